From an optimization exercise on the open Yosys and OpenROAD flow, aimed at small area; shortcuts taken in it are not production practice.
At most, simulation tests tie the RTL to the original design; equivalence was not proved.
Order is by start time. A run may have started before the one above it ended, and the first run may already hold edits.
Not every run is shown, and edits may drop behaviour that the tests do not exercise.
Function not checked in run 1: the RTL went through the layout flow alone.

===== design.v =====
module Direct (
    input wire clk,
    input wire reset,
    input wire[7:0] ascii,
    input wire press,
    output reg[2:0] direct,
    output reg moving,
    output reg shoot
    );
parameter LEFT = 3'b000;
parameter RIGHT = 3'b001;
parameter UP = 3'b010;
parameter DOWN = 3'b011;
always @(posedge clk) begin
    if (reset) begin
        direct <= LEFT;
        moving <= 1'b0;
        shoot <= 1'b0;
    end
    else if (press) begin
        case (ascii)
            8'h61: begin
                direct <= LEFT;
                moving <= 1'b1;
                shoot <= 1'b0;
            end 
            8'h64: begin
                direct <= RIGHT;
                moving <= 1'b1;
                shoot <= 1'b0;
            end 
            8'h77: begin
                direct <= UP;
                moving <= 1'b1;
                shoot <= 1'b0;
            end 
            8'h73: begin
                direct <= DOWN;
                moving <= 1'b1;
                shoot <= 1'b0;
            end
            8'h6A: begin
                shoot <= 1'b1;
                moving <= 1'b0;
                direct <= direct;
            end
            default: begin
                direct <= direct;
                moving <= 1'b0;
                shoot <= 1'b0;
            end
        endcase
    end
    else begin
        moving <= 1'b0;
        shoot <= 1'b0;
        direct <= direct;
    end
end
endmodule
module GameLoop (
    input wire clk_100mhz,
    input wire reset,
    input wire clk_500ms,
    input wire clk_250ms,
    input wire clk_5s,
    input wire clk_bullet,
    input wire[2:0] direct,
    input wire moving,
    input wire shoot,
    input wire[9:0] pixel_x,
    input wire[9:0] pixel_y,
    input wire rst,
	 input wire press,
    output reg[3:0] category,
    output reg[9:0] addr,
    output reg[2:0] tank_direct,
    output reg alive,
    output reg start,
    output reg[15:0] score,
    output reg player_tank
    ); 
parameter MAX_TANKS = 6'd10;            
parameter MAX_BULLETS = 7'd10;          
parameter WIDTH = 10'd60;
parameter HEIGHT = 10'd45;
parameter BLOCK_SIZE = 10'd10;
parameter BOUNDARY_WIDTH = 10'd10;
parameter LEFT = 3'b000;
parameter RIGHT = 3'b001;
parameter UP = 3'b010;
parameter DOWN = 3'b011;
parameter NONE = 4'd0;
parameter WALL = 4'd1;
parameter TANK = 4'd2;
parameter BULLET = 4'd3;
reg[9:0] tanks_x[MAX_TANKS : 0];
reg[9:0] tanks_y[MAX_TANKS : 0];
reg[2:0] tanks_direct[MAX_TANKS : 0];
reg[5:0] n_tanks;
reg[9:0] bullets_x[MAX_BULLETS : 0];
reg[9:0] bullets_y[MAX_BULLETS : 0];
reg[2:0] bullets_direct[MAX_BULLETS : 0];
reg[6:0] n_bullets;
reg is_player[MAX_BULLETS : 0];
integer i, j, k, m, n;
reg[6:0] bullets_ptr;
reg[5:0] tanks_ptr;
reg[5:0] tanks_cnt;
reg[5:0] tanks_p;
reg bullets_go;
reg tanks_go;
reg tank_turn;
reg[4:0] random_pos;
reg[1:0] random_direct;
always @(posedge clk_100mhz) begin
    if (reset)
        random_pos <= 5'd0;
    else
        random_pos <= random_pos + 1'd1;
end
reg[2:0] moving_sync;
reg[2:0] clk500_sync;
reg[2:0] shoot_sync;
reg[2:0] clk250_sync;
reg[2:0] clk5s_sync;
reg[2:0] clkbullet_sync;
always @(posedge clk_100mhz) begin
  if (reset) begin
    moving_sync <= 3'b0;
    clk500_sync <= 3'b0;
    shoot_sync <= 3'b0;
    clk250_sync <= 3'b0;
    clk5s_sync <= 3'b0;
    clkbullet_sync <= 3'b0;
  end
  else begin
    moving_sync <= {moving, moving_sync[2:1]};
    clk500_sync <= {clk_500ms, clk500_sync[2:1]};
    shoot_sync <= {shoot, shoot_sync[2:1]};
    clk250_sync <= {clk_250ms, clk250_sync[2:1]};
    clk5s_sync <= {clk_5s, clk5s_sync[2:1]};
    clkbullet_sync <= {clk_bullet, clkbullet_sync[2:1]};
  end
end
assign moving_edge = ~moving_sync[0] & moving_sync[1];
assign clk500_edge = ~clk500_sync[0] & clk500_sync[1];
assign shoot_edge = ~shoot_sync[0] & shoot_sync[1];
assign clk250_edge = ~clk250_sync[0] & clk250_sync[1];
assign clk5s_edge = ~clk5s_sync[0] & clk5s_sync[1];
assign clkbullet_edge = ~clkbullet_sync[0] & clkbullet_sync[1];
always @(posedge clk_100mhz) begin
if (reset) begin
    n_bullets <= 7'd0;
    bullets_ptr <= 7'd0;
    bullets_go <= 1'b0;
    tanks_cnt <= 6'd1;
end
else if (start) begin  
if (rst) begin
    n_bullets <= 7'd0;
    bullets_ptr <= 7'd0;
    bullets_go <= 1'b0;
    tanks_cnt <= 6'd1;  
end
else begin
    if (shoot_edge && n_bullets < MAX_BULLETS) begin
        case (tanks_direct[0])
        LEFT: begin
            if (tanks_x[0] > 10'd0) begin
                n_bullets <= n_bullets + 7'd1;
                bullets_x[n_bullets] <= tanks_x[0] - 10'd1;
                bullets_y[n_bullets] <= tanks_y[0] + 10'd1;
                bullets_direct[n_bullets] <= tanks_direct[0];
                is_player[n_bullets] <= 1'b1;
            end
        end
        RIGHT: begin
            if (tanks_x[0] < WIDTH - 1) begin
                n_bullets <= n_bullets + 7'd1;
                bullets_x[n_bullets] <= tanks_x[0] + 10'd3;
                bullets_y[n_bullets] <= tanks_y[0] + 10'd1;
                bullets_direct[n_bullets] <= tanks_direct[0];
                is_player[n_bullets] <= 1'b1;
            end
        end
        UP: begin
            if (tanks_y[0] > 10'd0) begin
                n_bullets <= n_bullets + 7'd1;
                bullets_x[n_bullets] <= tanks_x[0] + 10'd1;
                bullets_y[n_bullets] <= tanks_y[0] - 10'd1;
                bullets_direct[n_bullets] <= tanks_direct[0];
                is_player[n_bullets] <= 1'b1;
            end
        end
        DOWN: begin
            if (tanks_y[0] < HEIGHT - 1) begin
                n_bullets <= n_bullets + 7'd1;
                bullets_x[n_bullets] <= tanks_x[0] + 10'd1;
                bullets_y[n_bullets] <= tanks_y[0] + 10'd3;
                bullets_direct[n_bullets] <= tanks_direct[0];
                is_player[n_bullets] <= 1'b1;
            end
        end
        endcase
    end
    else if (clkbullet_edge | bullets_go) begin
        if (clkbullet_edge & ~bullets_go) begin
            bullets_go <= 1'b1;
        end
        if (bullets_ptr < n_bullets) begin
            if (bullets_x[bullets_ptr] < 0 | bullets_x[bullets_ptr] > WIDTH | bullets_y[bullets_ptr] < 0 | bullets_y[bullets_ptr] > HEIGHT) begin
                n_bullets <= n_bullets - 7'd1;
                if (n_bullets != 7'd0) begin
                    bullets_x[bullets_ptr] <= bullets_x[n_bullets - 7'd1];
                    bullets_y[bullets_ptr] <= bullets_y[n_bullets - 7'd1];
                    bullets_direct[bullets_ptr] <= bullets_direct[n_bullets - 7'd1];
                    is_player[bullets_ptr] <= is_player[n_bullets - 7'd1];
                end
            end
            else begin
                case (bullets_direct[bullets_ptr])
                    LEFT: begin
                        bullets_x[bullets_ptr] <= bullets_x[bullets_ptr] - 10'd1;
                    end
                    RIGHT: begin
                        bullets_x[bullets_ptr] <= bullets_x[bullets_ptr] + 10'd1;
                    end
                    UP: begin
                        bullets_y[bullets_ptr] <= bullets_y[bullets_ptr] - 10'd1;
                    end
                    DOWN: begin
                        bullets_y[bullets_ptr] <= bullets_y[bullets_ptr] + 10'd1;
                    end
                endcase
                bullets_ptr <= bullets_ptr + 7'd1;
            end
        end
        else begin
            bullets_ptr <= 7'd0;
            bullets_go <= 1'b0;
        end
    end
    else if (clk250_edge && n_bullets < MAX_BULLETS) begin
        if (tanks_cnt < n_tanks && tanks_cnt != 6'd0) begin
            case (tanks_direct[tanks_cnt])
            LEFT: begin
                if (tanks_x[tanks_cnt] > 10'd0) begin
                    n_bullets <= n_bullets + 7'd1;
                    bullets_x[n_bullets] <= tanks_x[tanks_cnt] - 10'd1;
                    bullets_y[n_bullets] <= tanks_y[tanks_cnt] + 10'd1;
                    bullets_direct[n_bullets] <= LEFT;
                    is_player[n_bullets] <= 1'b0;
                end
            end
            RIGHT: begin
                if (tanks_x[tanks_cnt] < WIDTH - 1) begin
                    n_bullets <= n_bullets + 7'd1;
                    bullets_x[n_bullets] <= tanks_x[tanks_cnt] + 10'd3;
                    bullets_y[n_bullets] <= tanks_y[tanks_cnt] + 10'd1;
                    bullets_direct[n_bullets] <= RIGHT;
                    is_player[n_bullets] <= 1'b0;
                end
            end
            UP: begin
                if (tanks_y[tanks_cnt] > 10'd0) begin
                    n_bullets <= n_bullets + 7'd1;
                    bullets_x[n_bullets] <= tanks_x[tanks_cnt] + 10'd1;
                    bullets_y[n_bullets] <= tanks_y[tanks_cnt] - 10'd1;
                    bullets_direct[n_bullets] <= UP;
                    is_player[n_bullets] <= 1'b0;
                end
            end
            DOWN: begin
                if (tanks_y[tanks_cnt] < HEIGHT - 1) begin
                    n_bullets <= n_bullets + 7'd1;
                    bullets_x[n_bullets] <= tanks_x[tanks_cnt] + 10'd1;
                    bullets_y[n_bullets] <= tanks_y[tanks_cnt] + 10'd3;
                    bullets_direct[n_bullets] <= DOWN;
                    is_player[n_bullets] <= 1'b0;
                end
            end
            endcase 
            tanks_cnt <= tanks_cnt + 6'd1;       
        end
        else begin
            tanks_cnt <= 6'd1;
        end
    end
end
end  
end
always @(posedge clk_100mhz) begin
if (reset) begin
    tanks_x[0] <= 10'd0;
    tanks_y[0] <= 10'd0;
    tanks_direct[0] <= RIGHT;
    n_tanks <= 6'd1;
    tanks_ptr <= 6'd1;
    tanks_go <= 1'b0;
    tanks_p <= 6'd1;
    tank_turn <= 1'b0;
    random_direct <= 2'b00;
    score <= 16'b0;
end
else if (start) begin  
if (rst) begin
    tanks_x[0] <= 10'd0;
    tanks_y[0] <= 10'd0;
    tanks_direct[0] <= RIGHT;
    n_tanks <= 6'd1;
    tanks_ptr <= 6'd1;
    tanks_go <= 1'b0;
    score <= 16'b0;
end
else begin
    if (clk5s_edge && (n_tanks < MAX_TANKS)) begin
        n_tanks <= n_tanks + 6'd1;
        tanks_x[n_tanks] <= {5'b00, random_pos};
        tanks_y[n_tanks] <= {5'b00, random_pos};
        tanks_direct[n_tanks] <= {1'b0, random_direct};
        random_direct <= random_direct + 2'b01;
    end
    if (moving_edge | clk500_edge) begin  
        if (moving) begin
            if (tanks_x[0] >= 10'd0 && tanks_x[0] < WIDTH - 10'd2 && tanks_y[0] >= 0 && tanks_y[0] < HEIGHT - 10'd2) begin
                case (direct)
                LEFT:
                    if (tanks_x[0] > 10'd0) begin
                        tanks_x[0] <= tanks_x[0] - 10'd1;
                    end
                RIGHT:
                    if (tanks_x[0] < WIDTH - 10'd3) begin
                        tanks_x[0] <= tanks_x[0] + 10'd1;
                    end
                UP:
                    if (tanks_y[0] > 10'd0) begin
                        tanks_y[0] <= tanks_y[0] - 10'd1;
                    end
                DOWN:
                    if (tanks_y[0] < HEIGHT - 10'd3) begin
                        tanks_y[0] <= tanks_y[0] + 10'd1;
                    end
                endcase 
                tanks_direct[0] <= direct;
            end
        end
    end
    n = 0;
    if (clk250_edge | tanks_go) begin    
        if (clk250_edge & ~tanks_go) begin
            tanks_go <= 1'b1;
        end
        if (tanks_ptr != n_tanks) begin
            for (m = 0; m < MAX_BULLETS; m = m + 1) begin
                if (m < n_bullets && is_player[m] == 1'b1) begin
                    if (bullets_x[m] >= tanks_x[tanks_ptr] && bullets_x[m] < tanks_x[tanks_ptr] + 10'd3 && 
                        bullets_y[m] >= tanks_y[tanks_ptr] && bullets_y[m] < tanks_y[tanks_ptr] + 10'd3) begin
                        n = 1;    
                    end
                end
            end
            if (n == 1) begin
                n_tanks <= n_tanks - 6'b1;
                tanks_x[tanks_ptr] <= tanks_x[n_tanks - 6'd1];
                tanks_y[tanks_ptr] <= tanks_y[n_tanks - 6'd1];
                tanks_direct[tanks_ptr] <= tanks_direct[n_tanks - 6'd1];
                if (score[3:0] < 4'b1001)
                    score[3:0] <= score[3:0] + 4'b0001;   
                else if (score[7:4] < 4'b1001) begin
                    score[7:4] <= score[7:4] + 4'b0001;
                    score[3:0] <= 4'b0000;
                end
                else if (score[11:8] < 4'b1001) begin
                    score[11:8] <= score[11:8] + 4'b0001;
                    score[7:4] <= 4'b0000;
                    score[3:0] <= 4'b0000;
                end
                else if (score[15:12] < 4'b1001) begin
                    score[15:12] <= score[15:12] + 4'b0001;
                    score[11:8] <= 4'b0000;
                    score[7:4] <= 4'b0000;
                    score[3:0] <= 4'b0000;                    
                end
            end
            else begin
                case (tanks_direct[tanks_ptr])
                LEFT:
                    if (tanks_x[tanks_ptr] > 10'd0) begin
                        tanks_x[tanks_ptr] <= tanks_x[tanks_ptr] - 10'd1;
                    end
                    else begin
                        tanks_direct[tanks_ptr] <= {1'b0, random_direct};
                        random_direct <= random_direct + 2'b01;
                    end
                RIGHT: begin
                    if (tanks_x[tanks_ptr] < WIDTH - 10'd3) begin
                        tanks_x[tanks_ptr] <= tanks_x[tanks_ptr] + 10'd1;
                    end
                    else begin
                        tanks_direct[tanks_ptr] <= {1'b0, random_direct};
                        random_direct <= random_direct + 2'b01;
                    end                    
                end
                UP:
                    if (tanks_y[tanks_ptr] > 10'd0) begin
                        tanks_y[tanks_ptr] <= tanks_y[tanks_ptr] - 10'd1;
                    end
                    else begin
                        tanks_direct[tanks_ptr] <= {1'b0, random_direct};
                        random_direct <= random_direct + 2'b01;
                    end                    
                DOWN:
                    if (tanks_y[tanks_ptr] < HEIGHT - 10'd3) begin
                        tanks_y[tanks_ptr] <= tanks_y[tanks_ptr] + 10'd1;
                    end
                    else begin
                        tanks_direct[tanks_ptr] <= {1'b0, random_direct};
                        random_direct <= random_direct + 2'b01;
                    end                    
                endcase
                tanks_ptr <= tanks_ptr + 6'd1;
            end
        end
        else begin
            tanks_ptr <= 6'd1;
            tanks_go <= 1'b0;
        end
    end
    if (clk5s_edge | tank_turn) begin
        if (clk5s_edge & ~tank_turn) begin
            tank_turn <= 1'b1;
        end
        if (tanks_p < n_tanks && tanks_p != 6'd0) begin
            tanks_direct[tanks_p] <= random_direct;
            random_direct <= random_direct + 2'b01;
            tanks_p <= tanks_p + 6'd1;
        end
        else begin
            tanks_p <= 6'd1;
            tank_turn <= 1'b0;
        end
    end
end
end  
end
always @(posedge clk_100mhz) begin
if (reset) begin
    category <= NONE;
    tank_direct <= RIGHT;
    addr <= 10'b0;
    player_tank <= 1'b0;
end
else if (start) begin  
    j = 0;
    if (pixel_x >= 0 && pixel_x < (WIDTH) * BLOCK_SIZE + 2 * BOUNDARY_WIDTH && pixel_y >= 0 && pixel_y < (HEIGHT) * BLOCK_SIZE + 2 * BOUNDARY_WIDTH &&
        (pixel_x < BOUNDARY_WIDTH || pixel_x >= (WIDTH) * BLOCK_SIZE + BOUNDARY_WIDTH || pixel_y < BOUNDARY_WIDTH || pixel_y >= (HEIGHT) * BLOCK_SIZE + BOUNDARY_WIDTH)) begin
        j = 1;   
    end
    for (i = 0; i < MAX_TANKS; i = i + 1) begin
        if (i < n_tanks) begin
            if (pixel_x >= tanks_x[i] * BLOCK_SIZE + BOUNDARY_WIDTH && pixel_x < (tanks_x[i] + 10'd3) * BLOCK_SIZE + BOUNDARY_WIDTH &&
                pixel_y >= tanks_y[i] * BLOCK_SIZE + BOUNDARY_WIDTH && pixel_y < (tanks_y[i] + 10'd3) * BLOCK_SIZE + BOUNDARY_WIDTH) begin
                j = 2;
                addr <= (pixel_y - tanks_y[i] * BLOCK_SIZE - BOUNDARY_WIDTH) * 10'd30 + (pixel_x - tanks_x[i] * BLOCK_SIZE - BOUNDARY_WIDTH) + 10'b1;
                tank_direct <= tanks_direct[i];
                player_tank <= (i == 0) ? 1'b1 : 1'b0;
            end
        end
	end
    for (k = 0; k < MAX_BULLETS; k = k + 1) begin
        if (k < n_bullets) begin
            if (pixel_x >= bullets_x[k] * BLOCK_SIZE + BOUNDARY_WIDTH && pixel_x < (bullets_x[k] + 10'd1) * BLOCK_SIZE + BOUNDARY_WIDTH &&
                pixel_y >= bullets_y[k] * BLOCK_SIZE + BOUNDARY_WIDTH && pixel_y < (bullets_y[k] + 10'd1) * BLOCK_SIZE + BOUNDARY_WIDTH) begin
                j = 3;
            end            
        end
    end
    if (j == 0) begin
        category <= NONE;
    end 
    else if (j == 1) begin
        category <= WALL;
    end
    else if (j == 2) begin
        category <= TANK;
    end
    else if (j == 3) begin
        category <= BULLET;
    end
    else begin
        category <= NONE;
    end
end  
end
integer a, b, c;
always @(posedge clk_100mhz) begin
if (reset) begin
    alive <= 1'b1;
    start <= 1'b0;
end
else if (start) begin  
if (rst) begin
    alive <= 1'b1;
    start <= 1'b0;
end
else begin
    b = 0;
    for (a = 0; a < MAX_BULLETS; a = a + 1) begin
        if (a < n_bullets && is_player[a] == 1'b0) begin
            if (bullets_x[a] >= tanks_x[0] && bullets_x[a] < tanks_x[0] + 10'd3 && 
                bullets_y[a] >= tanks_y[0] && bullets_y[a] < tanks_y[0] + 10'd3) begin
                b = 1;    
            end            
        end
    end
    if (b == 1) begin
        alive <= 1'b0;    
    end
end
end  
else begin 
    if (alive && press) begin
        start <= 1'b1;
    end
end
end
endmodule
module TankGame (
    input wire clk,
    input wire reset,
    input wire[7:0] ascii,
    input wire press,
    input wire tick_bullet,
    input wire tick_250ms,
    input wire tick_500ms,
    input wire tick_5s,
    input wire[9:0] pixel_x,
    input wire[9:0] pixel_y,
    output wire[3:0] category,
    output wire[9:0] addr,
    output wire[2:0] tank_direct,
    output wire alive,
    output wire start,
    output wire[15:0] score,
    output wire player_tank
    );
wire[2:0] moving_direct;
wire moving;
wire shoot;
Direct M2 (
    .clk(clk),
    .reset(reset),
    .ascii(ascii),
    .press(press),
    .direct(moving_direct),
    .moving(moving),
    .shoot(shoot)
    );
GameLoop M3 (
    .clk_100mhz(clk),
    .reset(reset),
    .clk_500ms(tick_500ms),
    .clk_250ms(tick_250ms),
    .clk_5s(tick_5s),
    .clk_bullet(tick_bullet),
    .direct(moving_direct),
    .moving(moving),
    .pixel_x(pixel_x),
    .pixel_y(pixel_y),
    .shoot(shoot),
    .rst(1'b0),
    .press(press),
    .category(category),
    .addr(addr),
    .tank_direct(tank_direct),
    .alive(alive),
    .start(start),
    .score(score),
    .player_tank(player_tank)
    );
endmodule

===== run.sh =====
#!/bin/bash
# synth_recipe.tcl (not shown) runs the flow's synth.tcl, then flattens the netlist and writes it again
# the make line also repeats each setting of config.mk as NAME=value (left out here)
make -C /OpenROAD-flow-scripts/flow DESIGN_CONFIG=/design/flow/config.mk WORK_HOME=/design/flow/orfs CLKGATE_MAP_FILE= SYNTH_SCRIPT=/design/flow/synth_recipe.tcl finish

===== config.mk =====
export PLATFORM = sky130hd
export DESIGN_NAME = TankGame
export DESIGN_NICKNAME = TankGame
export VERILOG_FILES = /design/flow/design.v
export SDC_FILE = /design/flow/constraint.sdc
export NUM_CORES = 4
export LEC_CHECK = 0
export CAP_MARGIN = 40
export CORE_MARGIN = 2
export CORE_UTILIZATION = 35
export SLEW_MARGIN = 20

===== constraint.sdc =====
create_clock -name core_clock -period 12.0 [get_ports {clk}]
set_input_delay 2.4000 -clock core_clock [delete_from_list [all_inputs] [get_ports {clk}]]
set_output_delay 2.4000 -clock core_clock [all_outputs]
set_load 0.01 [all_outputs]

==> reports/metrics.cfg, run 1 <==
[place]
place.gp.congestion=1.01
io_buffers=68
hpwl_um=427000
pre_cts_ws_ns=2.22

[clock_tree]
postCtsResizedCells=0
cts_sinks=853
cts_root_buf=clkbuf_16
clockBufferDepth=3
tritoncts=yes
clk_latency_ns=0.83
post_cts_buffers=0
ctsHoldBuffers=0
clkSlewWorstSetupHoldPaths_ns=0.07
h-tree-depth=3
cts_buffers=101

[floorplan]
die_height_um=623
coreArea_um2=382000
die_x_um=623
num_rows=227
start_util=0.351
ioPinCount=71
dieArea_um2=388000

[layout]
drive_gt1_frac=0.108
utilization=0.384
seq_area_um2=24300
multiInputGateArea_um2=104000
area_delta_synth_final_pct=9.47
final_common_cell=ha_1
nets=17100
n_fill_cell=38200
final_cell_mix=2882 x ha_1, 1179 x xnor2_1, 1113 x inv_1, 838 x a21oi_1, 721 x edfxtp_1

[synthesis]
yosys-top-cells-area=ha_1 27%, edfxtp_1 16%, mux4_2 8.6%, xnor2_1 7.7%, fa_1 4.0%
yosys.area.top_type=ha_1
synth_cells=13700
yosys.area_share.simple=0.101
syn_area_um2=134000
synth_fa_ha_area_frac=0.310
synth_cell_types=106
synth_top_family_by_area=adder cells
synth-seq-cells=853
ys_async_sr_fraction=0
synth-compound-area-share=0.137
synthFlopType=edfxtp_1
synth_edf_count=721
synth_top_area_share=0.269
synth.mux.area_fraction=0.113
synth_seq_area_share=0.181
yosys_warnings=8
synth_xor_area_frac=0.113
synth.avg_cell_area_um2=9.78

[timing]
finalHoldViolCount=0
maxSlewViolCount=0
relSlewSlack=0.280
period_minus_slack_ns=9.04
finalClockSkew_ns=0.0699
setup_violations=0
fin_tns_setup_ns=0
fmax_mhz=111
fin_crit_sh=0.753
setup_ws_ns=2.96
max_slew.worst_pin.slew_ns=1.08
rsz0062_at_grt=no

[worst_setup_path]
arrival_ns=9.78
cp_max_fo=13
crit_type=input pin to register
worstSetupEndpointType=register
crit_slowest_cell=clkdlybuf4s50_1
crit_family=adder cells
critPathBufInv=7
critPathLaunchType=input pin
critPathMaxStageDelay_ns=0.53
cp.required_ns=12.74

[drt]
dr.pass1.iters=6
drt-total-wl_um=537000
ant_nets=0
drt_drc_violations_left=0
vias=113000
drt-initial-drc-count=12000
wl_per_cell_um=28.2
viasPerCell=5.95

[grt]
grtUsageTotal=0.270
grt_pass1_wl_um=766000
grt_pass1_vias=109000
grt_max_degree=55
grt-ovfl-total=0
antenna_found_initial=44

[worst_hold_path]
min_path_type=register to register

[outcome]
status=no timing/DRC/antenna violations

[flow_run]
max-cap-violations=0

final cells by class:
| type | count | area share |
|---|---|---|
| Clock inverter | 79 | 0.00646 |
| Inverter | 1123 | 0.0287 |
| Sequential cell | 853 | 0.166 |
| Timing Repair Buffer | 525 | 0.0293 |
| Tap cell | 5038 | 0.0430 |
| Clock buffer | 111 | 0.0178 |
| Multi-Input combinational cell | 11300 | 0.709 |
| Antenna cell | 10 | 0.000171 |
metrics by stage:
stage / area, µm² / cells / hold slack (ns)
2_1_floorplan: 134000 / 13700 / 0.414
3_3_place_gp: 142000 / 18800 / 0.421
3_5_place_dp: 143000 / 18800 / 0.429
4_1_cts: 146000 / 19000 / 0.444
5_1_grt: 147000 / 19100 / 0.458
6_report: 147000 / 19100 / 0.439
logic make-up after synthesis:
kind of cell	after synthesis
adder cells (fa/ha/maj)	3160
AO/OA/AOI/OAI	2870
AND/OR/NAND/NOR	2735
XOR/XNOR	1705
buffers and inverters	1532
flip-flops	853
multiplexers	850
other	1
state kept, by name (all words and copies together) (netlist names), 10 cells and up, named ones only:
name	cells
M3.bullets_x	160
M3.bullets_y	160
M3.tanks_x	160
M3.is_player	16
M3.tanks_y	160
M3.addr	10
M3.tanks_direct	48
M3.bullets_direct	33
M3.score	16
path summary, 6_finish.rpt:
| check | startpoint | end | slack (ns) | cells after the start |
|---|---|---|---|---|
| setup / recovery | pixel_y[1] | M3.addr[9] | 2.96 | 27 |
| hold / removal | M3.clk5s_sync[2] | M3.clk5s_sync[1] | 0.44 | 1 |
| setup reg to reg | register | M3.tanks_y[14][8] | 3.14 | 20 |
| hold reg to reg | M3.clk5s_sync[2] | M3.clk5s_sync[1] | 0.44 | 1 |
synth_stat cells, drive strengths merged (98+ instances only):
library cell	count
mux4	512
o21bai	179
mux2i	114
fa	270
xor2	512
dfxtp	132
nand2	610
edfxtp	721
nor2	692
nor2b	172
nand2b	126
o21ai	594
ha	2884
nand3	394
nor3	175
inv	1116
mux2	224
a21oi	843
a21o	355
buf	159
o21a	234
o211ai	98
a211oi	114
clkbuf	250
xnor2	1183
per-layer routing:
metal,vias to the layer above,track usage,wire [µm],share of wire
met4,18,0.179,44500,0.083
met3,1493,0.0569,51100,0.095
met1,55300,0.331,205000,0.38
li1,50800,-,-,-
met2,5842,0.426,236000,0.44
met5,-,0,118,0.00022
Power of run 1 is not shown: the default activity estimate is doubtful for this run.
==> run 2, diff against run 1 <==
==> design.v (replaced) <==
module Direct (
    input wire clk,
    input wire reset,
    input wire[7:0] ascii,
    input wire press,
    output reg[1:0] direct,
    output reg moving,
    output reg shoot
    );
wire k_a = (ascii == 8'h61);
wire k_d = (ascii == 8'h64);
wire k_w = (ascii == 8'h77);
wire k_s = (ascii == 8'h73);
wire k_j = (ascii == 8'h6A);
always @(posedge clk) begin
    if (reset) begin
        direct <= 2'd0;
        moving <= 1'b0;
        shoot <= 1'b0;
    end
    else begin
        moving <= press & (k_a | k_d | k_w | k_s);
        shoot <= press & k_j;
        if (press & (k_a | k_d | k_w | k_s))
            direct <= {k_w | k_s, k_d | k_s};
    end
end
endmodule
module GameLoop (
    input wire clk,
    input wire reset,
    input wire clk_500ms,
    input wire clk_250ms,
    input wire clk_5s,
    input wire clk_bullet,
    input wire[1:0] direct,
    input wire moving,
    input wire shoot,
    input wire[9:0] pixel_x,
    input wire[9:0] pixel_y,
    input wire press,
    output reg[1:0] category,
    output reg[9:0] addr,
    output reg[1:0] tank_direct,
    output reg alive,
    output reg start,
    output reg[15:0] score,
    output reg player_tank
    );
localparam LEFT = 2'd0;
localparam RIGHT = 2'd1;
localparam UP = 2'd2;
localparam DOWN = 2'd3;
function [5:0] sel6(input [59:0] v, input [3:0] i);
    case (i[3] ? {3'b100, i[0]} : {1'b0, i[2:0]})
        4'd0: sel6 = v[5:0];
        4'd1: sel6 = v[11:6];
        4'd2: sel6 = v[17:12];
        4'd3: sel6 = v[23:18];
        4'd4: sel6 = v[29:24];
        4'd5: sel6 = v[35:30];
        4'd6: sel6 = v[41:36];
        4'd7: sel6 = v[47:42];
        4'd8: sel6 = v[53:48];
        default: sel6 = v[59:54];
    endcase
endfunction
function [1:0] sel2(input [19:0] v, input [3:0] i);
    case (i[3] ? {3'b100, i[0]} : {1'b0, i[2:0]})
        4'd0: sel2 = v[1:0];
        4'd1: sel2 = v[3:2];
        4'd2: sel2 = v[5:4];
        4'd3: sel2 = v[7:6];
        4'd4: sel2 = v[9:8];
        4'd5: sel2 = v[11:10];
        4'd6: sel2 = v[13:12];
        4'd7: sel2 = v[15:14];
        4'd8: sel2 = v[17:16];
        default: sel2 = v[19:18];
    endcase
endfunction
function sel1(input [9:0] v, input [3:0] i);
    case (i[3] ? {3'b100, i[0]} : {1'b0, i[2:0]})
        4'd0: sel1 = v[0];
        4'd1: sel1 = v[1];
        4'd2: sel1 = v[2];
        4'd3: sel1 = v[3];
        4'd4: sel1 = v[4];
        4'd5: sel1 = v[5];
        4'd6: sel1 = v[6];
        4'd7: sel1 = v[7];
        4'd8: sel1 = v[8];
        default: sel1 = v[9];
    endcase
endfunction
function in3(input [5:0] a, input [5:0] b);
    reg [5:0] d;
    begin
        d = a - b;
        in3 = (d[5:2] == 4'd0) & ~(d[1] & d[0]);
    end
endfunction
reg[4:0] random_pos;
always @(posedge clk) begin
    if (reset)
        random_pos <= 5'd0;
    else
        random_pos <= random_pos + 5'd1;
end
reg[2:0] moving_sync;
reg[2:0] clk500_sync;
reg[2:0] shoot_sync;
reg[2:0] clk250_sync;
reg[2:0] clk5s_sync;
reg[2:0] clkbullet_sync;
always @(posedge clk) begin
    if (reset) begin
        moving_sync <= 3'b0;
        clk500_sync <= 3'b0;
        shoot_sync <= 3'b0;
        clk250_sync <= 3'b0;
        clk5s_sync <= 3'b0;
        clkbullet_sync <= 3'b0;
    end
    else begin
        moving_sync <= {moving, moving_sync[2:1]};
        clk500_sync <= {clk_500ms, clk500_sync[2:1]};
        shoot_sync <= {shoot, shoot_sync[2:1]};
        clk250_sync <= {clk_250ms, clk250_sync[2:1]};
        clk5s_sync <= {clk_5s, clk5s_sync[2:1]};
        clkbullet_sync <= {clk_bullet, clkbullet_sync[2:1]};
    end
end
wire moving_edge = ~moving_sync[0] & moving_sync[1];
wire clk500_edge = ~clk500_sync[0] & clk500_sync[1];
wire shoot_edge = ~shoot_sync[0] & shoot_sync[1];
wire clk250_edge = ~clk250_sync[0] & clk250_sync[1];
wire clk5s_edge = ~clk5s_sync[0] & clk5s_sync[1];
wire clkbullet_edge = ~clkbullet_sync[0] & clkbullet_sync[1];
reg[59:0] tx, ty;
reg[19:0] td;
reg[3:0] n_tanks;
reg[3:0] tanks_ptr;
reg[3:0] tanks_p;
reg[3:0] tanks_cnt;
reg tanks_go;
reg tank_turn;
reg[1:0] random_direct;
reg[59:0] bx, by;
reg[19:0] bd;
reg[9:0] bp;
reg[3:0] n_bullets;
reg[3:0] bullets_ptr;
reg bullets_go;
wire[5:0] t0x = tx[5:0];
wire[5:0] t0y = ty[5:0];
wire[1:0] t0d = td[1:0];
wire b_room = (n_bullets < 4'd10);
wire pl_shoot = shoot_edge & b_room;
wire b_pass = ~pl_shoot & (clkbullet_edge | bullets_go);
wire en_shoot = ~pl_shoot & ~b_pass & clk250_edge & b_room;
wire en_fire = en_shoot & (tanks_cnt < n_tanks);
wire[3:0] s_idx = pl_shoot ? 4'd0 : tanks_cnt;
wire[5:0] s_x = sel6(tx, s_idx);
wire[5:0] s_y = sel6(ty, s_idx);
wire[1:0] s_d = sel2(td, s_idx);
reg[5:0] nb_x, nb_y;
reg nb_ok;
always @(*) begin
    case (s_d)
        LEFT:  begin nb_x = s_x - 6'd1; nb_y = s_y + 6'd1; nb_ok = (s_x != 6'd1); end
        RIGHT: begin nb_x = s_x + 6'd3; nb_y = s_y + 6'd1; nb_ok = 1'b1; end
        UP:    begin nb_x = s_x + 6'd1; nb_y = s_y - 6'd1; nb_ok = (s_y != 6'd1); end
        default: begin nb_x = s_x + 6'd1; nb_y = s_y + 6'd3; nb_ok = 1'b1; end
    endcase
end
wire create = (pl_shoot | en_fire) & nb_ok;
wire[9:0] b_out;
genvar g;
generate
    for (g = 0; g < 10; g = g + 1) begin : bo
        wire[5:0] sx = bx[6*g +: 6];
        wire[5:0] sy = by[6*g +: 6];
        assign b_out[g] = (sx == 6'd0) | (sx >= 6'd62) | (sy == 6'd0) | (sy >= 6'd47);
    end
endgenerate
wire p_act = b_pass & (bullets_ptr < n_bullets);
wire p_del = sel1(b_out, bullets_ptr);
wire[3:0] b_last = n_bullets - 4'd1;
wire[3:0] r_idx = p_del ? b_last : bullets_ptr;
wire[5:0] r_x = sel6(bx, r_idx);
wire[5:0] r_y = sel6(by, r_idx);
wire[1:0] r_d = sel2(bd, r_idx);
wire r_p = sel1(bp, r_idx);
reg[5:0] m_x, m_y;
always @(*) begin
    m_x = r_x;
    m_y = r_y;
    if (!p_del) begin
        case (r_d)
            LEFT:  m_x = r_x - 6'd1;
            RIGHT: m_x = r_x + 6'd1;
            UP:    m_y = r_y - 6'd1;
            default: m_y = r_y + 6'd1;
        endcase
    end
end
wire b_we = create | p_act;
wire[3:0] w_idx = create ? n_bullets : bullets_ptr;
wire[5:0] w_x = create ? nb_x : m_x;
wire[5:0] w_y = create ? nb_y : m_y;
wire[1:0] w_d = create ? s_d : r_d;
wire w_p = create ? pl_shoot : r_p;
integer k;
always @(posedge clk) begin
    if (start) begin
        for (k = 0; k < 10; k = k + 1) begin
            if (b_we && w_idx == k) begin
                bx[6*k +: 6] <= w_x;
                by[6*k +: 6] <= w_y;
                bd[2*k +: 2] <= w_d;
                bp[k] <= w_p;
            end
        end
    end
end
always @(posedge clk) begin
    if (reset) begin
        n_bullets <= 4'd0;
        bullets_ptr <= 4'd0;
        bullets_go <= 1'b0;
        tanks_cnt <= 4'd1;
    end
    else if (start) begin
        if (create)
            n_bullets <= n_bullets + 4'd1;
        else if (p_act & p_del)
            n_bullets <= b_last;
        if (b_pass) begin
            if (clkbullet_edge & ~bullets_go)
                bullets_go <= 1'b1;
            if (p_act) begin
                if (!p_del)
                    bullets_ptr <= bullets_ptr + 4'd1;
            end
            else begin
                bullets_ptr <= 4'd0;
                bullets_go <= 1'b0;
            end
        end
        if (en_shoot)
            tanks_cnt <= (tanks_cnt < n_tanks) ? tanks_cnt + 4'd1 : 4'd1;
    end
end
wire[5:0] c_x = sel6(tx, tanks_ptr);
wire[5:0] c_y = sel6(ty, tanks_ptr);
wire[1:0] c_d = sel2(td, tanks_ptr);
wire[3:0] t_last = n_tanks - 4'd1;
wire[5:0] l_x = sel6(tx, t_last);
wire[5:0] l_y = sel6(ty, t_last);
wire[1:0] l_d = sel2(td, t_last);
wire[9:0] hit_e, hit_p;
generate
    for (g = 0; g < 10; g = g + 1) begin : hc
        wire[5:0] sx = bx[6*g +: 6];
        wire[5:0] sy = by[6*g +: 6];
        wire v = (g < n_bullets);
        assign hit_e[g] = v & bp[g] & in3(sx, c_x) & in3(sy, c_y);
        assign hit_p[g] = v & ~bp[g] & in3(sx, t0x) & in3(sy, t0y);
    end
endgenerate
wire spawn = clk5s_edge & (n_tanks < 4'd10);
wire t_pass = clk250_edge | tanks_go;
wire t_act = t_pass & (tanks_ptr != n_tanks);
wire kill = t_act & (|hit_e);
wire turn_on = clk5s_edge | tank_turn;
wire turn_act = turn_on & (tanks_p < n_tanks);
reg[5:0] e_x, e_y;
reg e_bounce;
always @(*) begin
    e_x = c_x;
    e_y = c_y;
    e_bounce = 1'b0;
    case (c_d)
        LEFT:  if (c_x > 6'd1) e_x = c_x - 6'd1; else e_bounce = 1'b1;
        RIGHT: if (c_x < 6'd58) e_x = c_x + 6'd1; else e_bounce = 1'b1;
        UP:    if (c_y > 6'd1) e_y = c_y - 6'd1; else e_bounce = 1'b1;
        default: if (c_y < 6'd43) e_y = c_y + 6'd1; else e_bounce = 1'b1;
    endcase
end
wire[5:0] pw_x = kill ? l_x : e_x;
wire[5:0] pw_y = kill ? l_y : e_y;
wire[1:0] pw_d = kill ? l_d : (e_bounce ? random_direct : c_d);
wire[5:0] sp = {1'b0, random_pos} + 6'd1;
wire pl_move = (moving_edge | clk500_edge) & moving;
reg[5:0] p_x, p_y;
always @(*) begin
    p_x = t0x;
    p_y = t0y;
    case (direct)
        LEFT:  if (t0x > 6'd1) p_x = t0x - 6'd1;
        RIGHT: if (t0x < 6'd58) p_x = t0x + 6'd1;
        UP:    if (t0y > 6'd1) p_y = t0y - 6'd1;
        default: if (t0y < 6'd43) p_y = t0y + 6'd1;
    endcase
end
integer i;
always @(posedge clk) begin
    if (reset) begin
        tx[5:0] <= 6'd1;
        ty[5:0] <= 6'd1;
        td[1:0] <= RIGHT;
    end
    else if (start) begin
        if (pl_move) begin
            tx[5:0] <= p_x;
            ty[5:0] <= p_y;
            td[1:0] <= direct;
        end
    end
end
always @(posedge clk) begin
    if (start) begin
        for (i = 1; i < 10; i = i + 1) begin
            if (t_act && tanks_ptr == i) begin
                tx[6*i +: 6] <= pw_x;
                ty[6*i +: 6] <= pw_y;
            end
            else if (spawn && n_tanks == i) begin
                tx[6*i +: 6] <= sp;
                ty[6*i +: 6] <= sp;
            end
            if ((turn_act && tanks_p == i) || (spawn && n_tanks == i))
                td[2*i +: 2] <= random_direct;
            else if (t_act && tanks_ptr == i)
                td[2*i +: 2] <= pw_d;
        end
    end
end
always @(posedge clk) begin
    if (reset) begin
        n_tanks <= 4'd1;
        tanks_ptr <= 4'd1;
        tanks_go <= 1'b0;
        tanks_p <= 4'd1;
        tank_turn <= 1'b0;
        random_direct <= 2'b00;
        score <= 16'b0;
    end
    else if (start) begin
        if (kill)
            n_tanks <= t_last;
        else if (spawn)
            n_tanks <= n_tanks + 4'd1;
        if (spawn | (t_act & ~kill & e_bounce) | turn_act)
            random_direct <= random_direct + 2'b01;
        if (t_pass) begin
            if (clk250_edge & ~tanks_go)
                tanks_go <= 1'b1;
            if (t_act) begin
                if (!kill)
                    tanks_ptr <= tanks_ptr + 4'd1;
            end
            else begin
                tanks_ptr <= 4'd1;
                tanks_go <= 1'b0;
            end
        end
        if (turn_on) begin
            if (clk5s_edge & ~tank_turn)
                tank_turn <= 1'b1;
            if (turn_act)
                tanks_p <= tanks_p + 4'd1;
            else begin
                tanks_p <= 4'd1;
                tank_turn <= 1'b0;
            end
        end
        if (kill) begin
            if (score[3:0] < 4'd9)
                score[3:0] <= score[3:0] + 4'd1;
            else if (score[7:4] < 4'd9) begin
                score[7:4] <= score[7:4] + 4'd1;
                score[3:0] <= 4'd0;
            end
            else if (score[11:8] < 4'd9) begin
                score[11:8] <= score[11:8] + 4'd1;
                score[7:4] <= 4'd0;
                score[3:0] <= 4'd0;
            end
            else if (score[15:12] < 4'd9) begin
                score[15:12] <= score[15:12] + 4'd1;
                score[11:8] <= 4'd0;
                score[7:4] <= 4'd0;
                score[3:0] <= 4'd0;
            end
        end
    end
end
wire[17:0] px_m = pixel_x * 8'd205;
wire[17:0] py_m = pixel_y * 8'd205;
wire[6:0] qx7 = px_m[17:11];
wire[6:0] qy7 = py_m[17:11];
wire[5:0] qx = (pixel_x >= 10'd630) ? 6'd63 : qx7[5:0];
wire[5:0] qy = (pixel_y >= 10'd630) ? 6'd63 : qy7[5:0];
wire[3:0] rx = pixel_x[3:0] - {qx7[2:0], 1'b0} - {qx7[0], 3'b000};
wire[3:0] ry = pixel_y[3:0] - {qy7[2:0], 1'b0} - {qy7[0], 3'b000};
wire wall = (qx <= 6'd61) & (qy <= 6'd46) &
            ((qx == 6'd0) | (qx >= 6'd61) | (qy == 6'd0) | (qy >= 6'd46));
wire[9:0] b_hit;
wire[9:0] t_hit;
wire[19:0] t_dx, t_dy;
generate
    for (g = 0; g < 10; g = g + 1) begin : pc
        wire[5:0] dx = qx - tx[6*g +: 6];
        wire[5:0] dy = qy - ty[6*g +: 6];
        assign t_dx[2*g +: 2] = dx[1:0];
        assign t_dy[2*g +: 2] = dy[1:0];
        assign t_hit[g] = (g < n_tanks) & (dx[5:2] == 4'd0) & ~(dx[1] & dx[0]) &
                          (dy[5:2] == 4'd0) & ~(dy[1] & dy[0]);
        assign b_hit[g] = (g < n_bullets) & (bx[6*g +: 6] == qx) & (by[6*g +: 6] == qy);
    end
endgenerate
reg[1:0] w_dx, w_dy, w_dir;
integer j;
always @(*) begin
    w_dx = t_dx[1:0];
    w_dy = t_dy[1:0];
    w_dir = td[1:0];
    for (j = 1; j < 10; j = j + 1) begin
        if (t_hit[j]) begin
            w_dx = t_dx[2*j +: 2];
            w_dy = t_dy[2*j +: 2];
            w_dir = td[2*j +: 2];
        end
    end
end
wire w_player = ~(|t_hit[9:1]);
wire[9:0] a_base = {1'b0, ry, 5'd0} - {5'd0, ry, 1'b0} + {6'd0, rx} + 10'd1;
reg[9:0] a_off;
always @(*) begin
    case ({w_dy, w_dx})
        4'b0000: a_off = 10'd0;
        4'b0001: a_off = 10'd10;
        4'b0010: a_off = 10'd20;
        4'b0100: a_off = 10'd300;
        4'b0101: a_off = 10'd310;
        4'b0110: a_off = 10'd320;
        4'b1000: a_off = 10'd600;
        4'b1001: a_off = 10'd610;
        default: a_off = 10'd620;
    endcase
end
always @(posedge clk) begin
    if (reset) begin
        category <= 2'd0;
        tank_direct <= RIGHT;
        addr <= 10'b0;
        player_tank <= 1'b0;
    end
    else if (start) begin
        if (|t_hit) begin
            addr <= a_base + a_off;
            tank_direct <= w_dir;
            player_tank <= w_player;
        end
        if (|b_hit)
            category <= 2'd3;
        else if (|t_hit)
            category <= 2'd2;
        else if (wall)
            category <= 2'd1;
        else
            category <= 2'd0;
    end
end
always @(posedge clk) begin
    if (reset) begin
        alive <= 1'b1;
        start <= 1'b0;
    end
    else if (start) begin
        if (|hit_p)
            alive <= 1'b0;
    end
    else if (alive && press) begin
        start <= 1'b1;
    end
end
endmodule
module TankGame (
    input wire clk,
    input wire reset,
    input wire[7:0] ascii,
    input wire press,
    input wire tick_bullet,
    input wire tick_250ms,
    input wire tick_500ms,
    input wire tick_5s,
    input wire[9:0] pixel_x,
    input wire[9:0] pixel_y,
    output wire[3:0] category,
    output wire[9:0] addr,
    output wire[2:0] tank_direct,
    output wire alive,
    output wire start,
    output wire[15:0] score,
    output wire player_tank
    );
wire[1:0] moving_direct;
wire moving;
wire shoot;
wire[1:0] cat2;
wire[1:0] tdir2;
assign category = {2'b00, cat2};
assign tank_direct = {1'b0, tdir2};
Direct M2 (
    .clk(clk),
    .reset(reset),
    .ascii(ascii),
    .press(press),
    .direct(moving_direct),
    .moving(moving),
    .shoot(shoot)
    );
GameLoop M3 (
    .clk(clk),
    .reset(reset),
    .clk_500ms(tick_500ms),
    .clk_250ms(tick_250ms),
    .clk_5s(tick_5s),
    .clk_bullet(tick_bullet),
    .direct(moving_direct),
    .moving(moving),
    .pixel_x(pixel_x),
    .pixel_y(pixel_y),
    .shoot(shoot),
    .press(press),
    .category(cat2),
    .addr(addr),
    .tank_direct(tdir2),
    .alive(alive),
    .start(start),
    .score(score),
    .player_tank(player_tank)
    );
endmodule
==> reports/metrics.cfg, run 2 <==
[synthesis]
yosys.area_share.simple=0.152
synth.mux.area_fraction=0.0624
synth_cell_types=114
synth_cells=4645
yosys.area.top_type=edfxtp_1
syn_area_um2=41500
synth_seq_area_share=0.249
yosys_warnings=2
synthFlopType=edfxtp_1
synth_top_area_share=0.200
synth_commonest_cells=484 x ha_1, 420 x inv_1, 310 x nand2_1
synth_fa_ha_area_frac=0.195
synth_most_common_cell=ha_1
synth_edf_count=276
synth.avg_cell_area_um2=8.94
synth_top_family_by_area=adder cells
synth-compound-area-share=0.194
synth_xor_area_frac=0.0890
synth-seq-cells=379
yosys-top-cells-area=edfxtp_1 20%, ha_1 15%, xnor2_1 5.7%, dfxtp_1 5.0%, fa_1 4.9%
ys_async_sr_fraction=0

[grt]
grt-ovfl-total=0
grt_pass1_vias=37300
antenna_found_initial=14
grt_max_degree=50
grtUsageTotal=0.300
grt_pass1_wl_um=265000

[layout]
utilization=0.408
final_common_cell=ha_1
n_fill_cell=11700
area_delta_synth_final_pct=15.8
final_cell_mix=484 x ha_1, 418 x inv_1, 310 x nand2_1, 307 x buf_4, 276 x edfxtp_1
nets=5546
drive_gt1_frac=0.125

[place]
hpwl_um=143000
io_buffers=67
place.gp.congestion=1.04

[floorplan]
dieArea_um2=121000
num_rows=126
ioPinCount=71
die_x_um=348
die_height_um=348
start_util=0.352
coreArea_um2=118000

[timing]
fin_crit_sh=0.951
period_minus_slack_ns=11.42
relSlewSlack=0.345
fmax_mhz=87.6
maxSlewViolCount=0
max_slew.worst_pin.slew_ns=0.983
finalClockSkew_ns=0.0359
fin_tns_setup_ns=0
setup_violations=0
rsz0062_at_grt=no
finalHoldViolCount=0

[worst_setup_path]
crit_type=input pin to register
ff2ff_setup_slack_ns=3.94
critPathLaunchType=input pin
cp_max_fo=5
critPathMaxStageDelay_ns=0.56
arrival_ns=11.91
r2r_end=M3.ty[15]
cp.required_ns=12.50
crit_slowest_cell=fa_1
ff2ff_path_depth=24
rr_startpoint=M3.tanks_ptr[0]
worstSetupEndpointType=register

[clock_tree]
clkSlewWorstSetupHoldPaths_ns=0.06
tritoncts=yes
ctsHoldBuffers=0
cts_buffers=48
h-tree-depth=2
cts_root_buf=clkbuf_16
clk_latency_ns=0.66
cts_sinks=379
clockBufferDepth=3

[drt]
drt_drc_violations_left=0
viasPerCell=6.11
dr.pass1.iters=8
wl_per_cell_um=28.8
drt-initial-drc-count=5143
ant_nets=0
vias=39700
drt-total-wl_um=187000

[worst_hold_path]
min_to=M3.shoot_sync[2]
min_path_type=register to register
worstHoldPathCells=1
hp-start=M2.shoot

[outcome]
status=no timing/DRC/antenna violations

[flow_run]
max-cap-violations=0

-- run 2: changes by cell type after synthesis, sizes merged, moves of 297 or more --
cell    change
inv       -693
edfxtp    -445
mux4      -480
nor2      -444
xnor2     -912
nand2     -297
a21oi     -569
ha       -2400
xor2      -361
o21ai     -315
-- run 2: timing repair --
action,4_1_cts,5_1_grt
buffers inserted,0,2
resized for setup,0,36
setup endpoints to repair,0,3
-- run 2: worst max-delay path, delay by kind of cell --
family / cells / cell delay (ns)
AO/OA/AOI/OAI: 14 / 1.90
multiplexers: 1 / 0.17
buffers and inverters: 7 / 0.91
adder cells (fa/ha/maj): 9 / 3.79
AND/OR/NAND/NOR: 10 / 2.38
XOR/XNOR: 2 / 0.39
-- run 2: cell type report --
class                   instances  area [µm²]  share of cell area
inverters                     425        1600              0.0332
clock buffers                  66        1290              0.0268
diodes                          3        7.51            0.000156
well taps                    1536        1920              0.0400
multi-input cells            3660       29100               0.605
flip-flops and latches        379       10400               0.215
repair buffers                412        3530              0.0733
clock inverters                24         289             0.00601
-- run 2: metrics by stage --
stage	instance area [µm²]	hold WS, ns	setup slack, ns	cells
CTS	47800	0.435	0.331	6493
finish	48100	0.436	0.585	6505
detailed placement	46200	0.420	-0.323	6403
floorplan	41500	0.410	0.130	4647
global route	48100	0.450	0.00921	6502
global placement	45800	0.418	-0.243	6366
-- run 2: layer usage --
layer | routed length [µm] | GRT usage | vias to the layer above
li1 | - | - | 17500
met1 | 78900 | 0.419 | 19400
met2 | 76800 | 0.439 | 2306
met3 | 22300 | 0.0752 | 438
met4 | 9080 | 0.124 | 14
met5 | 89 | 0 | -
-- run 2: worst max-delay path by stage --
stage | from | to | slack [ns]
after floorplan | pixel_y[3] | M3.addr[9] | 0.13
after global placement | pixel_x[3] | M3.addr[9] | -0.24
after detailed placement | pixel_x[3] | M3.addr[9] | -0.32
after CTS | pixel_x[3] | M3.addr[9] | 0.33
after global routing | pixel_y[3] | M3.addr[9] | 0.009
final | pixel_x[3] | M3.addr[9] | 0.58
-- run 2: cell families (layout without fill, tap and decap cells) --
| logic type | Yosys count | in the layout |
|---|---|---|
| other cells | 1 | 6 |
| simple gates | 1232 | 1232 |
| flops | 379 | 379 |
| buf+inv | 608 | 927 |
| mux | 210 | 210 |
| xor+xnor | 422 | 422 |
| fa+ha+maj | 585 | 585 |
| compound gates | 1208 | 1208 |
Power of run 2 is not shown: the default activity estimate is doubtful for this run.
==> run 3, diff against run 2 <==
--- a/design.v
+++ b/design.v
@@ -51,55 +51,45 @@
 localparam RIGHT = 2'd1;
 localparam UP = 2'd2;
 localparam DOWN = 2'd3;
-function [5:0] sel6(input [59:0] v, input [3:0] i);
-    case (i[3] ? {3'b100, i[0]} : {1'b0, i[2:0]})
-        4'd0: sel6 = v[5:0];
-        4'd1: sel6 = v[11:6];
-        4'd2: sel6 = v[17:12];
-        4'd3: sel6 = v[23:18];
-        4'd4: sel6 = v[29:24];
-        4'd5: sel6 = v[35:30];
-        4'd6: sel6 = v[41:36];
-        4'd7: sel6 = v[47:42];
-        4'd8: sel6 = v[53:48];
-        default: sel6 = v[59:54];
-    endcase
-endfunction
-function [1:0] sel2(input [19:0] v, input [3:0] i);
-    case (i[3] ? {3'b100, i[0]} : {1'b0, i[2:0]})
-        4'd0: sel2 = v[1:0];
-        4'd1: sel2 = v[3:2];
-        4'd2: sel2 = v[5:4];
-        4'd3: sel2 = v[7:6];
-        4'd4: sel2 = v[9:8];
-        4'd5: sel2 = v[11:10];
-        4'd6: sel2 = v[13:12];
-        4'd7: sel2 = v[15:14];
-        4'd8: sel2 = v[17:16];
-        default: sel2 = v[19:18];
-    endcase
+function [9:0] dec10(input [3:0] i);
+    integer n;
+    begin
+        for (n = 0; n < 8; n = n + 1)
+            dec10[n] = ~i[3] & (i[2:0] == n);
+        dec10[8] = i[3] & ~i[0];
+        dec10[9] = i[3] & i[0];
+    end
 endfunction
-function sel1(input [9:0] v, input [3:0] i);
-    case (i[3] ? {3'b100, i[0]} : {1'b0, i[2:0]})
-        4'd0: sel1 = v[0];
-        4'd1: sel1 = v[1];
-        4'd2: sel1 = v[2];
-        4'd3: sel1 = v[3];
-        4'd4: sel1 = v[4];
-        4'd5: sel1 = v[5];
-        4'd6: sel1 = v[6];
-        4'd7: sel1 = v[7];
-        4'd8: sel1 = v[8];
-        default: sel1 = v[9];
-    endcase
+function [5:0] sel6(input [59:0] v, input [9:0] oh);
+    integer n;
+    begin
+        sel6 = 6'd0;
+        for (n = 0; n < 10; n = n + 1)
+            sel6 = sel6 | (v[6*n +: 6] & {6{oh[n]}});
+    end
 endfunction
-function in3(input [5:0] a, input [5:0] b);
-    reg [5:0] d;
+function [1:0] sel2(input [19:0] v, input [9:0] oh);
+    integer n;
     begin
-        d = a - b;
-        in3 = (d[5:2] == 4'd0) & ~(d[1] & d[0]);
+        sel2 = 2'd0;
+        for (n = 0; n < 10; n = n + 1)
+            sel2 = sel2 | (v[2*n +: 2] & {2{oh[n]}});
     end
 endfunction
+function sel1(input [9:0] v, input [9:0] oh);
+    sel1 = |(v & oh);
+endfunction
+function [7:0] wmask(input [1:0] bl);
+    case (bl)
+        2'd0: wmask = {4'b0000, 4'b0111};
+        2'd1: wmask = {4'b0000, 4'b1110};
+        2'd2: wmask = {4'b0001, 4'b1100};
+        default: wmask = {4'b0011, 4'b1000};
+    endcase
+endfunction
+function in3(input [5:0] a, input [3:0] bh, input [3:0] bh1, input [7:0] m);
+    in3 = ((a[5:2] == bh) & m[a[1:0]]) | ((a[5:2] == bh1) & m[4 + a[1:0]]);
+endfunction
 reg[4:0] random_pos;
 always @(posedge clk) begin
     if (reset)
@@ -160,7 +150,7 @@
 wire b_pass = ~pl_shoot & (clkbullet_edge | bullets_go);
 wire en_shoot = ~pl_shoot & ~b_pass & clk250_edge & b_room;
 wire en_fire = en_shoot & (tanks_cnt < n_tanks);
-wire[3:0] s_idx = pl_shoot ? 4'd0 : tanks_cnt;
+wire[9:0] s_idx = pl_shoot ? 10'd1 : dec10(tanks_cnt);
 wire[5:0] s_x = sel6(tx, s_idx);
 wire[5:0] s_y = sel6(ty, s_idx);
 wire[1:0] s_d = sel2(td, s_idx);
@@ -185,9 +175,10 @@
     end
 endgenerate
 wire p_act = b_pass & (bullets_ptr < n_bullets);
-wire p_del = sel1(b_out, bullets_ptr);
+wire[9:0] bptr_oh = dec10(bullets_ptr);
+wire p_del = sel1(b_out, bptr_oh);
 wire[3:0] b_last = n_bullets - 4'd1;
-wire[3:0] r_idx = p_del ? b_last : bullets_ptr;
+wire[9:0] r_idx = p_del ? dec10(b_last) : bptr_oh;
 wire[5:0] r_x = sel6(bx, r_idx);
 wire[5:0] r_y = sel6(by, r_idx);
 wire[1:0] r_d = sel2(bd, r_idx);
@@ -252,21 +243,31 @@
             tanks_cnt <= (tanks_cnt < n_tanks) ? tanks_cnt + 4'd1 : 4'd1;
     end
 end
-wire[5:0] c_x = sel6(tx, tanks_ptr);
-wire[5:0] c_y = sel6(ty, tanks_ptr);
-wire[1:0] c_d = sel2(td, tanks_ptr);
+wire[9:0] tptr_oh = dec10(tanks_ptr);
+wire[5:0] c_x = sel6(tx, tptr_oh);
+wire[5:0] c_y = sel6(ty, tptr_oh);
+wire[1:0] c_d = sel2(td, tptr_oh);
+wire[3:0] c_xh1 = c_x[5:2] + 4'd1;
+wire[3:0] c_yh1 = c_y[5:2] + 4'd1;
+wire[3:0] t0_xh1 = t0x[5:2] + 4'd1;
+wire[3:0] t0_yh1 = t0y[5:2] + 4'd1;
+wire[7:0] c_xm = wmask(c_x[1:0]);
+wire[7:0] c_ym = wmask(c_y[1:0]);
+wire[7:0] t0_xm = wmask(t0x[1:0]);
+wire[7:0] t0_ym = wmask(t0y[1:0]);
 wire[3:0] t_last = n_tanks - 4'd1;
-wire[5:0] l_x = sel6(tx, t_last);
-wire[5:0] l_y = sel6(ty, t_last);
-wire[1:0] l_d = sel2(td, t_last);
+wire[9:0] tlast_oh = dec10(t_last);
+wire[5:0] l_x = sel6(tx, tlast_oh);
+wire[5:0] l_y = sel6(ty, tlast_oh);
+wire[1:0] l_d = sel2(td, tlast_oh);
 wire[9:0] hit_e, hit_p;
 generate
     for (g = 0; g < 10; g = g + 1) begin : hc
         wire[5:0] sx = bx[6*g +: 6];
         wire[5:0] sy = by[6*g +: 6];
         wire v = (g < n_bullets);
-        assign hit_e[g] = v & bp[g] & in3(sx, c_x) & in3(sy, c_y);
-        assign hit_p[g] = v & ~bp[g] & in3(sx, t0x) & in3(sy, t0y);
+        assign hit_e[g] = v & bp[g] & in3(sx, c_x[5:2], c_xh1, c_xm) & in3(sy, c_y[5:2], c_yh1, c_ym);
+        assign hit_p[g] = v & ~bp[g] & in3(sx, t0x[5:2], t0_xh1, t0_xm) & in3(sy, t0y[5:2], t0_yh1, t0_ym);
     end
 endgenerate
 wire spawn = clk5s_edge & (n_tanks < 4'd10);
@@ -397,44 +398,56 @@
         end
     end
 end
-wire[17:0] px_m = pixel_x * 8'd205;
-wire[17:0] py_m = pixel_y * 8'd205;
-wire[6:0] qx7 = px_m[17:11];
-wire[6:0] qy7 = py_m[17:11];
-wire[5:0] qx = (pixel_x >= 10'd630) ? 6'd63 : qx7[5:0];
-wire[5:0] qy = (pixel_y >= 10'd630) ? 6'd63 : qy7[5:0];
-wire[3:0] rx = pixel_x[3:0] - {qx7[2:0], 1'b0} - {qx7[0], 3'b000};
-wire[3:0] ry = pixel_y[3:0] - {qy7[2:0], 1'b0} - {qy7[0], 3'b000};
+wire[9:0] qx10 = pixel_x / 10'd10;
+wire[9:0] qy10 = pixel_y / 10'd10;
+wire[9:0] rx10 = pixel_x % 10'd10;
+wire[9:0] ry10 = pixel_y % 10'd10;
+wire[5:0] qx = (pixel_x >= 10'd630) ? 6'd63 : qx10[5:0];
+wire[5:0] qy = (pixel_y >= 10'd630) ? 6'd63 : qy10[5:0];
+wire[3:0] rx = rx10[3:0];
+wire[3:0] ry = ry10[3:0];
 wire wall = (qx <= 6'd61) & (qy <= 6'd46) &
             ((qx == 6'd0) | (qx >= 6'd61) | (qy == 6'd0) | (qy >= 6'd46));
+wire[3:0] qxh1 = qx[5:2] - 4'd1;
+wire[3:0] qyh1 = qy[5:2] - 4'd1;
+function [7:0] qmask(input [1:0] ql);
+    case (ql)
+        2'd0: qmask = {4'b1100, 4'b0001};
+        2'd1: qmask = {4'b1000, 4'b0011};
+        2'd2: qmask = {4'b0000, 4'b0111};
+        default: qmask = {4'b0000, 4'b1110};
+    endcase
+endfunction
+wire[7:0] qxm = qmask(qx[1:0]);
+wire[7:0] qym = qmask(qy[1:0]);
 wire[9:0] b_hit;
 wire[9:0] t_hit;
-wire[19:0] t_dx, t_dy;
 generate
     for (g = 0; g < 10; g = g + 1) begin : pc
-        wire[5:0] dx = qx - tx[6*g +: 6];
-        wire[5:0] dy = qy - ty[6*g +: 6];
-        assign t_dx[2*g +: 2] = dx[1:0];
-        assign t_dy[2*g +: 2] = dy[1:0];
-        assign t_hit[g] = (g < n_tanks) & (dx[5:2] == 4'd0) & ~(dx[1] & dx[0]) &
-                          (dy[5:2] == 4'd0) & ~(dy[1] & dy[0]);
+        wire[5:0] ex = tx[6*g +: 6];
+        wire[5:0] ey = ty[6*g +: 6];
+        wire mx = ((qx[5:2] == ex[5:2]) & qxm[ex[1:0]]) | ((qxh1 == ex[5:2]) & qxm[4 + ex[1:0]]);
+        wire my = ((qy[5:2] == ey[5:2]) & qym[ey[1:0]]) | ((qyh1 == ey[5:2]) & qym[4 + ey[1:0]]);
+        assign t_hit[g] = (g < n_tanks) & mx & my;
         assign b_hit[g] = (g < n_bullets) & (bx[6*g +: 6] == qx) & (by[6*g +: 6] == qy);
     end
 endgenerate
-reg[1:0] w_dx, w_dy, w_dir;
+reg[1:0] w_xl, w_yl, w_dir;
 integer j;
 always @(*) begin
-    w_dx = t_dx[1:0];
-    w_dy = t_dy[1:0];
+    w_xl = tx[1:0];
+    w_yl = ty[1:0];
     w_dir = td[1:0];
     for (j = 1; j < 10; j = j + 1) begin
         if (t_hit[j]) begin
-            w_dx = t_dx[2*j +: 2];
-            w_dy = t_dy[2*j +: 2];
+            w_xl = tx[6*j +: 2];
+            w_yl = ty[6*j +: 2];
             w_dir = td[2*j +: 2];
         end
     end
 end
+wire[1:0] w_dx = qx[1:0] - w_xl;
+wire[1:0] w_dy = qy[1:0] - w_yl;
 wire w_player = ~(|t_hit[9:1]);
 wire[9:0] a_base = {1'b0, ry, 5'd0} - {5'd0, ry, 1'b0} + {6'd0, rx} + 10'd1;
 reg[9:0] a_off;
==> reports/metrics.cfg, run 3 <==
[worst_setup_path]
cp_max_fo=12
arrival_ns=11.90
crit_type=input pin to register
worstSetupEndpointType=register
critPathLaunchType=input pin
cp.required_ns=12.54
ff2ff_path_depth=33
cp.depth=41
cp_common_cell=a21o_1
crit_slowest_cell=clkdlybuf4s50_1
crit_family=compound AO/OA/AOI/OAI gates
critPathMaxStageDelay_ns=0.68
critPathBufInv=6

[synthesis]
synth_xor_area_frac=0.152
synth_most_common_cell=xnor2_1
yosys-top-cells-area=edfxtp_1 23%, xnor2_1 7.8%, xor2_1 6.8%, dfxtp_1 5.7%, ha_1 4.4%
synth_seq_area_share=0.286
synth-seq-cells=379
synth_cells=4209
yosys.area.top_type=edfxtp_1
synth_cell_types=129
syn_area_um2=36200
yosys_warnings=2
yosys.area_share.simple=0.171
synth_top_area_share=0.229
ys_async_sr_fraction=0
synthFlopType=edfxtp_1
synth-compound-area-share=0.228
synth.mux.area_fraction=0.0527
synth.avg_cell_area_um2=8.61
synth_edf_count=276
synth_commonest_cells=324 x xnor2_1, 280 x xor2_1, 276 x clkbuf_1, 276 x edfxtp_1
synth_fa_ha_area_frac=0.0481
synth_top_family_by_area=compound AO/OA/AOI/OAI gates

[clock_tree]
postCtsResizedCells=0
clockBufferDepth=3
cts_sinks=379
cts_root_buf=clkbuf_16
post_cts_buffers=0
ctsHoldBuffers=0
clkSlewWorstSetupHoldPaths_ns=0.06
clk_latency_ns=0.66
h-tree-depth=2
tritoncts=yes
cts_buffers=45

[grt]
met1_usage=0.427
antenna_found_initial=5
grt_max_degree=47
grt_pass1_wl_um=242000
use_met3=0.0881
grt_pass1_vias=33000
grtUsageTotal=0.308
grt-ovfl-total=0
grt-busiest-layer=met2
use_met2=0.436

[timing]
period_minus_slack_ns=11.37
fin_tns_setup_ns=0
relSlewSlack=0.327
finalHoldViolCount=0
max_slew.worst_pin.slew_ns=1.01
finalClockSkew_ns=0.0493
fin_crit_sh=0.947
fmax_mhz=88.0
rsz0062_at_grt=no
maxSlewViolCount=0
setup_violations=0

[drt]
vias=36300
drt-initial-drc-count=5899
drt-total-wl_um=171000
drt_drc_violations_left=0
ant_nets=0
wl_per_cell_um=30.6
dr.pass1.iters=13
viasPerCell=6.50

[floorplan]
dieArea_um2=106000
ioPinCount=71
coreArea_um2=103000
start_util=0.351
die_x_um=326
die_height_um=326
num_rows=118

[place]
place.gp.congestion=1.06
hpwl_um=125000
io_buffers=67

[layout]
final_common_cell=xnor2_1
drive_gt1_frac=0.109
final_cell_mix=324 x xnor2_1, 279 x xor2_1, 276 x edfxtp_1, 258 x nand2_1, 254 x a21oi_1
nets=4329
area_delta_synth_final_pct=11.6

[worst_hold_path]
worstHoldPathCells=1
min_path_type=register to register

[flow_run]
max-cap-violations=0

[outcome]
status=no timing/DRC/antenna violations

## run 3: final cells by class
class	instances	area, µm²
Sequential cell	379	10300
Tap cell	1380	1730
Antenna cell	1	2.50
Multi-Input combinational cell	3285	23700
Inverter	151	567
Fill cell	10500	62600
Clock buffer	59	1270
Timing Repair Buffer	297	2530
Clock inverter	24	231
## run 3: cells by family (layout without fill, tap and decap cells)
family          count (synthesis)  count (layout)
buf+inv                       547             531
simple gates                 1187            1187
flops                         379             379
xor+xnor                      613             613
compound gates               1169            1169
other cells                     1               4
fa+ha+maj                     135             135
mux                           178             178
## run 3: stage by stage
step / instance area [µm²] / hold WS [ns] / utilization / setup WS [ns] / instances
after floorplan: 36200 / 0.414 / - / 0.824 / 4211
after global placement: 38400 / 0.419 / 0.373 / 0.172 / 5447
after detailed placement: 38800 / 0.426 / 0.377 / 0.192 / 5481
after CTS: 40300 / 0.443 / 0.391 / 0.755 / 5564
after global routing: 40400 / 0.454 / 0.392 / 0.0132 / 5575
final: 40400 / 0.436 / 0.392 / 0.633 / 5576
## run 3: path summary, 6_finish.rpt
| path | startpoint | to | slack (ns) |
|---|---|---|---|
| setup / recovery | pixel_x[7] | M3.addr[9] | 0.63 |
| hold / removal | M3.shoot_sync[2] | M3.shoot_sync[1] | 0.44 |
| hold reg to reg | M3.shoot_sync[2] | M3.shoot_sync[1] | 0.44 |
| setup reg to reg | M3.n_tanks[1] | M3.addr[9] | 3.82 |
## run 3: metal layers
metal	vias up	wire (µm)
li1	15600	-
met1	17600	70600
met2	2536	68700
met3	519	21700
met4	6	9750
met5	-	55
Power of run 3 is not shown: the default activity estimate is doubtful for this run.
==> run 4, diff against run 3 <==
--- a/config.mk
+++ b/config.mk
@@ -5,6 +5,7 @@
 export SDC_FILE = /design/flow/constraint.sdc
 export NUM_CORES = 4
 export LEC_CHECK = 0
+export ABC_AREA = 1
 export CAP_MARGIN = 40
 export CORE_MARGIN = 2
 export CORE_UTILIZATION = 35
==> reports/metrics.cfg, run 4 <==
[clock_tree]
ctsHoldBuffers=0
clockBufferDepth=3
tritoncts=yes
h-tree-depth=2
clkSlewWorstSetupHoldPaths_ns=0.06
cts_buffers=47
cts_sinks=379
cts_root_buf=clkbuf_16
clk_latency_ns=0.67
postCtsResizedCells=0
post_cts_buffers=0

[timing]
max_slew.worst_pin.slew_ns=1.02
finalHoldViolCount=0
fin_tns_setup_ns=0
fmax_mhz=89.3
period_minus_slack_ns=11.19
maxSlewViolCount=0
fin_crit_sh=0.933
relSlewSlack=0.305
finalClockSkew_ns=0.0281
setup_violations=0
setup_ws_ns=0.807
rsz0062_at_grt=no

[floorplan]
coreArea_um2=96600
dieArea_um2=99700
die_height_um=316
num_rows=114
ioPinCount=71
start_util=0.352
die_x_um=316

[place]
hpwl_um=146000
dp.cells=5963
pre_cts_ws_ns=0.398
place.gp.congestion=1.14
io_buffers=67

[layout]
drive_gt1_frac=0.0855
final_cell_count_no_fill=6061
area_delta_synth_final_pct=12.7
n_fill_cell=10200
final_common_cell=nand2_1
nets=4916
utilization=0.397
final_cell_mix=747 x nand2_1, 567 x inv_1, 449 x o21ai_0, 334 x nor2_1, 320 x a21oi_1

[synthesis]
synth_most_common_cell=nand2_1
yosys.area.top_type=edfxtp_1
synth_top_area_share=0.244
synth.avg_cell_area_um2=7.28
synth_commonest_cells=747 x nand2_1, 568 x inv_1, 457 x o21ai_0
ys_async_sr_fraction=0
synth_cells=4678
synthFlopType=edfxtp_1
synth_seq_area_share=0.304
yosys-top-cells-area=edfxtp_1 24%, nand2_1 8.2%, xor2_1 6.8%, o21ai_0 6.7%, inv_1 6.3%
synth_edf_count=276
yosys_warnings=2
synth-seq-cells=379
syn_area_um2=34000
synth_cell_types=82

[drt]
vias=38400
viasPerCell=6.33
wl_per_cell_um=31.1
dr.pass1.iters=9
drt-initial-drc-count=5938
ant_nets=0
drt_drc_violations_left=0
drt-total-wl_um=189000

[worst_setup_path]
arrival_ns=11.72
cp.required_ns=12.52
ff2ff_setup_slack_ns=3.67
worstSetupEndpointType=register
r2r_end=M3.tx[15]
startpoint=pixel_y[8]
crit_slowest_cell=ha_1
crit_type=input pin to register
critPathLaunchType=input pin
cp_max_fo=10
critPathMaxStageDelay_ns=0.56
ff2ff_path_depth=22
rr_startpoint=M3.tanks_ptr[0]

[worst_hold_path]
min_path_type=register to register
hp-start=M3.clk500_sync[2]
worstHoldPathCells=2
min_to=M3.clk500_sync[1]

[grt]
grt_max_degree=52
grtUsageTotal=0.367
grt_pass1_vias=35100
antenna_found_initial=9
grt_pass1_wl_um=263000
grt-ovfl-total=0

[flow_run]
max-cap-violations=0

[outcome]
status=no timing/DRC/antenna violations

==> run 4: cell count changes after synthesis, moves of 46 or more <==
cell	change
xnor2_1	-269
and3_1	-63
nor2_1	+86
a22oi_1	-102
o22ai_1	+118
mux2_2	-46
clkbuf_1	-109
o21ai_0	+239
a21oi_1	+67
nand3_1	+88
inv_1	+423
mux2i_1	-124
a222oi_1	-54
nand2_1	+489
==> run 4: per-layer routing <==
layer  track usage  wire (µm)
met5             0         56
met4         0.164      10200
met3         0.136      27200
met2         0.513      74400
met1         0.500      76700
==> run 4: worst max path at each step <==
stage | end | slack [ns] | cells after the start
2_1_floorplan | M3.addr[9] | 1.87 | 59
6_report | M3.addr[9] | 0.81 | 57
3_3_place_gp | M3.addr[9] | 0.63 | 56
4_1_cts | M3.addr[9] | 1.06 | 57
5_1_grt | M3.addr[9] | 0.03 | 58
3_5_place_dp | M3.addr[9] | 0.40 | 57
==> run 4: critical path, delay by kind of cell <==
family	cells	cell delay, ns
xor gates and xnor gates	2	0.29
adders and majority gates	5	1.80
and+or+nand+nor	27	3.45
buffers and inverters	8	1.35
AOI/OAI and AO/OA	15	2.45
==> run 4: cell families after synthesis <==
logic type      share of synthesized area
simple gates                        0.207
compound gates                      0.256
buf+inv                            0.0969
flops                               0.304
xor+xnor                           0.0843
fa+ha+maj                          0.0512
mux                              0.000625
other cells                      0.000110
==> run 4: layout make-up <==
type / instances / area, µm² / share of cell area
clock buffer: 59 / 1320 / 0.0343
antenna: 3 / 7.51 / 0.000196
clock inverter: 26 / 265 / 0.00691
multi-input combinational: 3456 / 20500 / 0.534
timing repair buffer: 238 / 2010 / 0.0525
inverter: 624 / 2340 / 0.0610
tap: 1276 / 1600 / 0.0416
sequential: 379 / 10300 / 0.270
==> run 4: per-stage QoR <==
| step | cell area, µm² | hold WS (ns) |
|---|---|---|
| after global routing | 38400 | 0.414 |
| after CTS | 38300 | 0.387 |
| after floorplan | 34000 | 0.388 |
| after global placement | 36400 | 0.390 |
| final | 38400 | 0.389 |
| after detailed placement | 36700 | 0.392 |
Power of run 4 is not shown: the default activity estimate is doubtful for this run.
==> run 5, diff against run 4 <==
--- a/config.mk
+++ b/config.mk
@@ -6,7 +6,9 @@
 export NUM_CORES = 4
 export LEC_CHECK = 0
 export ABC_AREA = 1
-export CAP_MARGIN = 40
+export CAP_MARGIN = 15
 export CORE_MARGIN = 2
-export CORE_UTILIZATION = 35
-export SLEW_MARGIN = 20
+export CORE_UTILIZATION = 45
+export CTS_CLUSTER_DIAMETER = 60
+export CTS_CLUSTER_SIZE = 16
+export SLEW_MARGIN = 15
==> reports/metrics.cfg, run 5 <==
[outcome]
status=no timing/DRC/antenna violations

[clock_tree]
tritoncts=yes
cts_root_buf=clkbuf_16
post_cts_buffers=0
h-tree-depth=2
clockBufferDepth=3
clkSlewWorstSetupHoldPaths_ns=0.07
ctsHoldBuffers=0
postCtsResizedCells=0
cts_buffers=43
cts_sinks=379
clk_latency_ns=0.65

[timing]
maxSlewViolCount=0
fin_tns_setup_ns=0
setup_ws_ns=1.10
finalHoldViolCount=0
period_minus_slack_ns=10.90
max_slew.worst_pin.slew_ns=1.39
rsz0062_at_grt=no
setup_violations=0
fmax_mhz=91.7
finalClockSkew_ns=0.0441
fin_crit_sh=0.908
relSlewSlack=0.0657

[grt]
grt_pass1_wl_um=262000
grt-ovfl-total=0
antenna_found_initial=9
grt_pass1_vias=34900
grt_max_degree=52
grtUsageTotal=0.472

[flow_run]
max-cap-violations=0

[worst_hold_path]
min_path_type=register to register
worstHoldPathCells=2
min_to=M3.clkbullet_sync[1]
hp-start=M3.clkbullet_sync[2]

[floorplan]
die_x_um=279
die_height_um=279
dieArea_um2=77800
coreArea_um2=74700
ioPinCount=71
num_rows=100
start_util=0.456

[layout]
nets=4864
drive_gt1_frac=0.0751
final_common_cell=nand2_1
n_fill_cell=7545
final_cell_mix=747 x nand2_1, 567 x inv_1, 454 x o21ai_0, 335 x nor2_1, 321 x a21oi_1
area_delta_synth_final_pct=10.2

[drt]
viasPerCell=6.83
drt-met1-wl_um=74500
wl_met2_um=70500
ant_nets=0
dr_wl_met3_um=33300
vias=39000
drt_drc_violations_left=0
wl_per_cell_um=33.1
top_layer=met5
drt-total-wl_um=189000
dr.pass1.iters=12
drt-initial-drc-count=6738

[synthesis]
syn_area_um2=34000
synth_cell_types=82
synth_most_common_cell=nand2_1
synth_commonest_cells=747 x nand2_1, 568 x inv_1, 457 x o21ai_0
synth_seq_area_share=0.304
ys_async_sr_fraction=0
synth.avg_cell_area_um2=7.28
yosys-top-cells-area=edfxtp_1 24%, nand2_1 8.2%, xor2_1 6.8%, o21ai_0 6.7%, inv_1 6.3%
yosys.area.top_type=edfxtp_1
synth-seq-cells=379
synth_cells=4678
synth_top_area_share=0.244
synthFlopType=edfxtp_1
synth_edf_count=276
yosys_warnings=2

[place]
place.gp.congestion=1.18
io_buffers=67
pre_cts_ws_ns=0.503
hpwl_um=146000

[worst_setup_path]
cp.required_ns=12.52
startpoint=pixel_x[9]
ff2ff_path_depth=26
ff2ff_setup_slack_ns=2.59
cp_max_fo=8
rr_startpoint=M3.tanks_ptr[0]
crit_type=input pin to register
worstSetupEndpointType=register
crit_slowest_cell=clkdlybuf4s50_1
critPathMaxStageDelay_ns=0.58
r2r_end=M3.ty[28]
critPathLaunchType=input pin
arrival_ns=11.42

-- run 5: cell counts after synthesis --
No cell type changed its count.
-- run 5: layer usage --
metal / vias to the layer above / global-route usage
met5: - / 0.0250
met2: 3357 / 0.622
li1: 16600 / -
met1: 18400 / 0.631
met4: 12 / 0.212
met3: 679 / 0.239
-- run 5: critical path, delay by kind of cell --
family,cells,cell delay (ns)
buffers and inverters,7,1.16
adders and majority gates,5,1.50
xor gates and xnor gates,2,0.25
AOI/OAI and AO/OA,20,3.26
and+or+nand+nor,25,2.81
-- run 5: stage by stage --
stage / hold WS, ns / instances / cell area (µm²) / utilization
final: 0.399 / 5705 / 37500 / 0.502
after global routing: 0.426 / 5702 / 37500 / 0.502
after CTS: 0.403 / 5698 / 37500 / 0.502
after detailed placement: 0.395 / 5618 / 36000 / 0.481
after global placement: 0.393 / 5618 / 36000 / 0.481
after floorplan: 0.388 / 4680 / 34000 / -
-- run 5: how the worst max path moves through the flow --
stage | cells past startpoint | to | slack (ns)
3_3_place_gp | 59 | M3.addr[9] | 0.90
2_1_floorplan | 59 | M3.addr[9] | 1.87
5_1_grt | 62 | M3.addr[9] | 0.21
4_1_cts | 59 | M3.addr[9] | 1.14
3_5_place_dp | 59 | M3.addr[9] | 0.50
6_report | 59 | M3.addr[9] | 1.10
-- run 5: final cells by class --
class | instances | area, µm² | share of cell area
diodes | 7 | 17.5 | 0.000467
clock buffers | 50 | 1180 | 0.0313
clock inverters | 30 | 349 | 0.00930
inverters | 624 | 2340 | 0.0624
multi-input cells | 3456 | 20500 | 0.546
flip-flops and latches | 379 | 10300 | 0.276
well taps | 969 | 1210 | 0.0323
repair buffers | 190 | 1590 | 0.0424
-- run 5: cell families (layout without fill, tap and decap cells) --
kind of cell | Yosys count | after routing | share of synthesized area
mux | 2 | 2 | 0.000625
simple gates | 1584 | 1584 | 0.207
buf+inv | 845 | 894 | 0.0969
compound gates | 1408 | 1408 | 0.256
flops | 379 | 379 | 0.304
xor+xnor | 324 | 324 | 0.0843
other cells | 1 | 10 | 0.000110
fa+ha+maj | 135 | 135 | 0.0512
Power of run 5 is not shown: the default activity estimate is doubtful for this run.
==> run 6, diff against run 5 <==
--- a/design.v
+++ b/design.v
@@ -247,14 +247,6 @@
 wire[5:0] c_x = sel6(tx, tptr_oh);
 wire[5:0] c_y = sel6(ty, tptr_oh);
 wire[1:0] c_d = sel2(td, tptr_oh);
-wire[3:0] c_xh1 = c_x[5:2] + 4'd1;
-wire[3:0] c_yh1 = c_y[5:2] + 4'd1;
-wire[3:0] t0_xh1 = t0x[5:2] + 4'd1;
-wire[3:0] t0_yh1 = t0y[5:2] + 4'd1;
-wire[7:0] c_xm = wmask(c_x[1:0]);
-wire[7:0] c_ym = wmask(c_y[1:0]);
-wire[7:0] t0_xm = wmask(t0x[1:0]);
-wire[7:0] t0_ym = wmask(t0y[1:0]);
 wire[3:0] t_last = n_tanks - 4'd1;
 wire[9:0] tlast_oh = dec10(t_last);
 wire[5:0] l_x = sel6(tx, tlast_oh);
@@ -266,8 +258,13 @@
         wire[5:0] sx = bx[6*g +: 6];
         wire[5:0] sy = by[6*g +: 6];
         wire v = (g < n_bullets);
-        assign hit_e[g] = v & bp[g] & in3(sx, c_x[5:2], c_xh1, c_xm) & in3(sy, c_y[5:2], c_yh1, c_ym);
-        assign hit_p[g] = v & ~bp[g] & in3(sx, t0x[5:2], t0_xh1, t0_xm) & in3(sy, t0y[5:2], t0_yh1, t0_ym);
+        wire[5:0] px_ = bp[g] ? c_x : t0x;
+        wire[5:0] py_ = bp[g] ? c_y : t0y;
+        wire[3:0] pxh1 = px_[5:2] + 4'd1;
+        wire[3:0] pyh1 = py_[5:2] + 4'd1;
+        wire h = v & in3(sx, px_[5:2], pxh1, wmask(px_[1:0])) & in3(sy, py_[5:2], pyh1, wmask(py_[1:0]));
+        assign hit_e[g] = h & bp[g];
+        assign hit_p[g] = h & ~bp[g];
     end
 endgenerate
 wire spawn = clk5s_edge & (n_tanks < 4'd10);
@@ -320,25 +317,29 @@
         end
     end
 end
-always @(posedge clk) begin
-    if (start) begin
-        for (i = 1; i < 10; i = i + 1) begin
-            if (t_act && tanks_ptr == i) begin
-                tx[6*i +: 6] <= pw_x;
-                ty[6*i +: 6] <= pw_y;
-            end
-            else if (spawn && n_tanks == i) begin
-                tx[6*i +: 6] <= sp;
-                ty[6*i +: 6] <= sp;
-            end
-            if ((turn_act && tanks_p == i) || (spawn && n_tanks == i))
-                td[2*i +: 2] <= random_direct;
-            else if (t_act && tanks_ptr == i)
-                td[2*i +: 2] <= pw_d;
-        end
+reg[59:0] tx_n, ty_n;
+reg[19:0] td_n;
+reg sa, sb, sc, sd;
+always @(*) begin
+    tx_n = tx;
+    ty_n = ty;
+    td_n = td;
+    for (i = 1; i < 10; i = i + 1) begin
+        sa = start & t_act & (tanks_ptr == i);
+        sb = start & spawn & (n_tanks == i) & ~sa;
+        tx_n[6*i +: 6] = ({6{sa}} & pw_x) | ({6{sb}} & sp) | ({6{~sa & ~sb}} & tx[6*i +: 6]);
+        ty_n[6*i +: 6] = ({6{sa}} & pw_y) | ({6{sb}} & sp) | ({6{~sa & ~sb}} & ty[6*i +: 6]);
+        sc = start & ((turn_act & (tanks_p == i)) | (spawn & (n_tanks == i)));
+        sd = start & t_act & (tanks_ptr == i) & ~sc;
+        td_n[2*i +: 2] = ({2{sc}} & random_direct) | ({2{sd}} & pw_d) | ({2{~sc & ~sd}} & td[2*i +: 2]);
     end
 end
 always @(posedge clk) begin
+    tx[59:6] <= tx_n[59:6];
+    ty[59:6] <= ty_n[59:6];
+    td[19:2] <= td_n[19:2];
+end
+always @(posedge clk) begin
     if (reset) begin
         n_tanks <= 4'd1;
         tanks_ptr <= 4'd1;
--- a/config.mk
+++ b/config.mk
@@ -6,9 +6,9 @@
 export NUM_CORES = 4
 export LEC_CHECK = 0
 export ABC_AREA = 1
-export CAP_MARGIN = 15
+export CAP_MARGIN = 25
 export CORE_MARGIN = 2
 export CORE_UTILIZATION = 45
-export CTS_CLUSTER_DIAMETER = 60
-export CTS_CLUSTER_SIZE = 16
-export SLEW_MARGIN = 15
+export CTS_CLUSTER_DIAMETER = 80
+export CTS_CLUSTER_SIZE = 24
+export SLEW_MARGIN = 20
==> reports/metrics.cfg, run 6 <==
[outcome]
status=no timing/DRC/antenna violations

[layout]
area_delta_synth_final_pct=10.8
nets=4845
final_cell_mix=895 x nand2_1, 590 x inv_1, 326 x o21ai_0, 320 x nor2_1, 253 x xor2_1
final_common_cell=nand2_1
utilization=0.502
drive_gt1_frac=0.0688

[grt]
grt_pass1_wl_um=241000
grtUsageTotal=0.450
antenna_found_initial=13
grt-ovfl-total=0
grt_pass1_vias=33500
grt_max_degree=45

[synthesis]
synth_top_area_share=0.142
synth-seq-cells=379
syn_area_um2=32200
synth_cell_types=81
synth_commonest_cells=895 x nand2_1, 590 x inv_1, 331 x nor2_1
synth_most_common_cell=nand2_1
synth_cells=4603
synth_edf_count=150
yosys_warnings=2
synth.avg_cell_area_um2=7.00
synthFlopType=dfxtp_1
yosys-top-cells-area=dfxtp_1 14%, edfxtp_1 14%, nand2_1 10%, xor2_1 6.9%, inv_1 6.9%
yosys.area.top_type=dfxtp_1
synth_seq_area_share=0.282
ys_async_sr_fraction=0

[place]
hpwl_um=131000
place.gp.congestion=1.12
io_buffers=67

[worst_setup_path]
critPathLaunchType=input pin
worstSetupEndpointType=register
crit_slowest_cell=ha_1
critPathMaxStageDelay_ns=0.58
cp_max_fo=13
crit_type=input pin to register
cp.required_ns=12.52
cp_common_cell=nand2_1
arrival_ns=11.43

[floorplan]
num_rows=98
start_util=0.453
die_height_um=272
die_x_um=272
coreArea_um2=71100
dieArea_um2=73700
ioPinCount=71

[timing]
max_slew.worst_pin.slew_ns=1.19
fmax_mhz=91.7
setup_violations=0
relSlewSlack=0.205
fin_crit_sh=0.909
finalClockSkew_ns=0.0514
maxSlewViolCount=0
period_minus_slack_ns=10.91
rsz0062_at_grt=no
finalHoldViolCount=0
fin_tns_setup_ns=0

[flow_run]
max-cap-violations=0

[clock_tree]
postCtsResizedCells=0
clk_latency_ns=0.61
cts_root_buf=clkbuf_16
post_cts_buffers=0
ctsHoldBuffers=0
h-tree-depth=2
cts_sinks=379
clkSlewWorstSetupHoldPaths_ns=0.09
cts_buffers=34
clockBufferDepth=3
tritoncts=yes

[drt]
viasPerCell=6.55
drt_drc_violations_left=0
wl_per_cell_um=30.5
dr.pass1.iters=7
vias=37100
drt-total-wl_um=172000
ant_nets=0
drt-initial-drc-count=5641

[worst_hold_path]
min_path_type=register to register

-- run 6: path summary, 6_finish.rpt --
| path | start | end | slack, ns | cells after the start |
|---|---|---|---|---|
| max | pixel_x[8] | M3.addr[9] | 1.09 | 61 |
| min reg2reg | M3.shoot_sync[2] | M3.shoot_sync[1] | 0.40 | 2 |
| max reg2reg | M3.bx[5] | M3.by[11] | 2.88 | 31 |
| min | M3.shoot_sync[2] | M3.shoot_sync[1] | 0.40 | 2 |
-- run 6: cell families after synthesis --
| kind of cell | Yosys count | synth area share |
|---|---|---|
| mux | 4 | 0.00124 |
| compound gates | 1169 | 0.232 |
| simple gates | 1784 | 0.245 |
| fa+ha+maj | 138 | 0.0552 |
| xor+xnor | 320 | 0.0875 |
| buf+inv | 808 | 0.0976 |
| flops | 379 | 0.282 |
| other cells | 1 | 0.000116 |
-- run 6: final cells by class --
| type | count | area, µm² |
|---|---|---|
| well taps | 950 | 1190 |
| multi-input cells | 3418 | 20100 |
| fillers | 7179 | 35400 |
| flip-flops and latches | 379 | 9090 |
| repair buffers | 200 | 1680 |
| diodes | 5 | 12.5 |
| clock buffers | 36 | 880 |
| inverters | 640 | 2400 |
| clock inverters | 25 | 339 |
-- run 6: worst max-delay path: cells and delay by family --
family	cells	cell delay [ns]
buf+inv	9	1.31
compound gates	15	2.68
simple gates	31	3.06
xor+xnor	2	0.37
fa+ha+maj	4	1.60
-- run 6: through the flow --
step / area (µm²) / std cells / setup slack [ns] / hold WS, ns
finish: 35700 / 5653 / 1.09 / 0.403
global route: 35700 / 5648 / 0.0994 / 0.428
CTS: 35600 / 5644 / 1.24 / 0.405
detailed placement: 34400 / 5583 / 0.650 / 0.393
global placement: 34300 / 5576 / 0.866 / 0.390
floorplan: 32200 / 4605 / 2.02 / 0.388
-- run 6: per-layer routing --
| metal | vias up | share of wire | track usage |
|---|---|---|---|
| met5 | - | 0.00098 | 0.0109 |
| met1 | 17300 | 0.39 | 0.607 |
| met3 | 646 | 0.16 | 0.187 |
| met4 | 10 | 0.063 | 0.225 |
| li1 | 16100 | - | - |
| met2 | 2959 | 0.38 | 0.609 |
Power of run 6 is not shown: the default activity estimate is doubtful for this run.
==> run 7, diff against run 6 <==
--- a/config.mk
+++ b/config.mk
@@ -8,7 +8,7 @@
 export ABC_AREA = 1
 export CAP_MARGIN = 25
 export CORE_MARGIN = 2
-export CORE_UTILIZATION = 45
+export CORE_UTILIZATION = 52
 export CTS_CLUSTER_DIAMETER = 80
 export CTS_CLUSTER_SIZE = 24
 export SLEW_MARGIN = 20
==> reports/metrics.cfg, run 7 <==
[layout]
final_common_cell=nand2_1
multiInputGateArea_um2=20100
final_cell_count_no_fill=5482
n_fill_cell=5929
final_cell_mix=894 x nand2_1, 589 x inv_1, 325 x o21ai_0, 320 x nor2_1, 253 x xor2_1
seq_area_um2=9090
nets=4823
area_delta_synth_final_pct=10.0
drive_gt1_frac=0.0657

[flow_run]
max-cap-violations=0

[drt]
drt-total-wl_um=179000
ant_nets=0
drt-initial-drc-count=7063
viasPerCell=6.98
vias=38200
wl_per_cell_um=32.6
drt_drc_violations_left=0
dr.pass1.iters=10

[synthesis]
syn_area_um2=32200
synth-seq-cells=379
synth.mux.area_fraction=0.00124
synth_fa_ha_area_frac=0.0552
synth_top_family_by_area=simple AND/OR/NAND/NOR gates
yosys.area.top_type=dfxtp_1
synth_commonest_cells=895 x nand2_1, 590 x inv_1, 331 x nor2_1
synthFlopType=dfxtp_1
synth_edf_count=150
synth-compound-area-share=0.232
synth.avg_cell_area_um2=7.00
synth_cell_types=81
yosys_warnings=2
ys_async_sr_fraction=0
synth_most_common_cell=nand2_1
yosys-top-cells-area=dfxtp_1 14%, edfxtp_1 14%, nand2_1 10%, xor2_1 6.9%, inv_1 6.9%
synth_cells=4603
synth_seq_area_share=0.282
synth_xor_area_frac=0.0875
synth_top_area_share=0.142
yosys.area_share.simple=0.245

[floorplan]
num_rows=91
die_height_um=253
dieArea_um2=63900
start_util=0.524
ioPinCount=71
die_x_um=253
coreArea_um2=61500

[grt]
grt-ovfl-total=0
grt_pass1_wl_um=251000
grtUsageTotal=0.553
grt_max_degree=54
grt_pass1_vias=34800
antenna_found_initial=23

[worst_setup_path]
worstSetupEndpointType=register
cp_common_cell=nand2_1
cp_max_fo=20
ff2ff_path_depth=22
critPathBufInv=9
crit_slowest_cell=ha_1
arrival_ns=11.57
startpoint=pixel_y[8]
cp.depth=62
cp.required_ns=12.54
rr_startpoint=M3.tanks_ptr[0]
critPathLaunchType=input pin
crit_type=input pin to register
crit_family=simple AND/OR/NAND/NOR gates
critPathMaxStageDelay_ns=0.70

[timing]
holdWs_ns=0.402
finalHoldViolCount=0
period_minus_slack_ns=11.03
fin_crit_sh=0.919
fin_tns_setup_ns=0
relSlewSlack=0.113
fmax_mhz=90.6
setup_violations=0
finalClockSkew_ns=0.0419
rsz0062_at_grt=no
maxSlewViolCount=0
setup_ws_ns=0.968
max_slew.worst_pin.slew_ns=1.31

[worst_hold_path]
hp-start=M3.clk500_sync[2]
worstHoldPathCells=2
min_path_type=register to register

[clock_tree]
cts_root_buf=clkbuf_16
postCtsResizedCells=0
post_cts_buffers=0
clk_latency_ns=0.63
tritoncts=yes
clkSlewWorstSetupHoldPaths_ns=0.08
cts_sinks=379
h-tree-depth=2
ctsHoldBuffers=0
cts_buffers=34
clockBufferDepth=3

[place]
pre_cts_ws_ns=0.690
dp.cells=5390
hpwl_um=127000
io_buffers=67
place.gp.congestion=1.14

[outcome]
status=no timing/DRC/antenna violations

[run 7: logic make-up (layout without fill, tap and decap cells)]
logic type	Yosys count	count (layout)
flip-flops	379	379
AND/OR/NAND/NOR	1784	1784
adder cells (fa/ha/maj)	138	138
XOR/XNOR	320	320
buffers and inverters	808	877
multiplexers	4	4
other	1	21
AO/OA/AOI/OAI	1169	1169
[run 7: worst paths after layout]
path                                          end  slack (ns)
worst max-delay path                   M3.addr[9]        0.97
worst min-delay path            M3.clk500_sync[1]        0.40
worst max register to register          M3.ty[46]        2.81
worst min register to register  M3.clk500_sync[1]        0.40
[run 7: per-stage QoR]
step / area [µm²] / util
6_report: 35400 / 0.576
5_1_grt: 35400 / 0.576
4_1_cts: 35200 / 0.572
3_5_place_dp: 34000 / 0.552
3_3_place_gp: 33900 / 0.551
2_1_floorplan: 32200 / -
[run 7: per-layer routing]
| metal | part of all wire | global-route usage | vias up | wire [µm] |
|---|---|---|---|---|
| met5 | 0.0011 | 0.0224 | - | 194 |
| met4 | 0.12 | 0.494 | 16 | 21200 |
| met2 | 0.39 | 0.758 | 3378 | 69600 |
| met3 | 0.17 | 0.333 | 1286 | 29500 |
| li1 | - | - | 16100 | - |
| met1 | 0.33 | 0.591 | 17400 | 58200 |
[run 7: area by class of cell]
| type | instances | area share |
|---|---|---|
| diodes | 18 | 0.00127 |
| clock buffers | 40 | 0.0270 |
| inverters | 640 | 0.0678 |
| clock inverters | 19 | 0.00759 |
| well taps | 790 | 0.0279 |
| flip-flops and latches | 379 | 0.256 |
| repair buffers | 178 | 0.0435 |
| multi-input cells | 3418 | 0.568 |
[run 7: worst min-delay path, cell delays in order, from the launching register on]
cell and delay, ns:
dfxtp_1 0.30, inv_1 0.04, nor2_1 0.03
Power of run 7 is not shown: the default activity estimate is doubtful for this run.
==> run 8, diff against run 7 <==
--- a/config.mk
+++ b/config.mk
@@ -8,7 +8,7 @@
 export ABC_AREA = 1
 export CAP_MARGIN = 25
 export CORE_MARGIN = 2
-export CORE_UTILIZATION = 52
-export CTS_CLUSTER_DIAMETER = 80
-export CTS_CLUSTER_SIZE = 24
+export CORE_UTILIZATION = 45
+export CTS_CLUSTER_DIAMETER = 90
+export CTS_CLUSTER_SIZE = 27
 export SLEW_MARGIN = 20
==> reports/metrics.cfg, run 8 <==
[outcome]
status=no timing/DRC/antenna violations

[synthesis]
synth_commonest_cells=895 x nand2_1, 590 x inv_1, 331 x nor2_1
synth_top_area_share=0.142
synth_cells=4603
synth_edf_count=150
synthFlopType=dfxtp_1
synth.avg_cell_area_um2=7.00
ys_async_sr_fraction=0
synth_seq_area_share=0.282
synth-seq-cells=379
yosys.area.top_type=dfxtp_1
synth_most_common_cell=nand2_1
syn_area_um2=32200
yosys_warnings=2
synth_cell_types=81
yosys-top-cells-area=dfxtp_1 14%, edfxtp_1 14%, nand2_1 10%, xor2_1 6.9%, inv_1 6.9%

[grt]
grt_max_degree=45
antenna_found_initial=12
grt_pass1_wl_um=240000
grt_pass1_vias=33500
grt-ovfl-total=0
grtUsageTotal=0.448

[worst_setup_path]
crit_slowest_cell=clkdlybuf4s50_1
cp_common_cell=nand2_1
cp.required_ns=12.60
critPathBufInv=8
crit_type=input pin to register
critPathMaxStageDelay_ns=0.64
critPathLaunchType=input pin
cp_max_fo=12
arrival_ns=11.45
worstSetupEndpointType=register
crit_family=simple AND/OR/NAND/NOR gates

[clock_tree]
cts_sinks=379
post_cts_buffers=0
tritoncts=yes
cts_buffers=28
cts_root_buf=clkbuf_16
clkSlewWorstSetupHoldPaths_ns=0.11
clockBufferDepth=3
clk_latency_ns=0.67
h-tree-depth=1
postCtsResizedCells=0
ctsHoldBuffers=0

[layout]
final_common_cell=nand2_1
final_cell_mix=895 x nand2_1, 590 x inv_1, 326 x o21ai_0, 320 x nor2_1, 253 x xor2_1
final_cell_count_no_fill=5646
drive_gt1_frac=0.0672
n_fill_cell=7200
nets=4839
area_delta_synth_final_pct=10.3

[timing]
fin_tns_setup_ns=0
fin_crit_sh=0.904
relSlewSlack=0.200
finalClockSkew_ns=0.0329
finalHoldViolCount=0
rsz0062_at_grt=no
setup_violations=0
max_slew.worst_pin.slew_ns=1.20
maxSlewViolCount=0
fmax_mhz=92.2
period_minus_slack_ns=10.85

[floorplan]
coreArea_um2=71100
start_util=0.453
dieArea_um2=73700
die_x_um=272
die_height_um=272
ioPinCount=71
num_rows=98

[place]
hpwl_um=131000
io_buffers=67
place.gp.congestion=1.12
dp.cells=5583

[drt]
vias=37100
viasPerCell=6.58
dr.pass1.iters=7
drt-initial-drc-count=5398
wl_per_cell_um=30.6
ant_nets=0
drt_drc_violations_left=0
drt-total-wl_um=173000

[worst_hold_path]
min_path_type=register to register

[flow_run]
max-cap-violations=0

[run 8: cell counts after synthesis]
No cell type changed its count.
[run 8: final timing paths]
kind / from / end / slack, ns / depth (start not counted)
setup / recovery: pixel_y[9] / M3.addr[9] / 1.15 / 64
hold / removal: M3.shoot_sync[2] / M3.shoot_sync[1] / 0.40 / 2
setup reg to reg: M3.bx[5] / M3.by[35] / 2.96 / 31
hold reg to reg: M3.shoot_sync[2] / M3.shoot_sync[1] / 0.40 / 2
[run 8: worst min-delay path: stages, from the launching register on]
cell	delay, ns
dfxtp_1	0.31
inv_1	0.04
nor2_1	0.03
[run 8: final cells by class]
| class | instances | area (µm²) | area share |
|---|---|---|---|
| well taps | 950 | 1190 | 0.0335 |
| clock inverters | 22 | 335 | 0.00944 |
| diodes | 7 | 17.5 | 0.000493 |
| inverters | 640 | 2400 | 0.0676 |
| multi-input cells | 3418 | 20100 | 0.565 |
| repair buffers | 200 | 1680 | 0.0473 |
| clock buffers | 30 | 729 | 0.0205 |
| flip-flops and latches | 379 | 9090 | 0.256 |
[run 8: per-stage QoR]
| step | cell area [µm²] | utilization | setup slack [ns] | hold slack (ns) |
|---|---|---|---|---|
| 4_1_cts | 35500 | 0.499 | 1.32 | 0.400 |
| 3_5_place_dp | 34400 | 0.484 | 0.650 | 0.393 |
| 2_1_floorplan | 32200 | - | 2.02 | 0.388 |
| 6_report | 35500 | 0.500 | 1.15 | 0.396 |
| 5_1_grt | 35500 | 0.499 | 0.169 | 0.415 |
| 3_3_place_gp | 34300 | 0.483 | 0.866 | 0.390 |
[run 8: cell families after synthesis]
logic type | Yosys count | synth area share
AO/OA/AOI/OAI | 1169 | 0.232
XOR/XNOR | 320 | 0.0875
adder cells (fa/ha/maj) | 138 | 0.0552
buffers and inverters | 808 | 0.0976
flip-flops | 379 | 0.282
multiplexers | 4 | 0.00124
other | 1 | 0.000116
AND/OR/NAND/NOR | 1784 | 0.245
[run 8: layer usage]
metal,GRT usage,vias to the layer above,wire (µm)
li1,-,16100,-
met1,0.600,17400,68100
met2,0.603,3016,65200
met3,0.190,628,28300
met4,0.236,4,10900
met5,0,-,26
Power of run 8 is not shown: the default activity estimate is doubtful for this run.

[separate check: timing with driven ports]
Ports are ideal in the flow. The routed layouts listed here were re-timed in OpenROAD.
Step 1: set_driving_cell puts a clkbuf_16 on clk and a buf_2 on each other input, an assumption about the parent block.
Step 2 times the ports against the registers' clock, not the clock port: input delays grow and output delays shrink by t, the midpoint of the rising clock arrivals with the driver on.
Three values: ideal ports, drivers, drivers and shift; two values: the first two.
| run | t, ns | setup slack, ns | worst setup path after step 2 | slew at the worst register clock pin (ns) |
|---|---|---|---|---|
| run 1 | 0.893 | 2.959 / 2.861 / 1.968 | input to register | 0.10 / 0.10 |
| run 2 | 0.714 | 0.585 / 0.623 / -0.091 | input to register | 0.08 / 0.08 |
| run 3 | 0.708 | 0.633 / 0.681 / -0.027 | input to register | 0.07 / 0.07 |
| run 4 | 0.722 | 0.807 / 0.854 / 0.132 | input to register | 0.08 / 0.08 |
| run 5 | 0.696 | 1.099 / 1.146 / 0.450 | input to register | 0.08 / 0.08 |
| run 6 | 0.659 | 1.090 / 1.137 / 0.479 | input to register | 0.10 / 0.10 |
| run 7 | 0.681 | 0.968 / 1.003 / 0.322 | input to register | 0.10 / 0.10 |
| run 8 | 0.722 | 1.153 / 1.197 / 0.475 | input to register | 0.11 / 0.11 |
Met with ideal ports but missed after step 2: setup timing in run 2 and run 3. The setup slack of run 1, which loses most, moves by -0.098 ns with the drivers and by -0.991 ns with both steps.
